Context: an optimization exercise on an open-source flow, tuned for small area, a short achievable clock period and few clock cycles. The choices shown serve that exercise and are no tape-out recipe.
The RTL was checked by simulation tests, not by an equivalence proof against the original design.
Order is by start time. A run may have started before the one above it ended, and the first run may already hold edits.
Not every run is shown, and edits may drop behaviour that the tests do not exercise.
No activity file was given, so power comes from the tool's default toggle rates.

$ cat design/flow/design.v
module ALU(input [31:0] a, input [31:0] b, input sub, input [2:0] f3, input arith,
 output [31:0] sum, output [31:0] res, output eq, output lt, output ltu);
wire [32:0] s = {1'b0, a} + {1'b0, b ^ {32{sub}}} + {32'b0, sub};
assign sum = s[31:0];
assign eq = (a == b);
assign ltu = ~s[32];
assign lt = (a[31] ^ b[31]) ? a[31] : s[31];
wire left = ~f3[2];
wire [31:0] arev;
genvar i;
generate for (i = 0; i < 32; i = i + 1) begin : rv
 assign arev[i] = a[31-i];
end endgenerate
wire [31:0] shin = left ? arev : a;
wire fill = arith & a[31] & ~left;
wire signed [32:0] shs = {fill, shin};
wire [32:0] shx = shs >>> b[4:0];
wire [31:0] shr = shx[31:0];
wire [31:0] shl;
generate for (i = 0; i < 32; i = i + 1) begin : rv2
 assign shl[i] = shr[31-i];
end endgenerate
reg [31:0] r;
always @(*) begin
 case (f3)
 3'b000: r = sum;
 3'b001: r = shl;
 3'b010: r = {31'b0, lt};
 3'b011: r = {31'b0, ltu};
 3'b100: r = a ^ b;
 3'b101: r = shr;
 3'b110: r = a | b;
 default: r = a & b;
 endcase
end
assign res = r;
endmodule
module RegFile(input clk, input rst,
 input [4:0] ra1, input [4:0] ra2, output [31:0] rd1, output [31:0] rd2,
 input we, input [4:0] wa, input [31:0] wd);
reg [31:0] r [1:31];
reg [31:1] v;
always @(posedge clk)
 if (we) r[wa] <= wd;
always @(posedge clk or posedge rst)
 if (rst) v <= 31'b0;
 else if (we) v[wa] <= 1'b1;
assign rd1 = (ra1 != 5'd0 && v[ra1]) ? r[ra1] : 32'b0;
assign rd2 = (ra2 != 5'd0 && v[ra2]) ? r[ra2] : 32'b0;
endmodule
module LoadAlign(input [31:0] w, input [1:0] a, input [2:0] f3, output [31:0] d);
wire [15:0] h = a[1] ? w[31:16] : w[15:0];
wire [7:0] b = a[0] ? h[15:8] : h[7:0];
wire sgn = ~f3[2] & (f3[0] ? h[15] : b[7]);
assign d = f3[1] ? w : f3[0] ? {{16{sgn}}, h} : {{24{sgn}}, b};
endmodule
module StoreLanes(input [31:0] v, input [1:0] a, input [1:0] sz, output [31:0] wdata, output [3:0] strb);
assign wdata = sz[1] ? v : sz[0] ? {2{v[15:0]}} : {4{v[7:0]}};
assign strb = sz[1] ? 4'b1111 : sz[0] ? (a[1] ? 4'b1100 : 4'b0011) :
 (4'b0001 << a);
endmodule
module DataPath(input clk, input rst,
 output [31:0] imem_addr, input [31:0] imem_rdata,
 output [31:0] dmem_addr, output [31:0] dmem_wdata, output [3:0] dmem_wstrb,
 input [31:0] dmem_rdata,
 output halted);
reg [31:2] fa;       
reg [31:2] pcd;      
reg dv;              
reg [31:2] ir;       
reg [31:2] pce;      
reg ev;              
reg dep;             
reg m_ld, w_ld;      
reg w_wr;            
reg [4:0] m_rd, w_rd;
reg [2:0] m_f3, w_f3;
reg [1:0] m_a, w_a;
reg [31:2] ma;       
reg [31:0] wd;       
reg [3:0] ws;        
reg halt_r;
assign imem_addr = {fa, 2'b00};
assign dmem_addr = {ma, m_a};
assign dmem_wdata = wd;
assign dmem_wstrb = ws;
assign halted = halt_r;
wire [4:0] opc = ir[6:2];
wire [2:0] f3 = ir[14:12];
wire [4:0] rs1 = ir[19:15];
wire [4:0] rs2 = ir[24:20];
wire [4:0] rd = ir[11:7];
wire i_lui   = ~opc[4] &  opc[3] &  opc[2] &  opc[0];
wire i_auipc = ~opc[4] & ~opc[3] &  opc[2] &  opc[0];
wire i_op    = ~opc[4] &  opc[3] &  opc[2] & ~opc[0];
wire i_opimm = ~opc[4] & ~opc[3] &  opc[2] & ~opc[0];
wire i_load  = ~opc[4] & ~opc[3] & ~opc[2] & ~opc[0];
wire i_store = ~opc[4] &  opc[3] & ~opc[2];
wire i_br    =  opc[4] & ~opc[2] & ~opc[0];
wire i_jalr  =  opc[4] & ~opc[2] & ~opc[1] & opc[0];
wire i_jal   =  opc[4] &  opc[1];
wire i_sys   =  opc[4] &  opc[2];
wire wr_rd   = (~opc[4] & opc[2]) | (opc[4] & opc[0]);
wire [31:0] imm_i = {{20{ir[31]}}, ir[31:20]};
wire [31:0] imm_s = {{20{ir[31]}}, ir[31:25], ir[11:7]};
wire [31:0] imm_b = {{19{ir[31]}}, ir[31], ir[7], ir[30:25], ir[11:8], 1'b0};
wire [31:0] imm_u = {ir[31:12], 12'b0};
wire [31:0] imm_j = {{11{ir[31]}}, ir[31], ir[19:12], ir[20], ir[30:21], 1'b0};
wire [31:0] r1, r2;
wire rf_we;
wire [4:0] rf_wa;
wire [31:0] rf_wd;
RegFile RF(clk, rst, rs1, rs2, r1, r2, rf_we, rf_wa, rf_wd);
wire e_stall = w_ld | dep;
wire e_go = ev & ~e_stall & ~halt_r;
wire [31:0] opb = (i_op | i_br) ? r2 : i_store ? imm_s : imm_i;
wire sub = i_br | ((i_op | i_opimm) & (f3[2:1] == 2'b01)) | (i_op & ir[30] & (f3 == 3'b000));
wire [31:0] sum, alu_res;
wire eq, lt, ltu;
ALU alu(r1, opb, sub, f3, ir[30], sum, alu_res, eq, lt, ltu);
wire [31:2] pimm = i_br ? imm_b[31:2] : i_jal ? imm_j[31:2] : imm_u[31:2];
wire [31:2] pc_imm = pce + pimm;
wire [31:2] pc_4 = pce + 30'd1;
wire cond = f3[2] ? (f3[1] ? ltu : lt) : eq;
wire taken = i_jal | i_jalr | (i_br & (cond ^ f3[0]));
wire redirect = e_go & taken;
wire [31:2] target = i_jalr ? sum[31:2] : pc_imm;
wire [31:0] e_res = i_lui ? imm_u : i_auipc ? {pc_imm, 2'b00} :
 (i_jal | i_jalr) ? {pc_4, 2'b00} : alu_res;
wire [31:0] ld_val;
LoadAlign LA(dmem_rdata, w_a, w_f3, ld_val);
assign rf_we = w_wr | (e_go & wr_rd);
assign rf_wa = w_ld ? w_rd : rd;
assign rf_wd = w_ld ? ld_val : e_res;
wire [31:0] st_data;
wire [3:0] st_strb;
StoreLanes SL(r2, sum[1:0], f3[1:0], st_data, st_strb);
wire acc = ~(ev & e_stall);              
wire ev_n = acc ? (dv & ~redirect) : ev;
wire m_ld_n = e_go & i_load;
wire refetch = dv & ~acc;                
wire hold = m_ld & ev_n;                 
wire [4:0] nopc = imem_rdata[6:2];
wire n_rs1 = ~((~nopc[4] & nopc[2] & nopc[0]) | (nopc[4] & nopc[1]));
wire n_rs2 = (nopc[3] & ~nopc[2]) | (nopc[4] & ~nopc[2] & ~nopc[0]) | (~nopc[4] & nopc[3] & nopc[2] & ~nopc[0]);
wire dep_n = m_ld_n & dv & (rd != 5'd0) &
 ((n_rs1 & (imem_rdata[19:15] == rd)) | (n_rs2 & (imem_rdata[24:20] == rd)));
always @(posedge clk or posedge rst) begin
 if (rst) begin
  fa <= 30'd0;
  dv <= 1'b0;
  ev <= 1'b0;
  dep <= 1'b0;
  m_ld <= 1'b0;
  w_ld <= 1'b0;
  w_wr <= 1'b0;
  ws <= 4'b0;
  halt_r <= 1'b0;
 end else begin
  fa <= redirect ? target : refetch ? pcd : hold ? fa : fa + 30'd1;
  dv <= ~(redirect | refetch | hold);
  ev <= ev_n;
  dep <= dep_n;
  m_ld <= m_ld_n;
  w_ld <= m_ld;
  w_wr <= m_ld & ~(e_go & wr_rd & (rd == m_rd));
  ws <= (e_go & i_store) ? st_strb : 4'b0;
  halt_r <= halt_r | (e_go & i_sys & ir[20]);
 end
end
always @(posedge clk) begin
 pcd <= fa;
 if (acc) begin
  ir <= imem_rdata[31:2];
  pce <= pcd;
 end
 ma <= sum[31:2];
 m_a <= sum[1:0];
 wd <= st_data;
 m_rd <= rd;
 m_f3 <= f3;
 w_rd <= m_rd;
 w_f3 <= m_f3;
 w_a <= m_a;
end
endmodule
$ cat design/flow/constraint.sdc
create_clock -name core_clock -period 20.0 [get_ports {clk}]
set_input_delay 4.0000 -clock core_clock [delete_from_list [all_inputs] [get_ports {clk}]]
set_output_delay 4.0000 -clock core_clock [all_outputs]
set_load 0.01 [all_outputs]
$ cat design/flow/config.mk
export PLATFORM = sky130hd
export DESIGN_NAME = DataPath
export DESIGN_NICKNAME = DataPath
export VERILOG_FILES = /design/flow/design.v
export SDC_FILE = /design/flow/constraint.sdc
export NUM_CORES = 4
export LEC_CHECK = 0
export CAP_MARGIN = 20
export CORE_MARGIN = 2
export CORE_UTILIZATION = 40
export PLACE_DENSITY = 0.6
export SLEW_MARGIN = 20
$ cat design/flow/run.sh
#!/bin/bash
# synth_recipe.tcl (not shown) runs the flow's synth.tcl, then flattens the netlist and writes it again
# the make line also repeats each setting of config.mk as NAME=value (left out here)
make -C /OpenROAD-flow-scripts/flow DESIGN_CONFIG=/design/flow/config.mk WORK_HOME=/design/flow/orfs CLKGATE_MAP_FILE= SYNTH_SCRIPT=/design/flow/synth_recipe.tcl finish
==> results of run 1 <==
[kinds of logic (layout without fill, tap and decap cells)]
kind of cell,after synthesis,count (layout)
DFF,1246,1246
xor gates and xnor gates,137,137
buffers and inverters,444,667
other,1,6
AOI/OAI and AO/OA,1057,1057
adders and majority gates,142,142
muxes,822,822
and+or+nand+nor,960,960
[cell usage in the layout, fill, tap and decap left out, drive strengths merged, types with 24 or more instances in the layout]
cell	synthesis	routed
a211oi	66	66
a21o	82	82
a21oi	282	282
a221oi	25	25
a22o	26	26
a22oi	81	81
a31oi	54	54
and2	27	27
and3	27	27
buf	148	161
clkbuf	189	172
clkdlybuf4s50	0	162
clkinv	4	48
dfrtp	72	72
dfxtp	122	122
edfxtp	1052	1052
ha	140	140
inv	103	112
mux2	50	50
mux2i	275	275
mux4	497	497
nand2	321	321
nand2b	24	24
nand3	85	85
nand4	37	37
nor2	291	291
nor2b	39	39
nor3	41	41
o211ai	27	27
o21ai	149	149
o21bai	42	42
o221ai	26	26
o22ai	50	50
xnor2	95	95
xor2	42	42
[sequential cells by signal (all words and copies together) (netlist names), 2 cells and up, named ones only]
register and count:
RF.r 992, ws 4, m_rd 5, wd 32, m_f3 3, pcd 30
ir 30, ma 30, w_f3 3, w_a 2, m_a 2, RF.v 31
fa 30, pce 30, w_rd 5
[report_power, final]
part | total, uW | internal, uW | switching, uW
sequential | 3330 | 3150 | 177
clock | 2470 | 1390 | 1080
combinational | 1870 | 663 | 1210
[synth_stat cells, types with 24 or more instances]
library cell	instances	area share (%)
sky130_fd_sc_hd__nand4_1	37	0.35
sky130_fd_sc_hd__edfxtp_1	1052	47
sky130_fd_sc_hd__nand3_1	85	0.64
sky130_fd_sc_hd__a221oi_1	24	0.32
sky130_fd_sc_hd__a21oi_1	281	2.1
sky130_fd_sc_hd__xor2_1	42	0.55
sky130_fd_sc_hd__o211ai_1	26	0.29
sky130_fd_sc_hd__nor3_1	40	0.30
sky130_fd_sc_hd__o22ai_1	50	0.47
sky130_fd_sc_hd__and2_1	24	0.23
sky130_fd_sc_hd__inv_1	100	0.56
sky130_fd_sc_hd__buf_1	59	0.33
sky130_fd_sc_hd__clkbuf_1	188	1.1
sky130_fd_sc_hd__mux4_2	497	17
sky130_fd_sc_hd__dfrtp_1	72	2.7
sky130_fd_sc_hd__ha_1	140	2.6
sky130_fd_sc_hd__xnor2_1	95	1.2
sky130_fd_sc_hd__a21o_1	82	0.92
sky130_fd_sc_hd__mux2i_1	275	4.1
sky130_fd_sc_hd__nor2b_1	39	0.37
sky130_fd_sc_hd__nand2b_1	24	0.23
sky130_fd_sc_hd__nor2_1	291	1.6
sky130_fd_sc_hd__o221ai_1	26	0.34
sky130_fd_sc_hd__a22oi_1	81	0.91
sky130_fd_sc_hd__o21bai_1	42	0.47
sky130_fd_sc_hd__dfxtp_1	122	3.7
sky130_fd_sc_hd__a211oi_1	66	0.74
sky130_fd_sc_hd__mux2_2	50	0.84
sky130_fd_sc_hd__o21ai_0	146	1.1
sky130_fd_sc_hd__nand2_1	321	1.8
sky130_fd_sc_hd__buf_2	61	0.46
sky130_fd_sc_hd__a31oi_1	52	0.49
sky130_fd_sc_hd__and3_1	27	0.25
sky130_fd_sc_hd__a22o_1	26	0.34
[cell type report]
| type | count | area share (%) |
|---|---|---|
| flip-flops and latches | 1246 | 47.3 |
| multi-input cells | 3120 | 39.0 |
| clock buffers | 171 | 4.67 |
| repair buffers | 325 | 3.88 |
| well taps | 2189 | 3.61 |
| clock inverters | 64 | 1.01 |
| inverters | 107 | 0.540 |
| diodes | 4 | 0.0132 |
[worst max-delay path: stages (launching register included)]
cell and delay, ns:
sky130_fd_sc_hd__dfxtp_4 0.80, sky130_fd_sc_hd__buf_12 0.64, sky130_fd_sc_hd__buf_4 0.69, sky130_fd_sc_hd__buf_4 0.78
sky130_fd_sc_hd__mux4_2 0.61, sky130_fd_sc_hd__mux4_2 0.52, sky130_fd_sc_hd__mux2i_1 0.15, sky130_fd_sc_hd__nor2_1 0.17
sky130_fd_sc_hd__nand2_1 0.23, sky130_fd_sc_hd__nand2_1 0.14, sky130_fd_sc_hd__xnor2_1 0.15, sky130_fd_sc_hd__ha_1 0.23
sky130_fd_sc_hd__a21o_1 0.17, sky130_fd_sc_hd__a21oi_1 0.20, sky130_fd_sc_hd__o31ai_1 0.12, sky130_fd_sc_hd__a221oi_1 0.69
sky130_fd_sc_hd__a21oi_1 0.22, sky130_fd_sc_hd__o211a_1 0.27, sky130_fd_sc_hd__a2111oi_0 0.74, sky130_fd_sc_hd__o21ai_0 0.22
sky130_fd_sc_hd__a211oi_1 0.99, sky130_fd_sc_hd__a221oi_2 0.29, sky130_fd_sc_hd__xnor2_1 0.25, sky130_fd_sc_hd__a31oi_4 0.19
sky130_fd_sc_hd__buf_4 0.51, sky130_fd_sc_hd__mux2i_1 0.27
[through the flow]
step	utilization [%]	std cells	setup slack (ns)	instance area, sq um	power [uW]
6_report	45.8	7226	9.31	75800	7670
5_1_grt	45.8	7222	8.74	75800	7910
4_1_cts	45.8	7220	9.32	75800	7660
3_5_place_dp	43.2	6985	9.39	71400	5200
3_3_place_gp	43.2	6983	9.44	71400	5180
2_1_floorplan	-	4810	11.95	66700	4370
[worst paths after layout]
path	start	to	slack, ns	cells past startpoint
max reg2reg	flop	fa[21]	9.31	25
min in group asynchronous	rst	ev	3.78	3
min	m_f3[0]	w_f3[0]	0.33	0
max	flop	fa[21]	9.31	25
max in group asynchronous	rst	fa[16]	15.65	3
min reg2reg	m_f3[0]	w_f3[0]	0.33	0
[metal layers]
metal	share of wire (%)	wire, um
met3	9.9	24300
met2	45	112000
met5	0.0073	18
met1	39	95700
met4	5.9	14600
==> results.sh, run 1 <==
export IMPL_status="no timing/DRC/antenna violations"
export IMPL_globalRoute_totalOverflow=0
export IMPL_vias_per_cell=6.49
export IMPL_synth_mux_area_share_pct=21.8
export IMPL_yosys_warnings=3
export IMPL_grt_start_max_net_pins=120
export IMPL_global_route_wire_length_before_repair_mm=343
export IMPL_power_leakage_uw=0.0266
export IMPL_finalSetupViolations=0
export IMPL_worst_ir_drop_vdd_mv=0.0913
export IMPL_num_vias=46901
export IMPL_yosysSeqAreaShare_pct=53.7
export IMPL_port_buffer_count=162
export IMPL_post_synth_and_or_nand_nor_area_fraction_pct=6.59
export IMPL_gp_congestion=1.01
export IMPL_max_cap_violations=0
export IMPL_cts_tree="built"
export IMPL_pwr_density_cell_nw_per_um2=101
export IMPL_synth_avg_cell_area_sq_um=13.9
export IMPL_skew_ns=0.0550
export IMPL_synth_xor_area_share_pct=1.80
export IMPL_setup_repair_after_global_routing_missed_its_margin="false"
export IMPL_mappedNetlistArea_sq_um=66700
export IMPL_crit_path_start_kind="flop"
export IMPL_clock_path_buffers=3
export IMPL_clk_insertion_delay_late_ns=0.81
export IMPL_cts_hold_buffers=0
export IMPL_grtUsageMet3_pct=6.16
export IMPL_synth_flop_type="sky130_fd_sc_hd__edfxtp_1"
export IMPL_worst_ep_arrival_time_ns=11.39
export IMPL_route_final_wire_length_mm=246
export IMPL_yosys_area_share_adder_pct=2.69
export IMPL_hold_path_class="flop to flop"
export IMPL_final_max_slew_violation_count=0
export IMPL_pin_count=167
export IMPL_cts_resized=0
export IMPL_synth_enable_flop_cells=1052
export IMPL_die_width_um=412
export IMPL_netlist_cell_type_count=92
export IMPL_layout_area_overhead_vs_synth_pct=13.7
export IMPL_max_slew_worst_pin_slew_ns=1.32
export IMPL_antenna_found_initial=4
export IMPL_max_slew_margin_pct=11.8
export IMPL_period_minus_slack_ns=10.69
export IMPL_global_route_usage_met1_pct=37.8
export IMPL_timing_final_crit_share_pct=53.5
export IMPL_first_pass_iteration_count_of_the_detailed_router=6
export IMPL_maximum_fanout_encountered_on_the_critical_timing_path=85
export IMPL_wl_per_cell_um=34.1
export IMPL_fmaxAchievable_mhz=93.5
export IMPL_drt_antenna_violating_nets=0
export IMPL_floorplan_die_area_sq_um=170000
export IMPL_route_detailed_drc=0
export IMPL_dominant_combinational_cell_family_by_area_after_synthesis="multiplexers"
export IMPL_globalRouteTotalUtil_pct=28.6
export IMPL_tritoncts_num_sinks=1246
export IMPL_final_nets=5140
export IMPL_cts_buffers=132
export IMPL_ys_ff_latch=1246
export IMPL_dpl_hpwl_mm=161
export IMPL_finalHoldViolCount=0
export IMPL_global_route_peak_usage_layer="met2"
export IMPL_clock_tree_root_cell="sky130_fd_sc_hd__clkbuf_16"
export IMPL_use_met2_pct=44.1
export IMPL_worstSetupPathType="flop to flop"
export IMPL_floorplan_initialDensity_pct=40.3
export IMPL_worst_endpoint_required_ns=20.70
export IMPL_async_reset_ff_share_pct=5.78
export IMPL_setup_tns_ns=0
export IMPL_core_rowCount=149
export IMPL_fp_coreArea_sq_um=165000
export IMPL_drt_first_iter_violations=6258
export IMPL_finalHoldWorstSlack_ns=0.328
export IMPL_synth_compound_area_share_pct=10.6
export IMPL_multi_input_area_sq_um=29500
export IMPL_cts_setup_buffers=0
export IMPL_register_area_sq_um=35900
export IMPL_critPathCaptureType="flop"
export IMPL_cts_max_level=4
export IMPL_synthesis_instances=4809
export IMPL_die_height_um=412
export IMPL_clkSlewWorstSetupHoldPaths_ns=0.06
export IMPL_total_of_fill_cells_in_the_finished_design=14488
export IMPL_first_global_vias=45306
export IMPL_fraction_of_final_layout_cells_with_drive_strength_greater_than_1_pct=20.2
Testbench counts, summed over its fixed seeds: cycles 16,145.
==> run 2: changes to the inputs <==
==> design/flow/design.v (replaced) <==
module ALU(input [31:0] a, input [31:0] b, input sub, input [2:0] f3, input arith,
 output [31:0] sum, output [31:0] res);
wire [32:0] s = {1'b0, a} + {1'b0, b ^ {32{sub}}} + {32'b0, sub};
assign sum = s[31:0];
wire ltu = ~s[32];
wire lt = (a[31] ^ b[31]) ? a[31] : s[31];
wire left = ~f3[2];
wire [31:0] arev;
genvar i;
generate for (i = 0; i < 32; i = i + 1) begin : rv
 assign arev[i] = a[31-i];
end endgenerate
wire [31:0] shin = left ? arev : a;
wire fill = arith & a[31] & ~left;
wire signed [32:0] shs = {fill, shin};
wire [32:0] shx = shs >>> b[4:0];
wire [31:0] shr = shx[31:0];
wire [31:0] shl;
generate for (i = 0; i < 32; i = i + 1) begin : rv2
 assign shl[i] = shr[31-i];
end endgenerate
reg [31:0] r;
always @(*) begin
 case (f3)
 3'b000: r = sum;
 3'b001: r = shl;
 3'b010: r = {31'b0, lt};
 3'b011: r = {31'b0, ltu};
 3'b100: r = a ^ b;
 3'b101: r = shr;
 3'b110: r = a | b;
 default: r = a & b;
 endcase
end
assign res = r;
endmodule
module BranchCmp(input [31:0] a, input [31:0] b, input [2:0] f3, output taken);
wire eq = (a == b);
wire ltu = a < b;
wire lt = (a[31] ^ b[31]) ? a[31] : ltu;
wire c = f3[2] ? (f3[1] ? ltu : lt) : eq;
assign taken = c ^ f3[0];
endmodule
module RegFile(input clk, input rst,
 input [4:0] ra1, input [4:0] ra2, output [31:0] rd1, output [31:0] rd2,
 input we, input [4:0] wa, input [31:0] wd);
reg [31:0] r [1:31];
reg [31:1] v;
wire [31:1] wsel, s1, s2;
genvar gi;
generate for (gi = 1; gi < 32; gi = gi + 1) begin : row
 assign wsel[gi] = we & (wa == gi);
 assign s1[gi] = v[gi] & (ra1 == gi);
 assign s2[gi] = v[gi] & (ra2 == gi);
 always @(posedge clk)
  if (wsel[gi]) r[gi] <= wd;
end endgenerate
always @(posedge clk or posedge rst)
 if (rst) v <= 31'b0;
 else v <= v | wsel;
reg [31:0] o1, o2;
integer i;
always @(*) begin
 o1 = 32'b0;
 o2 = 32'b0;
 for (i = 1; i < 32; i = i + 1) begin
  o1 = o1 | ({32{s1[i]}} & r[i]);
  o2 = o2 | ({32{s2[i]}} & r[i]);
 end
end
assign rd1 = o1;
assign rd2 = o2;
endmodule
module LoadAlign(input [31:0] w, input [1:0] a, input [2:0] f3, output [31:0] d);
wire [15:0] h = a[1] ? w[31:16] : w[15:0];
wire [7:0] b = a[0] ? h[15:8] : h[7:0];
wire sgn = ~f3[2] & (f3[0] ? h[15] : b[7]);
assign d = f3[1] ? w : f3[0] ? {{16{sgn}}, h} : {{24{sgn}}, b};
endmodule
module StoreLanes(input [31:0] v, input [1:0] a, input [1:0] sz, output [31:0] wdata, output [3:0] strb);
assign wdata = sz[1] ? v : sz[0] ? {2{v[15:0]}} : {4{v[7:0]}};
assign strb = sz[1] ? 4'b1111 : sz[0] ? (a[1] ? 4'b1100 : 4'b0011) :
 (4'b0001 << a);
endmodule
module DataPath(input clk, input rst,
 output [31:0] imem_addr, input [31:0] imem_rdata,
 output [31:0] dmem_addr, output [31:0] dmem_wdata, output [3:0] dmem_wstrb,
 input [31:0] dmem_rdata,
 output halted);
reg [31:2] fa;       
reg dv;              
wire [31:2] pcd = fa - 30'd1;
reg ev;              
reg [31:2] pce;      
reg [31:0] ra, rb;   
reg [4:0] rd;
reg [31:0] imm;
reg [2:0] f3;
reg e_lui, e_auipc, e_jal, e_jalr, e_br, e_ld, e_st, e_wr, e_halt, e_brs2, e_sub, e_arith;
reg m_ld, w_ld;      
reg m_wr, w_wr;      
reg [4:0] m_rd, w_rd;
reg [2:0] m_f3, w_f3;
reg [1:0] m_a, w_a;
reg [31:2] ma;       
reg [31:0] wd;       
reg [3:0] ws;        
reg halt_r;
assign imem_addr = {fa, 2'b00};
assign dmem_addr = {ma, m_a};
assign dmem_wdata = wd;
assign dmem_wstrb = ws;
assign halted = halt_r;
wire [31:0] x = imem_rdata;
wire [4:0] xo = x[6:2];
wire x_lui   = ~xo[4] &  xo[3] &  xo[2] &  xo[0];
wire x_auipc = ~xo[4] & ~xo[3] &  xo[2] &  xo[0];
wire x_op    = ~xo[4] &  xo[3] &  xo[2] & ~xo[0];
wire x_opimm = ~xo[4] & ~xo[3] &  xo[2] & ~xo[0];
wire x_load  = ~xo[4] & ~xo[3] & ~xo[2] & ~xo[0];
wire x_store = ~xo[4] &  xo[3] & ~xo[2];
wire x_br    =  xo[4] & ~xo[2] & ~xo[0];
wire x_jalr  =  xo[4] & ~xo[2] & ~xo[1] & xo[0];
wire x_jal   =  xo[4] &  xo[1];
wire x_sys   =  xo[4] &  xo[2];
wire x_u1 = x_load | x_store | x_opimm | x_op | x_br | x_jalr;
wire x_u2 = x_br | x_store | x_op;
wire [2:0] x_f3 = x[14:12];
wire [4:0] x_rs1 = x[19:15];
wire [4:0] x_rs2 = x[24:20];
wire fU = x_lui | x_auipc;
wire fJ = x_jal;
wire fB = x_br;
wire fS = x_store;
wire fI = x_load | x_opimm | x_jalr;
wire [31:0] x_imm;
assign x_imm[31:20] = fU ? x[31:20] : {12{x[31]}};
assign x_imm[19:12] = (fU | fJ) ? x[19:12] : {8{x[31]}};
assign x_imm[11] = fU ? 1'b0 : fB ? x[7] : fJ ? x[20] : x[31];
assign x_imm[10:5] = fU ? 6'b0 : x[30:25];
assign x_imm[4:1] = fU ? 4'b0 : (fS | fB) ? x[11:8] : x[24:21];
assign x_imm[0] = fI ? x[20] : fS ? x[7] : 1'b0;
wire [31:0] x_ra, x_rb;
wire rf_we;
wire [4:0] rf_wa;
wire [31:0] rf_wd;
RegFile RF(clk, rst, x_rs1, x_rs2, x_ra, x_rb, rf_we, rf_wa, rf_wd);
wire e_go = ev & ~halt_r;
wire [31:0] opb = e_brs2 ? rb : imm;
wire [31:0] sum, alu_res;
ALU alu(ra, opb, e_sub, f3, e_arith, sum, alu_res);
wire br_t;
BranchCmp bc(ra, rb, f3, br_t);
wire [31:2] pc_imm = pce + imm[31:2];
wire [31:2] pc_4 = pce + 30'd1;
wire jalr_go = e_go & e_jalr;
wire pc_go = e_go & e_br & br_t;
wire redirect = jalr_go | pc_go;
wire ld_go = e_go & e_ld;
wire jal_e = e_go & e_jal;
wire hold = ld_go;
wire drop = dv & ld_go & (rd != 5'd0) &
 ((x_u1 & (x_rs1 == rd)) | (x_u2 & (x_rs2 == rd)));
wire [11:2] jal_lo = pcd[11:2] + {x[20], x[30:22]};
wire jal_d = dv & x_jal;
wire [31:2] fa_seq = drop ? pcd : jal_e ? pc_imm + 30'd1 :
 jal_d ? {fa[31:12], jal_lo} : hold ? fa : fa + 30'd1;
wire [31:2] fa_n = jalr_go ? sum[31:2] : pc_go ? pc_imm : fa_seq;
wire e_alu = ~(e_lui | e_auipc | e_jal | e_jalr);
wire [31:0] e_oth = e_lui ? imm : e_auipc ? {pc_imm, 2'b00} : {pc_4, 2'b00};
wire [31:0] ld_val;
LoadAlign LA(dmem_rdata, w_a, w_f3, ld_val);
assign rf_we = w_wr | (e_go & e_wr);
assign rf_wa = w_ld ? w_rd : rd;
wire [31:0] wb_oth = w_ld ? ld_val : e_oth;
assign rf_wd = (e_alu & ~w_ld) ? alu_res : wb_oth;
wire [31:0] st_data;
wire [3:0] st_strb;
StoreLanes SL(rb, sum[1:0], f3[1:0], st_data, st_strb);
wire e_kill = e_go & e_wr;
always @(posedge clk or posedge rst) begin
 if (rst) begin
  fa <= 30'd0;
  dv <= 1'b0;
  ev <= 1'b0;
  m_ld <= 1'b0; w_ld <= 1'b0;
  m_wr <= 1'b0; w_wr <= 1'b0;
  ws <= 4'b0;
  halt_r <= 1'b0;
 end else begin
  fa <= fa_n;
  dv <= ~(redirect | drop | jal_d | hold);
  ev <= dv & ~(redirect | drop);
  m_ld <= ld_go;
  m_wr <= ld_go & (rd != 5'd0);
  w_ld <= m_ld;
  w_wr <= m_wr & ~(e_kill & (rd == m_rd));
  ws <= (e_go & e_st) ? st_strb : 4'b0;
  halt_r <= halt_r | (e_go & e_halt);
 end
end
always @(posedge clk) begin
 pce <= pcd;
 ra <= (rf_we & (x_rs1 == rf_wa) & (rf_wa != 5'd0)) ? rf_wd : x_ra;
 rb <= (rf_we & (x_rs2 == rf_wa) & (rf_wa != 5'd0)) ? rf_wd : x_rb;
 rd <= x[11:7];
 imm <= x_imm;
 f3 <= x_f3;
 e_lui <= x_lui;
 e_auipc <= x_auipc;
 e_jal <= x_jal;
 e_jalr <= x_jalr;
 e_br <= x_br;
 e_ld <= x_load;
 e_st <= x_store;
 e_wr <= x_op | x_opimm | x_lui | x_auipc | x_jal | x_jalr;
 e_halt <= x_sys & x[20];
 e_brs2 <= x_op | x_br;
 e_sub <= x_br | ((x_op | x_opimm) & (x_f3[2:1] == 2'b01)) | (x_op & x[30] & (x_f3 == 3'b000));
 e_arith <= x[30];
 ma <= sum[31:2];
 wd <= st_data;
 m_rd <= rd;
 m_f3 <= f3;
 m_a <= sum[1:0];
 w_rd <= m_rd;
 w_f3 <= m_f3;
 w_a <= m_a;
end
endmodule
==> design/flow/flow/run.sh (new file) <==
#!/bin/bash
set -euo pipefail
bash standard.sh SETUP_SLACK_MARGIN=15 TNS_END_PERCENT=5 SKIP_GATE_CLONING=1 finish > make_finish.log 2>&1
==> design/flow/standard.sh (new file) <==
#!/bin/bash
# synth_recipe.tcl (not shown) runs the flow's synth.tcl, then flattens the netlist and writes it again
# the make line also repeats each setting of config.mk as NAME=value (left out here)
make -C /OpenROAD-flow-scripts/flow DESIGN_CONFIG=/design/flow/config.mk WORK_HOME=/design/flow/orfs CLKGATE_MAP_FILE= SYNTH_SCRIPT=/design/flow/synth_recipe.tcl "${@:-finish}"
removed: design/flow/run.sh
==> run 2 against run 1 <==
Effect of this change: cell count rose by 13%; first-iteration DRC count rose by 86%; register-to-register slack improved by 5.4 ns; largest power group unchanged.
==> results.sh, run 2 <==
export IMPL_fin_ws_ns=14.17
export IMPL_route_detailed_drc=0
export IMPL_hold_path_class="flop to flop"
export IMPL_worst_ep_arrival_time_ns=6.50
export IMPL_grt_start_max_net_pins=56
export IMPL_yosysTopAreaCellShare_pct=45.9
export IMPL_clock_tree_root_cell="sky130_fd_sc_hd__clkbuf_16"
export IMPL_mostFrequentLayoutCell="sky130_fd_sc_hd__edfxtp_1"
export IMPL_min_to="w_f3[2]"
export IMPL_place_ws_ns=11.79
export IMPL_worst_r2r_endpoint="RF.r[1][24]"
export IMPL_final_nets=6096
export IMPL_synth_top_cell_by_area="sky130_fd_sc_hd__edfxtp_1"
export IMPL_num_vias=60016
export IMPL_final_cell_mix="sky130_fd_sc_hd__edfxtp_1, sky130_fd_sc_hd__a22o_1, sky130_fd_sc_hd__a221oi_1"
export IMPL_cts_buffers=139
export IMPL_layout_area_overhead_vs_synth_pct=21.7
export IMPL_clkSlewWorstSetupHoldPaths_ns=0.06
export IMPL_final_max_slew_violation_count=0
export IMPL_yosysSeqAreaShare_pct=55.7
export IMPL_crit_path_start_kind="input port"
export IMPL_first_pass_iteration_count_of_the_detailed_router=13
export IMPL_synth_top_cells_by_area="sky130_fd_sc_hd__edfxtp_1, sky130_fd_sc_hd__dfxtp_1, sky130_fd_sc_hd__a221oi_1, sky130_fd_sc_hd__a22o_1, sky130_fd_sc_hd__ha_1"
export IMPL_ys_ff_latch=1292
export IMPL_cts_tree="built"
export IMPL_worstSetupPathType="input port to flop"
export IMPL_route_final_wire_length_mm=337
export IMPL_period_minus_slack_ns=5.83
export IMPL_timing_hold_worst_path_depth=0
export IMPL_worst_r2r_cell_count=18
export IMPL_fraction_of_final_layout_cells_with_drive_strength_greater_than_1_pct=18.8
export IMPL_floorplan_die_area_sq_um=166000
export IMPL_globalRouteTotalUtil_pct=39.5
export IMPL_total_of_fill_cells_in_the_finished_design=14002
export IMPL_largest_register_ffs=992
export IMPL_setup_tns_ns=0
export IMPL_worst_endpoint_required_ns=20.67
export IMPL_ys_top_cells_by_count="sky130_fd_sc_hd__edfxtp_1, sky130_fd_sc_hd__clkbuf_1, sky130_fd_sc_hd__a221oi_1"
export IMPL_critPathCaptureType="flop"
export IMPL_final_core_utilization_pct=49.1
export IMPL_die_height_um=407
export IMPL_floorplan_initialDensity_pct=40.4
export IMPL_async_reset_ff_share_pct=5.57
export IMPL_clock_path_buffers=3
export IMPL_power_leakage_uw=0.0282
export IMPL_finish_instance_area_sq_um=79100
export IMPL_synth_enable_flop_cells=992
export IMPL_r2r_setup_slack_ns=14.70
export IMPL_timing_final_crit_share_pct=29.1
export IMPL_fmaxAchievable_mhz=172
export IMPL_die_width_um=407
export IMPL_max_cap_violations=0
export IMPL_globalRoute_totalOverflow=0
export IMPL_synth_flop_type="sky130_fd_sc_hd__edfxtp_1"
export IMPL_drt_first_iter_violations=11669
export IMPL_worst_ir_drop_vdd_mv=0.0869
export IMPL_clk_insertion_delay_late_ns=0.84
export IMPL_synth_most_common_cell="sky130_fd_sc_hd__edfxtp_1"
export IMPL_placedInstanceArea_sq_um=69500
export IMPL_vias_per_cell=7.36
export IMPL_mappedNetlistArea_sq_um=65000
export IMPL_pwr_density_cell_nw_per_um2=106
export IMPL_core_rowCount=147
export IMPL_port_buffer_count=162
export IMPL_gp_congestion=1.01
export IMPL_yosys_warnings=4
export IMPL_largest_register="RF.r"
export IMPL_status="no timing/DRC/antenna violations"
export IMPL_tritoncts_num_sinks=1292
export IMPL_antenna_found_initial=20
export IMPL_finalHoldViolCount=0
export IMPL_cts_hold_buffers=0
export IMPL_cts_max_level=4
export IMPL_netlist_cell_type_count=106
export IMPL_maximum_fanout_encountered_on_the_critical_timing_path=19
export IMPL_first_global_vias=54631
export IMPL_timing_hold_worst_start="m_f3[2]"
export IMPL_finalSetupViolations=0
export IMPL_max_slew_worst_pin_slew_ns=1.21
export IMPL_max_slew_margin_pct=18.8
export IMPL_drt_antenna_violating_nets=0
export IMPL_placed_cells_incl_taps=7627
export IMPL_final_cell_count_without_fillers=8153
export IMPL_global_route_wire_length_before_repair_mm=452
export IMPL_register_area_sq_um=36200
export IMPL_fp_coreArea_sq_um=161000
export IMPL_multi_input_area_sq_um=28500
export IMPL_wl_per_cell_um=41.4
export IMPL_setup_repair_after_global_routing_missed_its_margin="true"
export IMPL_setup_worst_path_start="imem_rdata[16]"
export IMPL_synthesis_instances=5576
export IMPL_synth_avg_cell_area_sq_um=11.6
export IMPL_pin_count=167
export IMPL_dpl_hpwl_mm=189
export IMPL_skew_ns=0.0490
export IMPL_r2r_startpoint="e_brs2"
## run 2: changes by cell type in the layout (fill, tap and decap cells not counted), sizes merged, moves of 106 or more
cell	previous run	this run
clkdlybuf4s50	162	35
a22oi	81	228
mux2i	275	129
mux4	497	24
buf	161	447
dfxtp	122	228
a221oi	25	365
a22o	26	343
## run 2: layer usage
| metal | track usage, % | up-vias | part of all wire [%] | wire [um] |
|---|---|---|---|---|
| li1 | - | 22871 | - | - |
| met3 | 19.1 | 2072 | 17 | 56900 |
| met5 | 0 | - | 0.079 | 268 |
| met2 | 55.1 | 6292 | 40 | 134000 |
| met1 | 46.4 | 28753 | 33 | 111000 |
| met4 | 30.4 | 28 | 10 | 35200 |
## run 2: how the worst max path moves through the flow
stage                          to  depth (start not counted)
finish                     ra[29]                         10
global placement     RF.r[21][10]                          9
detailed placement   RF.r[25][10]                          9
floorplan                   fa[8]                         12
CTS                 imem_addr[24]                          1
global route                ra[3]                          9
## run 2: where the power goes
part / switching [uW] / total (uW) / internal (uW)
combinational: 1550 / 2410 / 860
sequential: 167 / 3340 / 3180
clock: 1170 / 2660 / 1490
## run 2: kinds of logic after synthesis
group                      Yosys count  synth area share, %
AOI/OAI and AO/OA                 1845                 21.5
buffers and inverters              609                 3.61
adders and majority gates          172                 3.35
and+or+nand+nor                   1285                 10.0
xor gates and xnor gates           208                 2.80
DFF                               1292                 55.7
other                                1              0.00577
muxes                              164                 3.04
## run 2: worst max-delay path: stages
cell and delay, ns:
sky130_fd_sc_hd__buf_6 0.13, sky130_fd_sc_hd__nand2_1 0.07, sky130_fd_sc_hd__nor2_1 0.11, sky130_fd_sc_hd__and3_4 0.41
sky130_fd_sc_hd__buf_6 0.29, sky130_fd_sc_hd__a22o_1 0.31, sky130_fd_sc_hd__a221oi_2 0.34, sky130_fd_sc_hd__nand4_1 0.22
sky130_fd_sc_hd__nor4_2 0.44, sky130_fd_sc_hd__a21oi_1 0.08
## run 2: layout make-up
cell class | count | share of cell area (%)
Antenna cell | 22 | 0.0696
Clock buffer | 183 | 4.75
Clock inverter | 71 | 1.08
Inverter | 162 | 0.840
Multi-Input combinational cell | 3676 | 36.0
Sequential cell | 1292 | 45.8
Tap cell | 2160 | 3.42
Timing Repair Buffer | 587 | 8.07
## run 2: repair_timing
| action | in CTS | in global routing |
|---|---|---|
| gates resized for setup | 721 | 91 |
| setup buffers | 221 | 28 |
| hold endpoints to repair | 0 | 0 |
| pin swaps | 113 | 29 |
| setup endpoints to repair | 1178 | 1185 |
## run 2: per-stage QoR
stage / power, uW / hold slack [ns]
2_1_floorplan: 4610 / 0.310
3_3_place_gp: 5450 / 0.310
3_5_place_dp: 5460 / 0.313
4_1_cts: 8240 / 0.327
5_1_grt: 8630 / 0.331
6_report: 8410 / 0.330
Testbench counts for the RTL of run 2, summed over its fixed seeds: cycles 15,745.
==> run 3: changes to the inputs <==
--- a/design/flow/design.v
+++ b/design/flow/design.v
@@ -71,11 +71,27 @@
 assign rd1 = o1;
 assign rd2 = o2;
 endmodule
-module LoadAlign(input [31:0] w, input [1:0] a, input [2:0] f3, output [31:0] d);
-wire [15:0] h = a[1] ? w[31:16] : w[15:0];
-wire [7:0] b = a[0] ? h[15:8] : h[7:0];
-wire sgn = ~f3[2] & (f3[0] ? h[15] : b[7]);
-assign d = f3[1] ? w : f3[0] ? {{16{sgn}}, h} : {{24{sgn}}, b};
+module LoadSel(input [1:0] a, input [2:0] f3, output [3:0] b0, output s1_l1,
+ output s1_l3, output s1_ext, output s2_w, output s2_ext, output [3:0] sg);
+wire wsz = f3[1];
+wire hsz = ~f3[1] & f3[0];
+wire bsz = ~f3[1] & ~f3[0];
+wire sgn = ~f3[2];
+assign b0 = wsz ? 4'b0001 : hsz ? (a[1] ? 4'b0100 : 4'b0001) : (4'b0001 << a);
+assign s1_l1 = wsz | (hsz & ~a[1]);
+assign s1_l3 = hsz & a[1];
+assign s1_ext = bsz;
+assign s2_w = wsz;
+assign s2_ext = ~wsz;
+assign sg = ~sgn ? 4'b0000 : hsz ? (a[1] ? 4'b1000 : 4'b0010) : bsz ? (4'b0001 << a) : 4'b0000;
+endmodule
+module LoadAlign(input [31:0] w, input [3:0] b0, input s1_l1, input s1_l3,
+ input s1_ext, input s2_w, input s2_ext, input [3:0] sg, output [31:0] d);
+wire ext = (sg[0] & w[7]) | (sg[1] & w[15]) | (sg[2] & w[23]) | (sg[3] & w[31]);
+assign d[7:0] = ({8{b0[0]}} & w[7:0]) | ({8{b0[1]}} & w[15:8]) |
+ ({8{b0[2]}} & w[23:16]) | ({8{b0[3]}} & w[31:24]);
+assign d[15:8] = ({8{s1_l1}} & w[15:8]) | ({8{s1_l3}} & w[31:24]) | {8{s1_ext & ext}};
+assign d[31:16] = ({16{s2_w}} & w[31:16]) | {16{s2_ext & ext}};
 endmodule
 module StoreLanes(input [31:0] v, input [1:0] a, input [1:0] sz, output [31:0] wdata, output [3:0] strb);
 assign wdata = sz[1] ? v : sz[0] ? {2{v[15:0]}} : {4{v[7:0]}};
@@ -92,16 +108,21 @@
 wire [31:2] pcd = fa - 30'd1;
 reg ev;              
 reg [31:2] pce;      
-reg [31:0] ra, rb;   
+reg [31:0] ra;       
+reg [31:0] rb;       
 reg [4:0] rd;
-reg [31:0] imm;
+reg [31:0] imm;      
 reg [2:0] f3;
-reg e_lui, e_auipc, e_jal, e_jalr, e_br, e_ld, e_st, e_wr, e_halt, e_brs2, e_sub, e_arith;
+reg e_lui, e_auipc, e_jal, e_jalr, e_br, e_ld, e_st, e_wr, e_halt, e_sub, e_arith;
+reg e_o1, e_o2;      
+reg e_jd;            
 reg m_ld, w_ld;      
 reg m_wr, w_wr;      
 reg [4:0] m_rd, w_rd;
-reg [2:0] m_f3, w_f3;
-reg [1:0] m_a, w_a;
+reg [2:0] m_f3;
+reg [1:0] m_a;
+reg [3:0] w_b0, w_sg;   
+reg w_s1l1, w_s1l3, w_s1x, w_s2w, w_s2x;
 reg [31:2] ma;       
 reg [31:0] wd;       
 reg [3:0] ws;        
@@ -146,7 +167,7 @@
 wire [31:0] rf_wd;
 RegFile RF(clk, rst, x_rs1, x_rs2, x_ra, x_rb, rf_we, rf_wa, rf_wd);
 wire e_go = ev & ~halt_r;
-wire [31:0] opb = e_brs2 ? rb : imm;
+wire [31:0] opb = rb;
 wire [31:0] sum, alu_res;
 ALU alu(ra, opb, e_sub, f3, e_arith, sum, alu_res);
 wire br_t;
@@ -154,30 +175,42 @@
 wire [31:2] pc_imm = pce + imm[31:2];
 wire [31:2] pc_4 = pce + 30'd1;
 wire jalr_go = e_go & e_jalr;
-wire pc_go = e_go & e_br & br_t;
+wire br_go = e_go & e_br & br_t;
+wire skip = br_go & e_o2 & dv;
+wire pc_go = (br_go & ~e_o1 & ~skip) | (e_go & e_jal & ~e_jd & ~e_o1);
 wire redirect = jalr_go | pc_go;
 wire ld_go = e_go & e_ld;
-wire jal_e = e_go & e_jal;
+wire jal_e = e_go & e_jal & e_jd;
 wire hold = ld_go;
 wire drop = dv & ld_go & (rd != 5'd0) &
  ((x_u1 & (x_rs1 == rd)) | (x_u2 & (x_rs2 == rd)));
-wire [11:2] jal_lo = pcd[11:2] + {x[20], x[30:22]};
-wire jal_d = dv & x_jal;
-wire [31:2] fa_seq = drop ? pcd : jal_e ? pc_imm + 30'd1 :
- jal_d ? {fa[31:12], jal_lo} : hold ? fa : fa + 30'd1;
-wire [31:2] fa_n = jalr_go ? sum[31:2] : pc_go ? pc_imm : fa_seq;
+wire x_jshort = (x[31:25] == 7'd0) & (x[21:12] == 10'd0);
+wire x_j4 = x_jshort & (x[24:22] == 3'd1);
+wire x_jd = x_jal & x_jshort & ~x_j4;
+wire [3:0] jal_l3 = {1'b0, pcd[4:2]} + {1'b0, x[24:22]};
+wire [11:5] pcd_hi1 = pcd[11:5] + 7'd1;
+wire [11:2] jal_lo = {jal_l3[3] ? pcd_hi1 : pcd[11:5], jal_l3[2:0]};
+wire jal_d = dv & x_jd;
+wire [31:2] fa_seq = jal_d ? {fa[31:12], jal_lo} :
+ drop ? pcd : jal_e ? pc_imm + 30'd1 : hold ? fa : fa + 30'd1;
+wire [31:2] fa_n = jalr_go ? sum[31:2] : pc_go ? pc_imm : skip ? fa + 30'd1 : fa_seq;
 wire e_alu = ~(e_lui | e_auipc | e_jal | e_jalr);
 wire [31:0] e_oth = e_lui ? imm : e_auipc ? {pc_imm, 2'b00} : {pc_4, 2'b00};
+wire [3:0] ls_b0, ls_sg;
+wire ls_s1l1, ls_s1l3, ls_s1x, ls_s2w, ls_s2x;
+LoadSel LS(m_a, m_f3, ls_b0, ls_s1l1, ls_s1l3, ls_s1x, ls_s2w, ls_s2x, ls_sg);
 wire [31:0] ld_val;
-LoadAlign LA(dmem_rdata, w_a, w_f3, ld_val);
+LoadAlign LA(dmem_rdata, w_b0, w_s1l1, w_s1l3, w_s1x, w_s2w, w_s2x, w_sg, ld_val);
 assign rf_we = w_wr | (e_go & e_wr);
 assign rf_wa = w_ld ? w_rd : rd;
-wire [31:0] wb_oth = w_ld ? ld_val : e_oth;
-assign rf_wd = (e_alu & ~w_ld) ? alu_res : wb_oth;
+assign rf_wd = w_ld ? ld_val : e_alu ? alu_res : e_oth;
 wire [31:0] st_data;
 wire [3:0] st_strb;
-StoreLanes SL(rb, sum[1:0], f3[1:0], st_data, st_strb);
+StoreLanes SL(imm, sum[1:0], f3[1:0], st_data, st_strb);
 wire e_kill = e_go & e_wr;
+wire x_brs2 = x_op | x_br;
+wire byp1 = rf_we & (x_rs1 == rf_wa) & (rf_wa != 5'd0);
+wire byp2 = rf_we & (x_rs2 == rf_wa) & (rf_wa != 5'd0);
 always @(posedge clk or posedge rst) begin
  if (rst) begin
   fa <= 30'd0;
@@ -189,8 +222,8 @@
   halt_r <= 1'b0;
  end else begin
   fa <= fa_n;
-  dv <= ~(redirect | drop | jal_d | hold);
-  ev <= dv & ~(redirect | drop);
+  dv <= ~(redirect | drop | (jal_d & ~skip) | hold);
+  ev <= dv & ~(redirect | drop | skip);
   m_ld <= ld_go;
   m_wr <= ld_go & (rd != 5'd0);
   w_ld <= m_ld;
@@ -201,10 +234,10 @@
 end
 always @(posedge clk) begin
  pce <= pcd;
- ra <= (rf_we & (x_rs1 == rf_wa) & (rf_wa != 5'd0)) ? rf_wd : x_ra;
- rb <= (rf_we & (x_rs2 == rf_wa) & (rf_wa != 5'd0)) ? rf_wd : x_rb;
+ ra <= byp1 ? rf_wd : x_ra;
+ rb <= x_brs2 ? (byp2 ? rf_wd : x_rb) : x_imm;
+ imm <= x_store ? (byp2 ? rf_wd : x_rb) : x_imm;
  rd <= x[11:7];
- imm <= x_imm;
  f3 <= x_f3;
  e_lui <= x_lui;
  e_auipc <= x_auipc;
@@ -215,7 +248,9 @@
  e_st <= x_store;
  e_wr <= x_op | x_opimm | x_lui | x_auipc | x_jal | x_jalr;
  e_halt <= x_sys & x[20];
- e_brs2 <= x_op | x_br;
+ e_o1 <= (x_imm == 32'd4);
+ e_jd <= x_jd;
+ e_o2 <= (x_imm == 32'd8);
  e_sub <= x_br | ((x_op | x_opimm) & (x_f3[2:1] == 2'b01)) | (x_op & x[30] & (x_f3 == 3'b000));
  e_arith <= x[30];
  ma <= sum[31:2];
@@ -224,7 +259,12 @@
  m_f3 <= f3;
  m_a <= sum[1:0];
  w_rd <= m_rd;
- w_f3 <= m_f3;
- w_a <= m_a;
-end
-endmodule
+ w_b0 <= ls_b0;
+ w_sg <= ls_sg;
+ w_s1l1 <= ls_s1l1;
+ w_s1l3 <= ls_s1l3;
+ w_s1x <= ls_s1x;
+ w_s2w <= ls_s2w;
+ w_s2x <= ls_s2x;
+end
+endmodule
==> design/flow/flow/run.sh (replaced) <==
#!/bin/bash
# Own layout flow: the standard ORFS layout (standard.sh) on the design's
# clock and constraints, with these changes to how the layout is made:
# - the port buffers are buf_4 (by default buffer_ports picked a slow delay
#   buffer), and sizing may change a cell's footprint.
# make's full output goes to make_finish.log here; ORFS's per-step logs are
# under orfs/logs.
set -euo pipefail
bash standard.sh SETUP_SLACK_MARGIN=15 TNS_END_PERCENT=5 SKIP_GATE_CLONING=1 \
  "BUFFER_PORTS_ARGS=-buffer_cell sky130_fd_sc_hd__buf_4" MATCH_CELL_FOOTPRINT=0 \
  finish > make_finish.log 2>&1
==> run 3 against run 2 <==
Effect of this change: still clean; synthesized cell count is 2.2% higher; sequential share of layout area down 1.6 points; hold slack better by 0.015 ns; clock skew up 0.033 ns; fmax decreased by 0.80%; sequential power is 2% higher; clock power grew 3%; clock-buffer cell count decreased by 12; non-clock buffer count is 83 higher; register-to-register slack got worse by 0.30 ns.
==> results.sh, run 3 <==
export IMPL_pwr_density_cell_nw_per_um2=101
export IMPL_timing_hold_worst_start="m_rd[2]"
export IMPL_cts_max_level=4
export IMPL_drt_first_iter_violations=13570
export IMPL_setup_tns_ns=0
export IMPL_worst_ep_arrival_time_ns=6.59
export IMPL_globalRoute_totalOverflow=0
export IMPL_placed_cells_incl_taps=7771
export IMPL_layout_area_overhead_vs_synth_pct=23.8
export IMPL_timing_final_crit_share_pct=29.4
export IMPL_mostFrequentLayoutCell="sky130_fd_sc_hd__edfxtp_1"
export IMPL_antenna_found_initial=35
export IMPL_maximum_fanout_encountered_on_the_critical_timing_path=8
export IMPL_synth_flop_type="sky130_fd_sc_hd__edfxtp_1"
export IMPL_clock_path_buffers=3
export IMPL_netlist_cell_type_count=125
export IMPL_tritoncts_num_sinks=1302
export IMPL_final_nets=6281
export IMPL_finalHoldViolCount=0
export IMPL_power_leakage_uw=0.0297
export IMPL_critical_path_cell_sequence="buf_16 > buf_4 > nor2b_4 > and3_4 > buf_16 > buf_16 > buf_4 > buf_4 > a22oi_1 > nand4_1 > nor3_2 > nand2_1 > o21ai_2 > buf_6 > mux2i_1"
export IMPL_hold_path_class="flop to flop"
export IMPL_route_final_wire_length_mm=355
export IMPL_fmaxAchievable_mhz=170
export IMPL_max_slew_margin_pct=18.0
export IMPL_async_reset_ff_share_pct=5.53
export IMPL_cts_tree="built"
export IMPL_setup_repair_after_global_routing_missed_its_margin="true"
export IMPL_critPathTopFamily="buffers and inverters"
export IMPL_status="no timing/DRC/antenna violations"
export IMPL_clkSlewWorstSetupHoldPaths_ns=0.06
export IMPL_final_cell_mix="sky130_fd_sc_hd__edfxtp_1, sky130_fd_sc_hd__buf_4, sky130_fd_sc_hd__nand2_1"
export IMPL_wl_per_cell_um=42.3
export IMPL_setup_worst_path_start="imem_rdata[23]"
export IMPL_floorplan_die_area_sq_um=170000
export IMPL_clk_insertion_delay_late_ns=0.85
export IMPL_worstSetupPathType="input port to flop"
export IMPL_route_detailed_drc=0
export IMPL_fp_coreArea_sq_um=165000
export IMPL_yosys_warnings=4
export IMPL_critPathCaptureType="flop"
export IMPL_globalRouteTotalUtil_pct=39.6
export IMPL_synth_avg_cell_area_sq_um=11.7
export IMPL_clock_tree_root_cell="sky130_fd_sc_hd__clkbuf_16"
export IMPL_crit_path_start_kind="input port"
export IMPL_largest_register_ffs=992
export IMPL_fraction_of_final_layout_cells_with_drive_strength_greater_than_1_pct=24.0
export IMPL_synth_top_cells_by_area="sky130_fd_sc_hd__edfxtp_1, sky130_fd_sc_hd__dfxtp_1, sky130_fd_sc_hd__a221oi_1, sky130_fd_sc_hd__a22o_1, sky130_fd_sc_hd__a22oi_1"
export IMPL_largest_register="RF.r"
export IMPL_timing_critical_path_slowest_cell_delay_ns=0.32
export IMPL_period_minus_slack_ns=5.88
export IMPL_grt_start_max_net_pins=66
export IMPL_final_cell_count_without_fillers=8385
export IMPL_synthesis_instances=5700
export IMPL_dpl_hpwl_mm=198
export IMPL_cts_hold_buffers=0
export IMPL_finalSetupViolations=0
export IMPL_vias_per_cell=7.54
export IMPL_max_cap_violations=0
export IMPL_r2r_startpoint="ra[15]"
export IMPL_synth_most_common_cell="sky130_fd_sc_hd__edfxtp_1"
export IMPL_yosysSeqAreaShare_pct=54.7
export IMPL_worst_endpoint_required_ns=20.72
export IMPL_port_buffer_count=162
export IMPL_core_rowCount=149
export IMPL_ys_ff_latch=1302
export IMPL_pin_count=167
export IMPL_synth_top_cell_by_area="sky130_fd_sc_hd__edfxtp_1"
export IMPL_first_pass_iteration_count_of_the_detailed_router=11
export IMPL_ys_top_cells_by_count="sky130_fd_sc_hd__edfxtp_1, sky130_fd_sc_hd__clkbuf_1, sky130_fd_sc_hd__nand2_1"
export IMPL_num_vias=63220
export IMPL_synth_enable_flop_cells=992
export IMPL_path_buf_inv=7
export IMPL_floorplan_initialDensity_pct=40.3
export IMPL_crit_path_top_delay_cell="sky130_fd_sc_hd__and3_4"
export IMPL_final_core_utilization_pct=49.9
export IMPL_die_height_um=412
export IMPL_die_width_um=412
export IMPL_max_slew_worst_pin_slew_ns=1.22
export IMPL_drt_antenna_violating_nets=0
export IMPL_gp_congestion=1.02
export IMPL_final_max_slew_violation_count=0
export IMPL_global_route_wire_length_before_repair_mm=466
export IMPL_skew_ns=0.0818
export IMPL_total_of_fill_cells_in_the_finished_design=14239
export IMPL_worst_ir_drop_vdd_mv=0.102
export IMPL_first_global_vias=57337
export IMPL_mappedNetlistArea_sq_um=66500
export IMPL_yosysTopAreaCellShare_pct=44.8
export IMPL_cts_buffers=140
==> run 3: cell type report <==
type                            count  area, sq um  share of cell area (%)
Sequential cell                  1302        36400                    44.2
Multi-Input combinational cell   3804        30200                    36.7
Timing Repair Buffer              670         7610                    9.24
Clock buffer                      171         3730                    4.53
Tap cell                         2189         2740                    3.33
Clock inverter                     88         1030                    1.25
Inverter                          130          534                   0.649
Antenna cell                       31         77.6                  0.0942
==> run 3: logic make-up after synthesis <==
group / share of synthesized area, %
other cells: 0.00564
fa+ha+maj: 3.18
mux: 3.49
buf+inv: 3.60
flops: 54.7
compound gates: 21.6
xor+xnor: 2.74
simple gates: 10.7
==> run 3: worst paths after layout <==
check | endpoint | slack, ns | depth (start not counted)
setup / recovery | imm[22] | 14.12 | 15
hold / removal | w_rd[2] | 0.35 | 0
setup reg to reg | fa[23] | 14.40 | 14
hold reg to reg | w_rd[2] | 0.35 | 0
max in group asynchronous | fa[29] | 15.59 | 3
min in group asynchronous | fa[12] | 3.27 | 2
==> run 3: worst register-to-register path, cell delays in order, from the launching register on <==
cell	delay (ns)
sky130_fd_sc_hd__dfxtp_1	0.67
sky130_fd_sc_hd__inv_1	0.18
sky130_fd_sc_hd__ha_1	0.38
sky130_fd_sc_hd__nor4_1	0.61
sky130_fd_sc_hd__nand3_1	0.46
sky130_fd_sc_hd__a311oi_2	0.51
sky130_fd_sc_hd__o31ai_1	0.19
sky130_fd_sc_hd__buf_4	0.21
sky130_fd_sc_hd__a21oi_2	0.36
sky130_fd_sc_hd__o21a_1	0.19
sky130_fd_sc_hd__buf_4	0.40
sky130_fd_sc_hd__nand2_1	0.45
sky130_fd_sc_hd__or4_1	0.57
sky130_fd_sc_hd__a211o_1	0.23
sky130_fd_sc_hd__o211ai_1	0.10
==> run 3: layer usage <==
| layer | routed length, um | share of wire, % | track usage [%] |
|---|---|---|---|
| met5 | 1050 | 0.29 | 1.72 |
| met4 | 38200 | 11 | 30.8 |
| met3 | 61500 | 17 | 18.6 |
| met2 | 139000 | 39 | 54.6 |
| met1 | 115000 | 33 | 47.1 |
==> run 3: metrics by stage <==
stage	setup slack (ns)	power (uW)	instance area (sq um)	hold WS, ns
after global routing	14.29	8470	82300	0.358
after floorplan	13.91	4600	67200	0.329
after global placement	11.99	5380	70600	0.337
after CTS	14.43	8130	80200	0.348
after detailed placement	11.95	5390	70600	0.339
final	14.12	8280	82300	0.345
==> run 3: where the power goes <==
part / switching, uW / internal, uW
logic: 1400 / 730
registers: 232 / 3190
clock network: 1210 / 1520
==> run 3: timing repair <==
action	in CTS	in global routing
setup endpoints to repair	690	942
pin swaps	144	83
endpoints found under the hold margin	0	0
buffers inserted	222	101
resized for setup	571	182
Testbench counts for the RTL of run 3, summed over its fixed seeds: cycles 15,183.
==> run 4: changes to the inputs <==
--- a/design/flow/design.v
+++ b/design/flow/design.v
@@ -111,9 +111,9 @@
 reg [31:0] ra;       
 reg [31:0] rb;       
 reg [4:0] rd;
-reg [31:0] imm;      
+reg [31:0] imm;
 reg [2:0] f3;
-reg e_lui, e_auipc, e_jal, e_jalr, e_br, e_ld, e_st, e_wr, e_halt, e_sub, e_arith;
+reg e_lui, e_auipc, e_jal, e_jalr, e_br, e_ld, e_st, e_wr, e_halt, e_brs2, e_sub, e_arith;
 reg e_o1, e_o2;      
 reg e_jd;            
 reg m_ld, w_ld;      
@@ -167,7 +167,7 @@
 wire [31:0] rf_wd;
 RegFile RF(clk, rst, x_rs1, x_rs2, x_ra, x_rb, rf_we, rf_wa, rf_wd);
 wire e_go = ev & ~halt_r;
-wire [31:0] opb = rb;
+wire [31:0] opb = e_brs2 ? rb : imm;
 wire [31:0] sum, alu_res;
 ALU alu(ra, opb, e_sub, f3, e_arith, sum, alu_res);
 wire br_t;
@@ -206,7 +206,7 @@
 assign rf_wd = w_ld ? ld_val : e_alu ? alu_res : e_oth;
 wire [31:0] st_data;
 wire [3:0] st_strb;
-StoreLanes SL(imm, sum[1:0], f3[1:0], st_data, st_strb);
+StoreLanes SL(rb, sum[1:0], f3[1:0], st_data, st_strb);
 wire e_kill = e_go & e_wr;
 wire x_brs2 = x_op | x_br;
 wire byp1 = rf_we & (x_rs1 == rf_wa) & (rf_wa != 5'd0);
@@ -235,8 +235,9 @@
 always @(posedge clk) begin
  pce <= pcd;
  ra <= byp1 ? rf_wd : x_ra;
- rb <= x_brs2 ? (byp2 ? rf_wd : x_rb) : x_imm;
- imm <= x_store ? (byp2 ? rf_wd : x_rb) : x_imm;
+ rb <= byp2 ? rf_wd : x_rb;
+ imm <= x_imm;
+ e_brs2 <= x_brs2;
  rd <= x[11:7];
  f3 <= x_f3;
  e_lui <= x_lui;
==> design/flow/flow/run.sh (replaced) <==
#!/bin/bash
# Own layout flow: the standard ORFS layout (standard.sh) on the design's
# clock and constraints, with these changes to how the layout is made:
# - the port buffers are buf_4 (by default buffer_ports picked a slow delay
#   buffer), and sizing may change a cell's footprint.
# - clock tree sinks are clustered 20 to a buffer (fewer clock buffers).
# make's full output goes to make_finish.log here; ORFS's per-step logs are
# under orfs/logs.
set -euo pipefail
bash standard.sh SETUP_SLACK_MARGIN=15 TNS_END_PERCENT=5 SKIP_GATE_CLONING=1 \
  "BUFFER_PORTS_ARGS=-buffer_cell sky130_fd_sc_hd__buf_4" MATCH_CELL_FOOTPRINT=0 \
  CTS_CLUSTER_SIZE=20 CTS_CLUSTER_DIAMETER=60 \
  finish > make_finish.log 2>&1
==> run 4 against run 3 <==
Effect of this change: still clean on timing, DRC and antenna; synthesized cell count is 0.75% lower; sequential power hardly changed; cell count is 3.2% lower; wire length is 2.9% lower; clock-buffer cell count is 56 lower; fmax is 2.1% lower; total power is 6.3% lower; register-to-register slack worse by 0.27 ns; hold slack worse by 0.050 ns; flip-flop and latch count is 1 higher; area after synthesis is 1.1% lower; via count is 4.2% lower; largest cell class unchanged; highest routed layer unchanged.
==> results.sh, run 4 <==
export IMPL_ys_ff_latch=1303
export IMPL_cts_max_level=3
export IMPL_synth_flop_type="sky130_fd_sc_hd__edfxtp_1"
export IMPL_grt_start_max_net_pins=60
export IMPL_clkSlewWorstSetupHoldPaths_ns=0.08
export IMPL_hold_path_class="flop to flop"
export IMPL_yosysSeqAreaShare_pct=55.3
export IMPL_timing_hold_worst_path_depth=0
export IMPL_total_of_fill_cells_in_the_finished_design=14451
export IMPL_clk_insertion_delay_late_ns=0.81
export IMPL_global_route_wire_length_before_repair_mm=463
export IMPL_final_nets=6074
export IMPL_placed_cells_incl_taps=7717
export IMPL_gp_congestion=0.992
export IMPL_worst_ep_arrival_time_ns=6.67
export IMPL_port_buffer_count=162
export IMPL_finalHoldViolCount=0
export IMPL_synth_most_common_cell="sky130_fd_sc_hd__edfxtp_1"
export IMPL_synth_avg_cell_area_sq_um=11.6
export IMPL_async_reset_ff_share_pct=5.53
export IMPL_drt_first_iter_violations=12070
export IMPL_timing_hold_worst_start="m_rd[1]"
export IMPL_max_slew_worst_pin_slew_ns=1.25
export IMPL_critPathTopFamily="simple AND/OR/NAND/NOR gates"
export IMPL_first_pass_iteration_count_of_the_detailed_router=15
export IMPL_crit_path_start_kind="input port"
export IMPL_synthesis_instances=5657
export IMPL_die_height_um=410
export IMPL_max_slew_margin_pct=16.4
export IMPL_wl_per_cell_um=42.5
export IMPL_finalSetupViolations=0
export IMPL_timing_critical_path_slowest_cell_delay_ns=0.51
export IMPL_multi_input_area_sq_um=28900
export IMPL_skew_ns=0.106
export IMPL_worst_r2r_cell_count=13
export IMPL_largest_register="RF.r"
export IMPL_clock_path_buffers=3
export IMPL_die_width_um=410
export IMPL_final_cell_mix="sky130_fd_sc_hd__edfxtp_1, sky130_fd_sc_hd__buf_4, sky130_fd_sc_hd__a22o_1"
export IMPL_globalRoute_totalOverflow=0
export IMPL_netlist_cell_type_count=106
export IMPL_yosys_warnings=4
export IMPL_worstSetupPathType="input port to flop"
export IMPL_path_buf_inv=2
export IMPL_mostFrequentLayoutCell="sky130_fd_sc_hd__edfxtp_1"
export IMPL_fraction_of_final_layout_cells_with_drive_strength_greater_than_1_pct=19.1
export IMPL_largest_register_ffs=992
export IMPL_register_area_sq_um=36400
export IMPL_layout_area_overhead_vs_synth_pct=18.1
export IMPL_path_depth=10
export IMPL_floorplan_die_area_sq_um=168000
export IMPL_vias_per_cell=7.47
export IMPL_setup_repair_after_global_routing_missed_its_margin="true"
export IMPL_mappedNetlistArea_sq_um=65800
export IMPL_status="no timing/DRC/antenna violations"
export IMPL_final_max_slew_violation_count=0
export IMPL_maximum_fanout_encountered_on_the_critical_timing_path=17
export IMPL_r2r_startpoint="f3[2]"
export IMPL_synth_top_cells_by_area="sky130_fd_sc_hd__edfxtp_1, sky130_fd_sc_hd__dfxtp_1, sky130_fd_sc_hd__a221oi_1, sky130_fd_sc_hd__a22o_1, sky130_fd_sc_hd__ha_1"
export IMPL_tritoncts_num_sinks=1303
export IMPL_max_cap_violations=0
export IMPL_worst_ir_drop_vdd_mv=0.0918
export IMPL_crit_path_top_delay_cell="sky130_fd_sc_hd__or4_1"
export IMPL_setup_tns_ns=0
export IMPL_core_rowCount=148
export IMPL_num_vias=60584
export IMPL_antenna_found_initial=31
export IMPL_globalRouteTotalUtil_pct=39.6
export IMPL_route_detailed_drc=0
export IMPL_pin_count=167
export IMPL_cts_hold_buffers=0
export IMPL_drt_antenna_violating_nets=0
export IMPL_route_final_wire_length_mm=345
export IMPL_critical_path_cell_sequence="buf_8 > nor2_1 > and2_1 > and3_4 > buf_4 > a22o_1 > a221oi_1 > nand4_1 > or4_1 > o21a_1"
export IMPL_fin_ws_ns=13.99
export IMPL_ys_top_cells_by_count="sky130_fd_sc_hd__edfxtp_1, sky130_fd_sc_hd__clkbuf_1, sky130_fd_sc_hd__a221oi_1"
export IMPL_timing_final_crit_share_pct=30.0
export IMPL_pwr_density_cell_nw_per_um2=99.8
export IMPL_place_ws_ns=12.27
export IMPL_setup_worst_path_start="imem_rdata[15]"
export IMPL_period_minus_slack_ns=6.01
export IMPL_fp_coreArea_sq_um=163000
export IMPL_fmaxAchievable_mhz=167
export IMPL_synth_enable_flop_cells=992
export IMPL_power_leakage_uw=0.0272
export IMPL_cts_buffers=96
export IMPL_cts_tree="built"
export IMPL_yosysTopAreaCellShare_pct=45.3
export IMPL_floorplan_initialDensity_pct=40.4
export IMPL_critPathCaptureType="flop"
export IMPL_final_cell_count_without_fillers=8114
export IMPL_dpl_hpwl_mm=196
export IMPL_synth_top_cell_by_area="sky130_fd_sc_hd__edfxtp_1"
export IMPL_first_global_vias=55549
export IMPL_worst_endpoint_required_ns=20.67
export IMPL_clock_tree_root_cell="sky130_fd_sc_hd__clkbuf_16"
-- run 4: cell count changes in the layout (fill, tap and decap cells not counted), moves of 33 or more --
cell | before | now
sky130_fd_sc_hd__a22o_1 | 284 | 343
sky130_fd_sc_hd__nand3_1 | 159 | 118
sky130_fd_sc_hd__a21oi_1 | 204 | 242
sky130_fd_sc_hd__mux2i_1 | 64 | 128
sky130_fd_sc_hd__inv_1 | 116 | 149
sky130_fd_sc_hd__a221oi_1 | 236 | 327
sky130_fd_sc_hd__buf_12 | 113 | 71
sky130_fd_sc_hd__a22oi_1 | 303 | 216
sky130_fd_sc_hd__clkbuf_16 | 142 | 99
sky130_fd_sc_hd__buf_4 | 444 | 394
sky130_fd_sc_hd__a221oi_2 | 72 | 27
-- run 4: through the flow --
step,power (uW),utilization (%),instance area [sq um],hold WS (ns)
final,7750,47.7,77700,0.295
after global routing,7970,47.6,77600,0.294
after CTS,7620,47.5,77400,0.278
after detailed placement,5520,42.9,70000,0.351
after global placement,5510,42.9,70000,0.339
after floorplan,4660,-,66000,0.326
-- run 4: worst register-to-register path: stages, from the launching register on --
cell and delay, ns:
sky130_fd_sc_hd__dfxtp_2 0.32, sky130_fd_sc_hd__buf_4 0.42, sky130_fd_sc_hd__clkinv_1 0.54, sky130_fd_sc_hd__buf_4 0.36, sky130_fd_sc_hd__or4_1 0.52, sky130_fd_sc_hd__o31ai_1 0.09, sky130_fd_sc_hd__a21oi_1 0.09, sky130_fd_sc_hd__a211oi_2 0.97
sky130_fd_sc_hd__or2_2 0.28, sky130_fd_sc_hd__o211a_1 0.16, sky130_fd_sc_hd__buf_4 0.42, sky130_fd_sc_hd__nand2_1 0.49, sky130_fd_sc_hd__or4_4 0.75, sky130_fd_sc_hd__mux2_4 0.34
-- run 4: what timing repair did --
| action | CTS | global route |
|---|---|---|
| pin swaps | 95 | 5 |
| setup buffers | 194 | 7 |
| gates resized for setup | 469 | 38 |
| endpoints found under the setup margin | 1128 | 1127 |
-- run 4: power breakdown --
part / internal [uW] / switching, uW / leakage (uW)
Clock: 1010 / 1110 / 0.00158
Combinational: 734 / 1470 / 0.0138
Sequential: 3200 / 237 / 0.0119
-- run 4: kinds of logic after synthesis --
family	Yosys count	share of synthesized area, %
AOI/OAI and AO/OA	1867	21.6
xor gates and xnor gates	200	2.71
adders and majority gates	167	3.21
buffers and inverters	615	3.59
DFF	1303	55.3
muxes	186	3.41
other	1	0.00570
and+or+nand+nor	1318	10.1
-- run 4: final cells by class --
cell class,count,share of cell area (%)
Multi-Input combinational cell,3740,37.2
Antenna cell,23,0.0741
Timing Repair Buffer,540,7.32
Sequential cell,1303,46.8
Clock inverter,58,0.970
Inverter,160,0.804
Clock buffer,115,3.30
Tap cell,2175,3.50
-- run 4: path summary, 6_finish.rpt --
kind	slack, ns	to
min in group asynchronous	3.33	m_wr
min reg2reg	0.30	w_rd[1]
max in group asynchronous	15.49	w_ld
max reg2reg	14.13	fa[10]
max	13.99	ra[30]
min	0.30	w_rd[1]
-- run 4: routing by layer --
layer / vias to the layer above / GRT usage (%) / wire, um
met5: - / 2.07 / 880
met4: 55 / 30.7 / 36000
met3: 2025 / 18.8 / 56600
met2: 6315 / 55.8 / 138000
met1: 29116 / 46.1 / 113000
li1: 23073 / - / -
Testbench counts for the RTL of run 4, summed over its fixed seeds: cycles 15,183.
==> run 5: changes to the inputs <==
--- a/design/flow/design.v
+++ b/design/flow/design.v
@@ -111,9 +111,9 @@
 reg [31:0] ra;       
 reg [31:0] rb;       
 reg [4:0] rd;
-reg [31:0] imm;
+reg [31:0] imm;      
 reg [2:0] f3;
-reg e_lui, e_auipc, e_jal, e_jalr, e_br, e_ld, e_st, e_wr, e_halt, e_brs2, e_sub, e_arith;
+reg e_lui, e_auipc, e_jal, e_jalr, e_br, e_ld, e_st, e_wr, e_halt, e_sub, e_arith;
 reg e_o1, e_o2;      
 reg e_jd;            
 reg m_ld, w_ld;      
@@ -167,7 +167,7 @@
 wire [31:0] rf_wd;
 RegFile RF(clk, rst, x_rs1, x_rs2, x_ra, x_rb, rf_we, rf_wa, rf_wd);
 wire e_go = ev & ~halt_r;
-wire [31:0] opb = e_brs2 ? rb : imm;
+wire [31:0] opb = rb;
 wire [31:0] sum, alu_res;
 ALU alu(ra, opb, e_sub, f3, e_arith, sum, alu_res);
 wire br_t;
@@ -206,7 +206,7 @@
 assign rf_wd = w_ld ? ld_val : e_alu ? alu_res : e_oth;
 wire [31:0] st_data;
 wire [3:0] st_strb;
-StoreLanes SL(rb, sum[1:0], f3[1:0], st_data, st_strb);
+StoreLanes SL(imm, sum[1:0], f3[1:0], st_data, st_strb);
 wire e_kill = e_go & e_wr;
 wire x_brs2 = x_op | x_br;
 wire byp1 = rf_we & (x_rs1 == rf_wa) & (rf_wa != 5'd0);
@@ -235,9 +235,8 @@
 always @(posedge clk) begin
  pce <= pcd;
  ra <= byp1 ? rf_wd : x_ra;
- rb <= byp2 ? rf_wd : x_rb;
- imm <= x_imm;
- e_brs2 <= x_brs2;
+ rb <= x_brs2 ? (byp2 ? rf_wd : x_rb) : x_imm;
+ imm <= x_store ? (byp2 ? rf_wd : x_rb) : x_imm;
  rd <= x[11:7];
  f3 <= x_f3;
  e_lui <= x_lui;
--- a/design/flow/flow/run.sh
+++ b/design/flow/flow/run.sh
@@ -7,7 +7,7 @@
 # make's full output goes to make_finish.log here; ORFS's per-step logs are
 # under orfs/logs.
 set -euo pipefail
-bash standard.sh SETUP_SLACK_MARGIN=15 TNS_END_PERCENT=5 SKIP_GATE_CLONING=1 \
+bash standard.sh SETUP_SLACK_MARGIN=15 TNS_END_PERCENT=0 SKIP_GATE_CLONING=1 \
   "BUFFER_PORTS_ARGS=-buffer_cell sky130_fd_sc_hd__buf_4" MATCH_CELL_FOOTPRINT=0 \
   CTS_CLUSTER_SIZE=20 CTS_CLUSTER_DIAMETER=60 \
   finish > make_finish.log 2>&1
==> run 5 against run 4 <==
Effect of this change: cell count down 0.49%; critical path depth down 1; largest cell class unchanged; clock-buffer cell count down 10; fmax up 1.1%; first-iteration DRC count up 4.7%; highest routed layer unchanged; still clean on timing, DRC and antenna; combinational power down 5%.
==> results.sh, run 5 <==
export IMPL_status="no timing/DRC/antenna violations"
export IMPL_floorplan_die_area_sq_um=170000
export IMPL_synth_avg_cell_area_sq_um=11.7
export IMPL_yosysSeqAreaShare_pct=54.7
export IMPL_synth_top_cells_by_area="sky130_fd_sc_hd__edfxtp_1, sky130_fd_sc_hd__dfxtp_1, sky130_fd_sc_hd__a221oi_1, sky130_fd_sc_hd__a22o_1, sky130_fd_sc_hd__a22oi_1"
export IMPL_worst_ep_arrival_time_ns=6.60
export IMPL_r2r_startpoint="rb[3]"
export IMPL_largest_register_ffs=992
export IMPL_worstSetupPathType="input port to flop"
export IMPL_setup_tns_ns=0
export IMPL_clk_insertion_delay_late_ns=0.82
export IMPL_max_cap_violations=0
export IMPL_synthesis_instances=5700
export IMPL_globalRouteTotalUtil_pct=39.2
export IMPL_crit_path_start_kind="input port"
export IMPL_pin_count=167
export IMPL_first_pass_iteration_count_of_the_detailed_router=12
export IMPL_vias_per_cell=7.51
export IMPL_fp_coreArea_sq_um=165000
export IMPL_num_vias=60672
export IMPL_seqPwrFrac_pct=44.8
export IMPL_fraction_of_final_layout_cells_with_drive_strength_greater_than_1_pct=18.5
export IMPL_setup_worst_path_start="imem_rdata[19]"
export IMPL_mostFrequentLayoutCell="sky130_fd_sc_hd__edfxtp_1"
export IMPL_timing_final_crit_share_pct=29.7
export IMPL_synth_enable_flop_cells=992
export IMPL_wl_per_cell_um=42.6
export IMPL_die_width_um=412
export IMPL_power_switching_fraction_pct=35.9
export IMPL_largest_register="RF.r"
export IMPL_antenna_found_initial=18
export IMPL_floorplan_initialDensity_pct=40.3
export IMPL_synth_flop_type="sky130_fd_sc_hd__edfxtp_1"
export IMPL_fmaxAchievable_mhz=168
export IMPL_power_share_clock_pct=27.6
export IMPL_r2r_setup_slack_ns=14.31
export IMPL_route_detailed_drc=0
export IMPL_setup_repair_after_global_routing_missed_its_margin="true"
export IMPL_routedLengthMet1_mm=115
export IMPL_gp_congestion=1.03
export IMPL_die_height_um=412
export IMPL_timing_hold_worst_start="m_ld"
export IMPL_grt_start_max_net_pins=66
export IMPL_place_ws_ns=11.84
export IMPL_switching_power_uw=2740
export IMPL_comb_power_share_pct=27.6
export IMPL_ys_ff_latch=1302
export IMPL_yosysTopAreaCellShare_pct=44.8
export IMPL_drt_first_iter_violations=12634
export IMPL_critPathCaptureType="flop"
export IMPL_hold_path_class="flop to flop"
export IMPL_core_rowCount=149
export IMPL_skew_ns=0.0988
export IMPL_layout_area_overhead_vs_synth_pct=15.5
export IMPL_max_slew_margin_pct=13.3
export IMPL_clkSlewWorstSetupHoldPaths_ns=0.08
export IMPL_maximum_fanout_encountered_on_the_critical_timing_path=22
export IMPL_finalHoldViolCount=0
export IMPL_synth_top_cell_by_area="sky130_fd_sc_hd__edfxtp_1"
export IMPL_tritoncts_num_sinks=1302
export IMPL_total_of_fill_cells_in_the_finished_design=14822
export IMPL_dpl_hpwl_mm=205
export IMPL_route_final_wire_length_mm=344
export IMPL_critical_path_cell_sequence="buf_4 > nand2_1 > nor2_1 > and3_4 > buf_8 > a221oi_1 > and3_1 > nand4_1 > o32a_1"
export IMPL_topRoutingLayerUsed="met5"
export IMPL_fin_ws_ns=14.06
export IMPL_worst_ir_drop_vdd_mv=0.0810
export IMPL_period_minus_slack_ns=5.94
export IMPL_port_buffer_count=162
export IMPL_pwr_density_cell_nw_per_um2=99.3
export IMPL_clock_path_buffers=3
export IMPL_critPathTopFamily="simple AND/OR/NAND/NOR gates"
export IMPL_max_slew_worst_pin_slew_ns=1.30
export IMPL_clock_tree_root_cell="sky130_fd_sc_hd__clkbuf_16"
export IMPL_finalSetupViolations=0
export IMPL_cts_tree="built"
export IMPL_routed_wl_met3_mm=56.5
export IMPL_first_global_vias=55638
export IMPL_timing_critical_path_slowest_cell_delay_ns=0.57
export IMPL_yosys_warnings=4
export IMPL_final_max_slew_violation_count=0
export IMPL_synth_most_common_cell="sky130_fd_sc_hd__edfxtp_1"
export IMPL_crit_path_top_delay_cell="sky130_fd_sc_hd__and3_4"
export IMPL_async_reset_ff_share_pct=5.53
export IMPL_p_int_uw=4880
export IMPL_power_leakage_uw=0.0272
export IMPL_mappedNetlistArea_sq_um=66500
export IMPL_worst_endpoint_required_ns=20.66
export IMPL_final_nets=6034
export IMPL_cts_max_level=3
export IMPL_netlist_cell_type_count=125
export IMPL_globalRoute_totalOverflow=0
export IMPL_final_cell_mix="sky130_fd_sc_hd__edfxtp_1, sky130_fd_sc_hd__buf_4, sky130_fd_sc_hd__nand2_1"
export IMPL_ys_top_cells_by_count="sky130_fd_sc_hd__edfxtp_1, sky130_fd_sc_hd__clkbuf_1, sky130_fd_sc_hd__nand2_1"
export IMPL_global_route_wire_length_before_repair_mm=461
export IMPL_cts_buffers=96
export IMPL_drt_antenna_violating_nets=0
export IMPL_path_buf_inv=2
export IMPL_wl_met2_mm=137
## run 5: cell types whose count changed after synthesis, moves of 15 or more
cell | previous run | this run
sky130_fd_sc_hd__o21ai_1 | 14 | 29
sky130_fd_sc_hd__nand3_1 | 123 | 159
sky130_fd_sc_hd__mux4_2 | 26 | 47
sky130_fd_sc_hd__a22oi_1 | 226 | 310
sky130_fd_sc_hd__a22o_1 | 344 | 285
sky130_fd_sc_hd__mux2i_1 | 137 | 68
sky130_fd_sc_hd__xor2_1 | 71 | 102
sky130_fd_sc_hd__o32a_1 | 0 | 22
sky130_fd_sc_hd__xnor2_1 | 125 | 102
sky130_fd_sc_hd__a221oi_1 | 354 | 309
sky130_fd_sc_hd__inv_1 | 156 | 123
sky130_fd_sc_hd__a21oi_1 | 265 | 234
sky130_fd_sc_hd__a211oi_1 | 33 | 49
sky130_fd_sc_hd__nand2_1 | 316 | 353
## run 5: worst paths after layout
kind | end | cells past startpoint
setup reg to reg | fa[29] | 13
hold / removal | w_ld | 0
max in group asynchronous | ws[3] | 3
setup / recovery | ra[18] | 9
min in group asynchronous | w_wr | 2
hold reg to reg | w_ld | 0
## run 5: power groups by stage
| stage | registers [uW] | logic (uW) | clock network (uW) |
|---|---|---|---|
| 3_3_place_gp | 3460 | 1960 | 0 |
| 6_report | 3420 | 2100 | 2110 |
| 2_1_floorplan | 3350 | 1250 | 0 |
| 5_1_grt | 3420 | 2200 | 2190 |
| 3_5_place_dp | 3460 | 1970 | 0 |
| 4_1_cts | 3400 | 2030 | 2090 |
## run 5: final cells by class
| class | instances | area (sq um) | area share (%) |
|---|---|---|---|
| Timing Repair Buffer | 467 | 4520 | 5.89 |
| Antenna cell | 13 | 32.5 | 0.0424 |
| Clock buffer | 105 | 2460 | 3.20 |
| Inverter | 130 | 538 | 0.701 |
| Clock inverter | 64 | 830 | 1.08 |
| Sequential cell | 1302 | 36400 | 47.4 |
| Tap cell | 2189 | 2740 | 3.57 |
| Multi-Input combinational cell | 3804 | 29300 | 38.2 |
## run 5: what timing repair did
action,in CTS,in global routing
hold buffers,0,0
setup buffers,124,1
resized for setup,446,10
pin swaps,86,6
endpoints found under the setup margin,953,1128
## run 5: kinds of logic after synthesis
logic type | count (synthesis) | share of synthesized area [%]
compound gates | 1879 | 21.6
xor+xnor | 206 | 2.74
fa+ha+maj | 167 | 3.18
buf+inv | 595 | 3.60
flops | 1302 | 54.7
mux | 154 | 3.49
other cells | 1 | 0.00564
simple gates | 1396 | 10.7
## run 5: stage by stage
stage | hold WS [ns] | power (uW) | utilization (%) | std cells | area [sq um]
2_1_floorplan | 0.329 | 4600 | - | 5701 | 66600
3_3_place_gp | 0.336 | 5420 | 42.7 | 7766 | 70500
3_5_place_dp | 0.343 | 5430 | 42.7 | 7766 | 70500
4_1_cts | 0.361 | 7520 | 46.5 | 8059 | 76700
5_1_grt | 0.376 | 7810 | 46.5 | 8062 | 76800
6_report | 0.357 | 7620 | 46.5 | 8074 | 76800
## run 5: per-layer routing
layer / vias up / GRT usage [%]
met2: 6319 / 55.3
met3: 1954 / 17.2
met1: 29314 / 47.4
met4: 32 / 28.3
li1: 23053 / -
met5: - / 0.678
Testbench counts for the RTL of run 5, summed over its fixed seeds: cycles 15,183.
==> run 6: changes to the inputs <==
--- a/design/flow/design.v
+++ b/design/flow/design.v
@@ -1,9 +1,12 @@
 module ALU(input [31:0] a, input [31:0] b, input sub, input [2:0] f3, input arith,
- output [31:0] sum, output [31:0] res);
+ output [31:0] sum, output [31:0] res, output br_t);
 wire [32:0] s = {1'b0, a} + {1'b0, b ^ {32{sub}}} + {32'b0, sub};
 assign sum = s[31:0];
 wire ltu = ~s[32];
 wire lt = (a[31] ^ b[31]) ? a[31] : s[31];
+wire eq = (a == b);
+wire c = f3[2] ? (f3[1] ? ltu : lt) : eq;
+assign br_t = c ^ f3[0];
 wire left = ~f3[2];
 wire [31:0] arev;
 genvar i;
@@ -33,13 +36,6 @@
  endcase
 end
 assign res = r;
-endmodule
-module BranchCmp(input [31:0] a, input [31:0] b, input [2:0] f3, output taken);
-wire eq = (a == b);
-wire ltu = a < b;
-wire lt = (a[31] ^ b[31]) ? a[31] : ltu;
-wire c = f3[2] ? (f3[1] ? ltu : lt) : eq;
-assign taken = c ^ f3[0];
 endmodule
 module RegFile(input clk, input rst,
  input [4:0] ra1, input [4:0] ra2, output [31:0] rd1, output [31:0] rd2,
@@ -169,9 +165,8 @@
 wire e_go = ev & ~halt_r;
 wire [31:0] opb = rb;
 wire [31:0] sum, alu_res;
-ALU alu(ra, opb, e_sub, f3, e_arith, sum, alu_res);
 wire br_t;
-BranchCmp bc(ra, rb, f3, br_t);
+ALU alu(ra, opb, e_sub, f3, e_arith, sum, alu_res, br_t);
 wire [31:2] pc_imm = pce + imm[31:2];
 wire [31:2] pc_4 = pce + 30'd1;
 wire jalr_go = e_go & e_jalr;
==> run 6 against run 5 <==
Effect of this change: still clean on timing, DRC and antenna; critical path depth unchanged; flip-flop and latch count is the same; clock power increased by 5%; critical endpoint is now ra[17].
==> results.sh, run 6 <==
export IMPL_seqPwrFrac_pct=44.4
export IMPL_synth_most_common_cell="sky130_fd_sc_hd__edfxtp_1"
export IMPL_worstSetupPathType="input port to flop"
export IMPL_clock_path_buffers=3
export IMPL_synth_top_cell_by_area="sky130_fd_sc_hd__edfxtp_1"
export IMPL_setup_tns_ns=0
export IMPL_antenna_found_initial=25
export IMPL_vias_per_cell=7.34
export IMPL_yosysTopAreaCellShare_pct=46.0
export IMPL_total_of_fill_cells_in_the_finished_design=14355
export IMPL_critical_path_cell_sequence="buf_4 > and3_1 > and3_2 > buf_4 > a22o_1 > a221oi_1 > nand4_1 > nor3_1 > a21oi_1"
export IMPL_num_vias=57944
export IMPL_clkSlewWorstSetupHoldPaths_ns=0.07
export IMPL_ys_ff_latch=1302
export IMPL_timing_critical_path_slowest_cell_delay_ns=0.77
export IMPL_worst_ep_arrival_time_ns=6.75
export IMPL_fmaxAchievable_mhz=163
export IMPL_synth_avg_cell_area_sq_um=11.7
export IMPL_timing_final_crit_share_pct=30.6
export IMPL_period_minus_slack_ns=6.12
export IMPL_worst_endpoint_required_ns=20.63
export IMPL_path_buf_inv=2
export IMPL_final_cell_mix="sky130_fd_sc_hd__edfxtp_1, sky130_fd_sc_hd__a22oi_1, sky130_fd_sc_hd__buf_4"
export IMPL_synth_top_cells_by_area="sky130_fd_sc_hd__edfxtp_1, sky130_fd_sc_hd__dfxtp_1, sky130_fd_sc_hd__a221oi_1, sky130_fd_sc_hd__a22oi_1, sky130_fd_sc_hd__a22o_1"
export IMPL_mostFrequentLayoutCell="sky130_fd_sc_hd__edfxtp_1"
export IMPL_die_width_um=406
export IMPL_port_buffer_count=162
export IMPL_first_global_vias=52848
export IMPL_wl_per_cell_um=40.8
export IMPL_max_slew_worst_pin_slew_ns=1.25
export IMPL_yosys_warnings=4
export IMPL_globalRoute_totalOverflow=0
export IMPL_crit_path_top_delay_cell="sky130_fd_sc_hd__nor3_1"
export IMPL_comb_power_share_pct=26.6
export IMPL_ys_top_cells_by_count="sky130_fd_sc_hd__edfxtp_1, sky130_fd_sc_hd__clkbuf_1, sky130_fd_sc_hd__a22oi_1"
export IMPL_crit_path_start_kind="input port"
export IMPL_setup_repair_after_global_routing_missed_its_margin="true"
export IMPL_global_route_wire_length_before_repair_mm=432
export IMPL_floorplan_initialDensity_pct=40.3
export IMPL_drt_antenna_violating_nets=0
export IMPL_dpl_hpwl_mm=191
export IMPL_worst_r2r_cell_count=16
export IMPL_synth_enable_flop_cells=992
export IMPL_drt_first_iter_violations=11453
export IMPL_clock_tree_root_cell="sky130_fd_sc_hd__clkbuf_16"
export IMPL_yosysSeqAreaShare_pct=56.2
export IMPL_placedInstanceArea_sq_um=68900
export IMPL_final_max_slew_violation_count=0
export IMPL_pwr_density_cell_nw_per_um2=102
export IMPL_route_detailed_drc=0
export IMPL_final_nets=5839
export IMPL_layout_area_overhead_vs_synth_pct=16.2
export IMPL_clk_insertion_delay_late_ns=0.82
export IMPL_first_pass_iteration_count_of_the_detailed_router=14
export IMPL_fraction_of_final_layout_cells_with_drive_strength_greater_than_1_pct=18.5
export IMPL_largest_register="RF.r"
export IMPL_cts_hold_buffers=0
export IMPL_core_rowCount=147
export IMPL_finish_instance_area_sq_um=75200
export IMPL_route_final_wire_length_mm=322
export IMPL_gp_congestion=1.00
export IMPL_cts_tree="built"
export IMPL_power_share_clock_pct=29.0
export IMPL_mappedNetlistArea_sq_um=64700
export IMPL_path_depth=9
export IMPL_timing_hold_worst_path_depth=0
export IMPL_finalHoldViolCount=0
export IMPL_globalRouteTotalUtil_pct=37.8
export IMPL_async_reset_ff_share_pct=5.53
export IMPL_p_int_uw=4950
export IMPL_critPathTopFamily="simple AND/OR/NAND/NOR gates"
export IMPL_worst_ir_drop_vdd_mv=0.107
export IMPL_crit_path_frequent_cell="sky130_fd_sc_hd__buf_4"
export IMPL_power_leakage_uw=0.0268
export IMPL_fp_coreArea_sq_um=161000
export IMPL_tritoncts_num_sinks=1302
export IMPL_maximum_fanout_encountered_on_the_critical_timing_path=32
export IMPL_switching_power_uw=2720
export IMPL_hold_path_class="flop to flop"
export IMPL_power_switching_fraction_pct=35.5
export IMPL_status="no timing/DRC/antenna violations"
export IMPL_finalSetupViolations=0
export IMPL_largest_register_ffs=992
export IMPL_fin_ws_ns=13.88
export IMPL_finalHoldWorstSlack_ns=0.354
export IMPL_synth_flop_type="sky130_fd_sc_hd__edfxtp_1"
export IMPL_max_slew_margin_pct=16.1
export IMPL_place_ws_ns=11.95
export IMPL_max_cap_violations=0
export IMPL_cts_buffers=105
export IMPL_grt_start_max_net_pins=73
export IMPL_pin_count=167
export IMPL_netlist_cell_type_count=101
export IMPL_cts_max_level=3
export IMPL_synthesis_instances=5542
export IMPL_critPathCaptureType="flop"
export IMPL_floorplan_die_area_sq_um=165000
export IMPL_die_height_um=406
export IMPL_skew_ns=0.124
-- run 6: changes by cell type in the layout (fill, tap and decap cells not counted), sizes merged, moves of 23 or more --
| cell | delta |
|---|---|
| nand2 | -73 |
| a22oi | +42 |
| nand3 | +33 |
| nand4 | -33 |
| ha | -32 |
| buf | -25 |
| a222oi | -23 |
-- run 6: cell families after synthesis --
family                   synth area share, %
AO/OA/AOI/OAI                           21.4
flip-flops                              56.2
AND/OR/NAND/NOR                         9.98
buffers and inverters                   3.44
XOR/XNOR                                2.76
multiplexers                            3.65
adder cells (fa/ha/maj)                 2.64
other                                0.00579
-- run 6: routing by layer --
layer  part of all wire [%]  GRT usage [%]  vias to the layer above
li1                       -              -                    22384
met2                     41           54.6                     5914
met3                     16           15.3                     1693
met5                  0.061              0                        -
met1                     34           46.7                    27929
met4                    8.6           24.0                       24
-- run 6: timing repair --
action                                  4_1_cts  5_1_grt
hold endpoints to repair                      0        0
endpoints found under the setup margin      860     1028
buffers inserted                             74       18
gates resized for setup                     349       84
pin swaps                                    52       54
-- run 6: path summary, 6_finish.rpt --
kind	startpoint	to	slack (ns)
setup / recovery	imem_rdata[15]	ra[17]	13.88
hold / removal	m_ld	w_ld	0.35
setup reg to reg	rb[0]	imm[28]	14.41
hold reg to reg	m_ld	w_ld	0.35
max in group asynchronous	rst	RF.v[28]	16.02
min in group asynchronous	rst	halt_r	3.44
-- run 6: power groups by stage --
stage	Sequential, uW	Clock (uW)	Combinational, uW
floorplan	3380	0	1170
global placement	3460	0	1900
detailed placement	3460	0	1910
CTS	3400	2210	1950
global route	3420	2310	2150
finish	3410	2220	2040
-- run 6: final cells by class --
cell class	count	area, sq um	area share, %
sequential	1302	36400	48.4
tap	2160	2700	3.59
timing repair buffer	443	4200	5.59
clock buffer	116	2710	3.61
antenna	13	32.5	0.0433
inverter	119	455	0.606
clock inverter	70	903	1.20
multi-input combinational	3667	27800	37.0
-- run 6: through the flow --
| step | total power, uW | std cells | util [%] |
|---|---|---|---|
| 2_1_floorplan | 4550 | 5543 | - |
| 3_3_place_gp | 5350 | 7599 | 42.9 |
| 3_5_place_dp | 5360 | 7599 | 42.9 |
| 4_1_cts | 7560 | 7859 | 46.5 |
| 5_1_grt | 7880 | 7878 | 46.8 |
| 6_report | 7670 | 7890 | 46.8 |
Testbench counts for the RTL of run 6, summed over its fixed seeds: cycles 15,183.
==> run 7: changes to the inputs <==
--- a/design/flow/flow/run.sh
+++ b/design/flow/flow/run.sh
@@ -7,7 +7,7 @@
 # make's full output goes to make_finish.log here; ORFS's per-step logs are
 # under orfs/logs.
 set -euo pipefail
-bash standard.sh SETUP_SLACK_MARGIN=15 TNS_END_PERCENT=0 SKIP_GATE_CLONING=1 \
+bash standard.sh SETUP_SLACK_MARGIN=15 TNS_END_PERCENT=2 SKIP_GATE_CLONING=1 \
   "BUFFER_PORTS_ARGS=-buffer_cell sky130_fd_sc_hd__buf_4" MATCH_CELL_FOOTPRINT=0 \
   CTS_CLUSTER_SIZE=20 CTS_CLUSTER_DIAMETER=60 \
   finish > make_finish.log 2>&1
==> run 7 against run 6 <==
Effect of this change: still clean; clock power shrank 4%; via count grew 3.7%; area after synthesis is the same; synthesized cell count stayed put; combinational power is essentially flat; non-clock buffer count is 212 higher; critical path type unchanged; largest cell class unchanged; highest routed layer unchanged.
==> results.sh, run 7 <==
export IMPL_status="no timing/DRC/antenna violations"
export IMPL_path_buf_inv=3
export IMPL_antenna_found_initial=17
export IMPL_fraction_of_final_layout_cells_with_drive_strength_greater_than_1_pct=22.4
export IMPL_path_depth=12
export IMPL_cts_buffers=99
export IMPL_port_buffer_count=162
export IMPL_fp_coreArea_sq_um=161000
export IMPL_pin_count=167
export IMPL_tritoncts_num_sinks=1302
export IMPL_timing_hold_worst_path_depth=0
export IMPL_timing_critical_path_slowest_cell_delay_ns=0.46
export IMPL_ys_top_cells_by_count="sky130_fd_sc_hd__edfxtp_1, sky130_fd_sc_hd__clkbuf_1, sky130_fd_sc_hd__a22oi_1"
export IMPL_cts_max_level=3
export IMPL_setup_worst_path_start="imem_rdata[21]"
export IMPL_floorplan_initialDensity_pct=40.3
export IMPL_setup_repair_after_global_routing_missed_its_margin="true"
export IMPL_netlist_cell_type_count=101
export IMPL_finish_instance_area_sq_um=78600
export IMPL_clock_path_buffers=3
export IMPL_synth_flop_type="sky130_fd_sc_hd__edfxtp_1"
export IMPL_wl_per_cell_um=41.8
export IMPL_critical_path_cell_sequence="buf_16 > nand2_1 > nor3_2 > buf_4 > buf_6 > a22o_1 > a221oi_1 > nand4_1 > nor3_4 > nand2_2 > o21ai_2 > o21ai_0"
export IMPL_worstSetupPathType="input port to flop"
export IMPL_largest_register_ffs=992
export IMPL_async_reset_ff_share_pct=5.53
export IMPL_crit_path_start_kind="input port"
export IMPL_globalRouteTotalUtil_pct=38.8
export IMPL_period_minus_slack_ns=6.03
export IMPL_clkSlewWorstSetupHoldPaths_ns=0.08
export IMPL_worst_r2r_cell_count=14
export IMPL_r2r_setup_slack_ns=14.45
export IMPL_power_leakage_uw=0.0283
export IMPL_num_vias=60108
export IMPL_multi_input_area_sq_um=28400
export IMPL_route_detailed_drc=0
export IMPL_finalSetupViolations=0
export IMPL_mostFrequentLayoutCell="sky130_fd_sc_hd__edfxtp_1"
export IMPL_synthesis_instances=5542
export IMPL_critPathCaptureType="flop"
export IMPL_crit_path_top_delay_cell="sky130_fd_sc_hd__nor3_4"
export IMPL_die_height_um=406
export IMPL_max_slew_margin_pct=16.8
export IMPL_floorplan_die_area_sq_um=165000
export IMPL_setup_tns_ns=0
export IMPL_worst_r2r_endpoint="ra[29]"
export IMPL_drt_first_iter_violations=13453
export IMPL_max_slew_worst_pin_slew_ns=1.23
export IMPL_final_nets=6045
export IMPL_largest_register="RF.r"
export IMPL_clock_tree_root_cell="sky130_fd_sc_hd__clkbuf_16"
export IMPL_vias_per_cell=7.43
export IMPL_grt_start_max_net_pins=73
export IMPL_yosysSeqAreaShare_pct=56.2
export IMPL_synth_top_cell_by_area="sky130_fd_sc_hd__edfxtp_1"
export IMPL_synth_top_cells_by_area="sky130_fd_sc_hd__edfxtp_1, sky130_fd_sc_hd__dfxtp_1, sky130_fd_sc_hd__a221oi_1, sky130_fd_sc_hd__a22oi_1, sky130_fd_sc_hd__a22o_1"
export IMPL_register_area_sq_um=36400
export IMPL_clk_insertion_delay_late_ns=0.80
export IMPL_final_max_slew_violation_count=0
export IMPL_fmaxAchievable_mhz=166
export IMPL_max_cap_violations=0
export IMPL_first_global_vias=53931
export IMPL_core_rowCount=147
export IMPL_pwr_density_cell_nw_per_um2=96.8
export IMPL_global_route_wire_length_before_repair_mm=443
export IMPL_cts_tree="built"
export IMPL_total_of_fill_cells_in_the_finished_design=13978
export IMPL_timing_final_crit_share_pct=30.1
export IMPL_synth_avg_cell_area_sq_um=11.7
export IMPL_synth_most_common_cell="sky130_fd_sc_hd__edfxtp_1"
export IMPL_ys_ff_latch=1302
export IMPL_worst_ir_drop_vdd_mv=0.0801
export IMPL_finalHoldViolCount=0
export IMPL_route_final_wire_length_mm=338
export IMPL_synth_enable_flop_cells=992
export IMPL_first_pass_iteration_count_of_the_detailed_router=17
export IMPL_drt_antenna_violating_nets=0
export IMPL_r2r_startpoint="e_sub"
export IMPL_skew_ns=0.0916
export IMPL_layout_area_overhead_vs_synth_pct=21.4
export IMPL_yosysTopAreaCellShare_pct=46.0
export IMPL_worst_ep_arrival_time_ns=6.60
export IMPL_cp_endpoint="rb[8]"
export IMPL_dpl_hpwl_mm=193
export IMPL_critPathTopFamily="simple AND/OR/NAND/NOR gates"
export IMPL_mappedNetlistArea_sq_um=64700
export IMPL_globalRoute_totalOverflow=0
export IMPL_maximum_fanout_encountered_on_the_critical_timing_path=23
export IMPL_placedInstanceArea_sq_um=69000
export IMPL_gp_congestion=1.01
export IMPL_yosys_warnings=4
export IMPL_die_width_um=406
export IMPL_worst_endpoint_required_ns=20.58
export IMPL_final_cell_mix="sky130_fd_sc_hd__edfxtp_1, sky130_fd_sc_hd__buf_4, sky130_fd_sc_hd__a22oi_1"
export IMPL_hold_path_class="flop to flop"
-- run 7: what timing repair did --
action / in CTS / in global routing
hold buffers: 0 / 0
gates cloned: 0 / 0
gates resized for setup: 490 / 248
setup buffers: 170 / 126
endpoints found under the setup margin: 868 / 892
pin swaps: 96 / 90
-- run 7: power breakdown --
group	internal (uW)	switching (uW)	total, uW
Clock	1030	1110	2140
Combinational	700	1360	2060
Sequential	3200	211	3410
-- run 7: cell type report --
cell class              instances  share of cell area (%)
flip-flops and latches       1302                    46.3
multi-input cells            3667                    36.1
repair buffers                655                    9.23
well taps                    2160                    3.44
clock buffers                 106                    3.24
clock inverters                69                    1.10
inverters                     119                   0.579
diodes                         17                  0.0541
-- run 7: worst min path at each step --
stage / from / end
finish: m_ld / w_ld
CTS: m_rd[1] / w_rd[1]
detailed placement: m_ld / w_ld
global placement: m_ld / w_ld
floorplan: f3[2] / m_f3[2]
global route: m_rd[1] / w_rd[1]
-- run 7: metrics by stage --
stage | hold slack (ns) | worst slack, ns | utilization (%) | instances | total power, uW
finish | 0.368 | 13.97 | 49.0 | 8095 | 7610
CTS | 0.367 | 14.11 | 47.4 | 7952 | 7480
global route | 0.381 | 14.06 | 48.9 | 8079 | 7820
global placement | 0.337 | 12.20 | 42.9 | 7606 | 5350
floorplan | 0.326 | 13.83 | - | 5543 | 4550
detailed placement | 0.337 | 12.19 | 42.9 | 7607 | 5360
-- run 7: kinds of logic after synthesis --
kind of cell	synth area share [%]
AOI/OAI and AO/OA	21.4
buffers and inverters	3.44
adders and majority gates	2.64
and+or+nand+nor	9.98
other	0.00579
muxes	3.65
xor gates and xnor gates	2.76
DFF	56.2
-- run 7: routing by layer --
layer  GRT usage, %  vias to the layer above  routed length (um)
met2           54.9                     6401              133000
li1               -                    22792                   -
met5           1.43                        -                 815
met3           17.3                     2135               58300
met4           27.7                       40               34800
met1           46.7                    28740              111000
==> run 8: changes to the inputs <==
--- a/design/flow/design.v
+++ b/design/flow/design.v
@@ -1,12 +1,9 @@
 module ALU(input [31:0] a, input [31:0] b, input sub, input [2:0] f3, input arith,
- output [31:0] sum, output [31:0] res, output br_t);
+ output [31:0] sum, output [31:0] res);
 wire [32:0] s = {1'b0, a} + {1'b0, b ^ {32{sub}}} + {32'b0, sub};
 assign sum = s[31:0];
 wire ltu = ~s[32];
 wire lt = (a[31] ^ b[31]) ? a[31] : s[31];
-wire eq = (a == b);
-wire c = f3[2] ? (f3[1] ? ltu : lt) : eq;
-assign br_t = c ^ f3[0];
 wire left = ~f3[2];
 wire [31:0] arev;
 genvar i;
@@ -36,6 +33,13 @@
  endcase
 end
 assign res = r;
+endmodule
+module BranchCmp(input [31:0] a, input [31:0] b, input [2:0] f3, output taken);
+wire eq = (a == b);
+wire ltu = a < b;
+wire lt = (a[31] ^ b[31]) ? a[31] : ltu;
+wire c = f3[2] ? (f3[1] ? ltu : lt) : eq;
+assign taken = c ^ f3[0];
 endmodule
 module RegFile(input clk, input rst,
  input [4:0] ra1, input [4:0] ra2, output [31:0] rd1, output [31:0] rd2,
@@ -165,8 +169,9 @@
 wire e_go = ev & ~halt_r;
 wire [31:0] opb = rb;
 wire [31:0] sum, alu_res;
+ALU alu(ra, opb, e_sub, f3, e_arith, sum, alu_res);
 wire br_t;
-ALU alu(ra, opb, e_sub, f3, e_arith, sum, alu_res, br_t);
+BranchCmp bc(ra, rb, f3, br_t);
 wire [31:2] pc_imm = pce + imm[31:2];
 wire [31:2] pc_4 = pce + 30'd1;
 wire jalr_go = e_go & e_jalr;
==> run 8 against run 7 <==
Effect of this change: clock power increased by 5%; register-to-register slack got worse by 0.22 ns; cell count increased by 0.74%; combinational power increased by 3%; synthesized cell count increased by 2.9%; flip-flop and latch count unchanged; setup slack improved by 0.12 ns; sequential share of layout area increased by 0.28 points; sequential power about the same; global-route usage increased by 0.83 points; first-iteration DRC count decreased by 6.9%; non-clock buffer count decreased by 138; largest power group unchanged.
==> results.sh, run 8 <==
export IMPL_maximum_fanout_encountered_on_the_critical_timing_path=22
export IMPL_crit_path_start_kind="input port"
export IMPL_yosys_warnings=4
export IMPL_worst_endpoint_required_ns=20.61
export IMPL_yosys_area_share_adder_pct=3.18
export IMPL_routed_wl_met3_mm=57.4
export IMPL_post_synth_and_or_nand_nor_area_fraction_pct=10.7
export IMPL_floorplan_die_area_sq_um=170000
export IMPL_ys_ff_latch=1302
export IMPL_hold_path_class="flop to flop"
export IMPL_gp_congestion=1.05
export IMPL_skew_ns=0.0917
export IMPL_crit_path_top_delay_cell="sky130_fd_sc_hd__buf_6"
export IMPL_clk_insertion_delay_late_ns=0.83
export IMPL_async_reset_ff_share_pct=5.53
export IMPL_netlist_cell_type_count=125
export IMPL_layout_area_overhead_vs_synth_pct=17.5
export IMPL_finalSetupViolations=0
export IMPL_yosysTopAreaCellShare_pct=44.8
export IMPL_worstSetupPathType="input port to flop"
export IMPL_vias_per_cell=7.50
export IMPL_power_leakage_uw=0.0278
export IMPL_final_nets=6091
export IMPL_yosysSeqAreaShare_pct=54.7
export IMPL_mappedNetlistArea_sq_um=66500
export IMPL_clock_tree_root_cell="sky130_fd_sc_hd__clkbuf_16"
export IMPL_largest_register_ffs=992
export IMPL_first_global_vias=55873
export IMPL_max_cap_violations=0
export IMPL_wl_met2_mm=138
export IMPL_routedLengthMet1_mm=116
export IMPL_route_detailed_drc=0
export IMPL_wl_per_cell_um=42.7
export IMPL_setup_tns_ns=0
export IMPL_synth_top_cells_by_area="sky130_fd_sc_hd__edfxtp_1, sky130_fd_sc_hd__dfxtp_1, sky130_fd_sc_hd__a221oi_1, sky130_fd_sc_hd__a22o_1, sky130_fd_sc_hd__a22oi_1"
export IMPL_die_height_um=412
export IMPL_first_pass_iteration_count_of_the_detailed_router=12
export IMPL_synth_compound_area_share_pct=21.6
export IMPL_worst_ir_drop_vdd_mv=0.0824
export IMPL_final_max_slew_violation_count=0
export IMPL_synth_top_cell_by_area="sky130_fd_sc_hd__edfxtp_1"
export IMPL_synth_most_common_cell="sky130_fd_sc_hd__edfxtp_1"
export IMPL_synth_mux_area_share_pct=3.49
export IMPL_die_width_um=412
export IMPL_topRoutingLayerUsed="met5"
export IMPL_antenna_found_initial=29
export IMPL_cts_buffers=103
export IMPL_largest_register="RF.r"
export IMPL_dpl_hpwl_mm=206
export IMPL_drt_first_iter_violations=12522
export IMPL_clkSlewWorstSetupHoldPaths_ns=0.07
export IMPL_synth_flop_type="sky130_fd_sc_hd__edfxtp_1"
export IMPL_tritoncts_num_sinks=1302
export IMPL_worst_ep_arrival_time_ns=6.52
export IMPL_crit_path_frequent_cell="sky130_fd_sc_hd__buf_6"
export IMPL_mostFrequentLayoutCell="sky130_fd_sc_hd__edfxtp_1"
export IMPL_core_rowCount=149
export IMPL_period_minus_slack_ns=5.91
export IMPL_synth_avg_cell_area_sq_um=11.7
export IMPL_num_vias=61202
export IMPL_drt_antenna_violating_nets=0
export IMPL_port_buffer_count=162
export IMPL_cts_tree="built"
export IMPL_final_core_utilization_pct=47.4
export IMPL_cts_hold_buffers=0
export IMPL_final_cell_mix="sky130_fd_sc_hd__edfxtp_1, sky130_fd_sc_hd__buf_4, sky130_fd_sc_hd__nand2_1"
export IMPL_synthesis_instances=5700
export IMPL_ys_top_cells_by_count="sky130_fd_sc_hd__edfxtp_1, sky130_fd_sc_hd__clkbuf_1, sky130_fd_sc_hd__nand2_1"
export IMPL_finalHoldViolCount=0
export IMPL_pin_count=167
export IMPL_synth_xor_area_share_pct=2.74
export IMPL_synth_enable_flop_cells=992
export IMPL_status="no timing/DRC/antenna violations"
export IMPL_setup_repair_after_global_routing_missed_its_margin="true"
export IMPL_fraction_of_final_layout_cells_with_drive_strength_greater_than_1_pct=20.4
export IMPL_critical_path_cell_sequence="buf_6 > nor3_4 > buf_4 > and3_4 > buf_6 > a22o_1 > a221oi_1 > nand4_1 > nor3_2 > a21oi_1"
export IMPL_timing_final_crit_share_pct=29.6
export IMPL_route_final_wire_length_mm=348
export IMPL_globalRoute_totalOverflow=0
export IMPL_global_route_wire_length_before_repair_mm=466
export IMPL_clock_path_buffers=3
export IMPL_pwr_density_cell_nw_per_um2=99.5
export IMPL_timing_critical_path_slowest_cell_delay_ns=0.49
export IMPL_dominant_combinational_cell_family_by_area_after_synthesis="compound AO/OA/AOI/OAI gates"
export IMPL_critPathCaptureType="flop"
export IMPL_grt_start_max_net_pins=56
export IMPL_fmaxAchievable_mhz=169
export IMPL_max_slew_worst_pin_slew_ns=1.27
export IMPL_max_slew_margin_pct=14.7
export IMPL_fp_coreArea_sq_um=165000
export IMPL_cts_max_level=3
export IMPL_globalRouteTotalUtil_pct=39.7
export IMPL_floorplan_initialDensity_pct=40.3
run 8: cell count changes in the layout (fill, tap and decap cells not counted), sizes merged, moves of 22 or more:
cell,delta
ha,+32
nand3,-33
a22oi,-42
a222oi,+23
buf,-133
o32a,+22
nand2,+73
nand4,+33
run 8: cells by family after synthesis:
group / after synthesis
compound gates: 1879
simple gates: 1396
flops: 1302
buf+inv: 595
xor+xnor: 206
fa+ha+maj: 167
mux: 154
other cells: 1
run 8: final cells by class:
cell class	instances	area (sq um)
Antenna cell	28	70.1
Clock inverter	66	905
Sequential cell	1302	36400
Multi-Input combinational cell	3804	29700
Fill cell	14628	86800
Timing Repair Buffer	517	5170
Clock buffer	119	2710
Tap cell	2189	2740
Inverter	130	538
run 8: path summary, 6_finish.rpt:
check	to	slack [ns]	cells past startpoint	start
worst max-delay path	ra[6]	14.09	10	imem_rdata[18]
worst min-delay path	w_ld	0.35	0	m_ld
worst max register to register	rb[3]	14.23	12	f3[2]
worst min register to register	w_ld	0.35	0	m_ld
max in group asynchronous	fa[24]	15.54	3	rst
min in group asynchronous	RF.v[11]	3.31	2	rst
run 8: metal layers:
layer | up-vias | global-route usage, %
met5 | - | 0.763
met4 | 26 | 29.7
met3 | 2064 | 17.0
met2 | 6484 | 55.8
met1 | 29395 | 47.9
li1 | 23233 | -
run 8: report_power, final:
part | leakage (uW) | internal (uW) | switching [uW] | total [uW]
combinational | 0.0142 | 713 | 1410 | 2120
clock | 0.00174 | 1090 | 1140 | 2240
sequential | 0.0119 | 3180 | 238 | 3420
total | 0.0278 | 4990 | 2790 | 7780
run 8: metrics by stage:
stage | area (sq um) | std cells | total power [uW] | hold WS [ns] | worst slack, ns
6_report | 78200 | 8155 | 7780 | 0.349 | 14.09
3_3_place_gp | 70500 | 7776 | 5420 | 0.332 | 11.95
2_1_floorplan | 66600 | 5701 | 4600 | 0.329 | 13.91
4_1_cts | 77600 | 8115 | 7670 | 0.353 | 14.38
3_5_place_dp | 70500 | 7776 | 5430 | 0.336 | 11.93
5_1_grt | 78100 | 8133 | 7970 | 0.369 | 14.25
run 8: what timing repair did:
| item | CTS | global route |
|---|---|---|
| pin swaps | 104 | 56 |
| buffers inserted | 154 | 12 |
| endpoints found under the setup margin | 846 | 1097 |
| gates resized for setup | 513 | 71 |
run 8: critical path, delay by kind of cell:
| kind | cells | cell delay, ns |
|---|---|---|
| AOI/OAI and AO/OA | 3 | 0.70 |
| buffers and inverters | 3 | 0.78 |
| and+or+nand+nor | 4 | 0.93 |
Testbench counts for the RTL of run 8, summed over its fixed seeds: cycles 15,183.

re-timing with driven ports:
The flow's constraints put no driver on any port. The routed layouts listed below were extracted and timed again, unchanged, in two steps.
Step 1 assumes that a clkbuf_16 drives the clock port and a buf_2 every other input.
Step 2 moves the port delays by t, midway between the first and last clock arrival at a register: inputs arrive t later, outputs are due t later. That takes back most of the time a late clock gives input paths.
Three values: no drivers, after step 1, after step 2; two values: the first two.
| run | t (ns) | slack for setup (ns) | worst setup path at the end | worst data-port slew with drivers (ns) |
|---|---|---|---|---|
| run 1 | 0.867 | 9.309 / 9.309 / 9.309 | register to register | 0.06 |
| run 2 | 0.905 | 14.170 / 14.226 / 13.320 | input to register | 0.08 |
| run 3 | 0.893 | 14.123 / 14.145 / 13.252 | input to register | 0.19 |
| run 4 | 0.845 | 13.995 / 14.030 / 13.186 | input to register | 0.09 |
| run 5 | 0.852 | 14.062 / 14.121 / 13.270 | input to register | 0.16 |
| run 6 | 0.864 | 13.882 / 13.885 / 13.022 | input to register | 0.16 |
| run 7 | 0.844 | 13.973 / 13.996 / 13.152 | input to register | 0.20 |
| run 8 | 0.867 | 14.089 / 14.143 / 13.276 | input to register | 0.18 |
After both steps every run listed still meets setup and hold. The setup slack of run 3, which loses most, moves by +0.022 ns with the drivers and by -0.871 ns with both steps.
